What follows belongs to an exercise in optimizing a design on an open flow for small area; a production flow would make more cautious choices.
In this exercise RTL edits were held to simulation tests only and were not proved equivalent to the original.
Runs are listed by start time; runs that overlapped did not see each other's results, and the first one shown may already differ from the original design.
Some runs may be left out. An edit can pass the tests and still lose a function that they never use.
No activity file was given, so power comes from the tool's default toggle rates.

$ cat flow/run.sh
#!/bin/bash
# synth_recipe.tcl (not shown) runs the flow's synth.tcl, then flattens the netlist and writes it again
# the make line also repeats each setting of config.mk as NAME=value (left out here)
make -C /OpenROAD-flow-scripts/flow DESIGN_CONFIG=/design/flow/config.mk WORK_HOME=/design/flow/orfs CLKGATE_MAP_FILE= SYNTH_SCRIPT=/design/flow/synth_recipe.tcl finish
$ cat flow/config.mk
export PLATFORM = sky130hd
export DESIGN_NAME = TimeTagger
export DESIGN_NICKNAME = TimeTagger
export VERILOG_FILES = /design/flow/design.v
export SDC_FILE = /design/flow/constraint.sdc
export NUM_CORES = 4
export LEC_CHECK = 0
export CAP_MARGIN = 20
export CORE_MARGIN = 2
export CORE_UTILIZATION = 40
export SLEW_MARGIN = 20
$ cat flow/constraint.sdc
create_clock -name core_clock -period 6.0 [get_ports {clk}]
set_input_delay 1.2000 -clock core_clock [delete_from_list [all_inputs] [get_ports {clk}]]
set_output_delay 1.2000 -clock core_clock [all_outputs]
set_load 0.01 [all_outputs]
$ cat flow/design.v
`timescale 1ns / 1ps
module ALU_TimeTagger(
    input clk,
    input clear,
    input count,
    input [5:0] dets,
    input [15:0] CoinWindow,
    input [23:0] tA, tB,
    output [31:0] C_0, C_1, C_2, C_3, C_4, C_5,
    output [31:0] CC_01, CC_02, CC_03, CC_04, CC_05,
    output [31:0] CC_12, CC_13, CC_14, CC_15,
    output [31:0] CC_23, CC_24, CC_25,
    output [31:0] CC_34, CC_35,
    output [31:0] CC_45
    );
    reg [29:0] c [0:5];
    reg [29:0] cc [0:14];
    wire [23:0] diff = (tA < tB) ? (tB - tA) : (tA - tB);
    wire coincidence = (diff[23:16] == 8'd0) & (diff[15:0] <= CoinWindow);
    wire [14:0] pair;
    genvar i, j;
    generate
        for (i = 0; i < 6; i = i + 1) begin : gi
            for (j = i + 1; j < 6; j = j + 1) begin : gj
                assign pair[i*(11-i)/2 + j - i - 1] =
                    dets == ((6'd1 << i) | (6'd1 << j));
            end
        end
    endgenerate
    integer k;
    always @(posedge clk) begin
        for (k = 0; k < 6; k = k + 1)
            if (clear)
                c[k] <= 30'd0;
            else if (count & dets[k])
                c[k] <= c[k] + 30'd1;
        for (k = 0; k < 15; k = k + 1)
            if (clear)
                cc[k] <= 30'd0;
            else if (count & coincidence & pair[k])
                cc[k] <= cc[k] + 30'd1;
    end
    assign C_0 = {2'b0, c[0]};
    assign C_1 = {2'b0, c[1]};
    assign C_2 = {2'b0, c[2]};
    assign C_3 = {2'b0, c[3]};
    assign C_4 = {2'b0, c[4]};
    assign C_5 = {2'b0, c[5]};
    assign CC_01 = {2'b0, cc[0]};
    assign CC_02 = {2'b0, cc[1]};
    assign CC_03 = {2'b0, cc[2]};
    assign CC_04 = {2'b0, cc[3]};
    assign CC_05 = {2'b0, cc[4]};
    assign CC_12 = {2'b0, cc[5]};
    assign CC_13 = {2'b0, cc[6]};
    assign CC_14 = {2'b0, cc[7]};
    assign CC_15 = {2'b0, cc[8]};
    assign CC_23 = {2'b0, cc[9]};
    assign CC_24 = {2'b0, cc[10]};
    assign CC_25 = {2'b0, cc[11]};
    assign CC_34 = {2'b0, cc[12]};
    assign CC_35 = {2'b0, cc[13]};
    assign CC_45 = {2'b0, cc[14]};
endmodule
`timescale 1ns / 1ps
module TimeTagger #(parameter [7:0] NTaps = 8'd192)(
    input wire clk,
    input wire [5:0] det,
    input wire [7:0] fine0,
    input wire [7:0] fine1,
    input wire [7:0] fine2,
    input wire [7:0] fine3,
    input wire [7:0] fine4,
    input wire [7:0] fine5,
    output reg enable,
    input wire start,
    input wire a_rst,
    output reg done,
    input wire [31:0] intTime,
    input wire [15:0] samplingWindow,
    input wire [15:0] CoinWindow,
    output wire [31:0] C_0,
    output wire [31:0] C_1,
    output wire [31:0] C_2,
    output wire [31:0] C_3,
    output wire [31:0] C_4,
    output wire [31:0] C_5,
    output wire [31:0] CC_01,
    output wire [31:0] CC_02,
    output wire [31:0] CC_03,
    output wire [31:0] CC_04,
    output wire [31:0] CC_05,
    output wire [31:0] CC_12,
    output wire [31:0] CC_13,
    output wire [31:0] CC_14,
    output wire [31:0] CC_15,
    output wire [31:0] CC_23,
    output wire [31:0] CC_24,
    output wire [31:0] CC_25,
    output wire [31:0] CC_34,
    output wire [31:0] CC_35,
    output wire [31:0] CC_45,
    input wire [15:0] delayTT0,
    input wire [15:0] delayTT1,
    input wire [15:0] delayTT2,
    input wire [15:0] delayTT3,
    input wire [15:0] delayTT4,
    input wire [15:0] delayTT5
    );
    reg [31:0] counter2;     
    reg [15:0] tick;         
    reg        notFirst;     
    reg        winStart;     
    reg [5:0]  dets;         
    reg [23:0] tsLo, tsHi;   
    reg        zLo, zHi;     
    wire integ   = enable & (counter2 != intTime);
    wire count   = enable & (winStart | ~integ);
    wire hasTick = ~winStart;
    wire winEnd  = hasTick & (tick == samplingWindow - 16'd1 - {15'd0, notFirst});
    wire [5:0] curF = winStart ? 6'd0 : dets;
    wire [5:0] g    = curF | det;
    wire [5:0] gLo  = g & ~(g - 6'd1);
    wire [5:0] gHi  = {g[5], g[4] & ~g[5], g[3] & ~|g[5:4], g[2] & ~|g[5:3],
                       g[1] & ~|g[5:2], g[0] & ~|g[5:1]};
    wire wLo = hasTick & |(gLo & det);
    wire wHi = hasTick & |(gHi & det);
    function [23:0] sel_ts;
        input [5:0] s;
        input [23:0] base;
        input [15:0] d0, d1, d2, d3, d4, d5;
        input [7:0]  f0, f1, f2, f3, f4, f5;
        reg [15:0] d;
        reg [7:0]  f;
        begin
            d = ({16{s[0]}} & d0) | ({16{s[1]}} & d1) | ({16{s[2]}} & d2) |
                ({16{s[3]}} & d3) | ({16{s[4]}} & d4) | ({16{s[5]}} & d5);
            f = ({8{s[0]}} & f0) | ({8{s[1]}} & f1) | ({8{s[2]}} & f2) |
                ({8{s[3]}} & f3) | ({8{s[4]}} & f4) | ({8{s[5]}} & f5);
            sel_ts = base + {8'd0, d} - {16'd0, f};
        end
    endfunction
    wire [23:0] base = {1'b0, tick, 7'd0} + {2'b0, tick, 6'd0};
    wire [23:0] newLo = sel_ts(gLo, base, delayTT0, delayTT1, delayTT2, delayTT3, delayTT4, delayTT5,
                               fine0, fine1, fine2, fine3, fine4, fine5);
    wire [23:0] newHi = sel_ts(gHi, base, delayTT0, delayTT1, delayTT2, delayTT3, delayTT4, delayTT5,
                               fine0, fine1, fine2, fine3, fine4, fine5);
    always @(posedge clk) begin
        if (a_rst) begin
            enable <= 1'b0;
            done   <= 1'b0;
        end else if (!enable) begin
            if (start) begin
                enable <= 1'b1;
                done   <= 1'b0;
            end
        end else if (!integ) begin
            enable <= 1'b0;
            done   <= 1'b1;
        end
        if (!enable) begin
            counter2 <= 32'd0;
            tick     <= 16'd0;
            notFirst <= 1'b0;
            winStart <= 1'b0;
            dets     <= 6'd0;
            zLo      <= 1'b1;
            zHi      <= 1'b1;
        end else if (integ) begin
            counter2 <= counter2 + 32'd1;
            winStart <= winEnd;
            if (winEnd) begin
                tick     <= 16'd0;
                notFirst <= 1'b1;
            end else if (hasTick) begin
                tick     <= tick + 16'd1;
            end
            dets <= g;
            if (winStart) begin
                zLo <= 1'b1;
                zHi <= 1'b1;
            end
            if (wLo) begin
                tsLo <= newLo;
                zLo  <= 1'b0;
            end
            if (wHi) begin
                tsHi <= newHi;
                zHi  <= 1'b0;
            end
        end
    end
    ALU_TimeTagger ALU_TimeTagger1(
        .clk(clk),
        .clear(~enable & start),
        .count(count),
        .dets(dets),
        .CoinWindow(CoinWindow),
        .tA(zLo ? 24'd0 : tsLo),
        .tB(zHi ? 24'd0 : tsHi),
        .C_0(C_0), .C_1(C_1), .C_2(C_2), .C_3(C_3), .C_4(C_4), .C_5(C_5),
        .CC_01(CC_01), .CC_02(CC_02), .CC_03(CC_03), .CC_04(CC_04), .CC_05(CC_05),
        .CC_12(CC_12), .CC_13(CC_13), .CC_14(CC_14), .CC_15(CC_15),
        .CC_23(CC_23), .CC_24(CC_24), .CC_25(CC_25),
        .CC_34(CC_34), .CC_35(CC_35),
        .CC_45(CC_45)
    );
endmodule
==> results of run 1 <==
power by group:
part / switching (mW) / internal (mW) / leakage [nW]
clock network: 2.28 / 3.18 / 1.44
registers: 0.0265 / 5.06 / 6.01
logic: 1.68 / 1.21 / 15.7
total: 3.99 / 9.45 / 23.2
state kept, by name, indices dropped and copies added, names as in the netlist:
signal / flops
tsHi: 24
ALU_TimeTagger1.c: 180
done: 1
counter2: 32
tick: 16
dets: 6
enable: 1
winStart: 1
zLo: 1
notFirst: 1
tsLo: 24
ALU_TimeTagger1.cc: 450
zHi: 1
path summary, 6_finish.rpt:
check                         from                                endpoint  slack, ns  depth (start not counted)
max               zHi$_SDFFE_PN1P_  ALU_TimeTagger1.cc[13][2]$_SDFFE_PP0P_       0.29                         30
min          notFirst$_SDFFE_PN0P_                   notFirst$_SDFFE_PN0P_       0.46                          2
max reg2reg       zHi$_SDFFE_PN1P_  ALU_TimeTagger1.cc[13][2]$_SDFFE_PP0P_       0.29                         30
min reg2reg  notFirst$_SDFFE_PN0P_                   notFirst$_SDFFE_PN0P_       0.46                          2
synthesized netlist by cell type (all sizes together) (148+ instances only):
| library cell | number | area share, % |
|---|---|---|
| nand4 | 148 | 2.1 |
| a21oi | 330 | 3.8 |
| clkbuf | 237 | 2.0 |
| and3 | 159 | 2.3 |
| o21ai | 216 | 2.5 |
| nand2b | 173 | 2.5 |
| xor2 | 181 | 3.6 |
| inv | 221 | 1.9 |
| nand2 | 563 | 4.9 |
| ha | 169 | 4.9 |
| nand3 | 193 | 2.2 |
| dfxtp | 690 | 32 |
| nor2 | 563 | 4.9 |
| xnor2 | 160 | 3.2 |
cell usage in the layout (no fill, tap or decap), types with 159 or more instances in the layout:
cell type	count
dfxtp_1	688
nand2b_1	167
nor2_1	560
o21ai_0	207
xor2_1	181
ha_1	161
xnor2_1	159
clkdlybuf4s50_1	848
inv_1	221
buf_4	258
nand3_1	190
nand2_1	562
a21oi_1	321
worst min-delay path: cells and delay by family, from the launching register on:
family / cells / cell delay, ns
flops: 1 / 0.33
compound gates: 1 / 0.06
simple gates: 1 / 0.05
area by class of cell:
type | count | area share [%]
antenna | 4 | 0.01723
clock buffer | 131 | 4.554
clock inverter | 26 | 0.4845
inverter | 221 | 1.428
multi-input combinational | 4124 | 45.25
sequential | 738 | 26.26
tap | 1403 | 3.021
timing repair buffer | 1139 | 18.99
logic make-up after synthesis:
kind of cell    after synthesis
other cells                   1
flops                       738
mux                         121
xor+xnor                    341
simple gates               2292
compound gates             1150
fa+ha+maj                   178
buf+inv                     581
repair_timing:
action | CTS | global route
pin swaps | 3 | 22
resized for setup | 14 | 58
endpoints found under the setup margin | 340 | 451
buffers inserted | 0 | 7
gates cloned | 0 | 0
hold endpoints to repair | 0 | 0
per-stage QoR:
stage | std cells | setup WS [ns] | power [mW]
floorplan | 5443 | 0.01672 | 6.856
global placement | 7618 | -0.3508 | 7.915
detailed placement | 7618 | -0.2921 | 7.923
CTS | 7775 | 0.009411 | 13.44
global route | 7784 | -0.03589 | 14.02
finish | 7786 | 0.2935 | 13.44
metal layers:
| metal | global-route usage [%] | share of wire, % |
|---|---|---|
| met1 | 34.49 | 41 |
| met5 | 0 | 0.034 |
| met4 | 11.08 | 4.2 |
| met3 | 7.512 | 7.8 |
| met2 | 47.60 | 47 |
==> results.txt, run 1 <==
- Status: no timing/DRC/antenna violations
- Crit path buf inv count: 8
- Netlist Area Pre-Place: 43,440 um^2
- Total congestion overflow: 0
- Largest net degree at the start of global routing: ~150
- Core area: 107,400 um^2
- Drt first-iter violations: roughly 3,100
- Post-synthesis xor/xnor area fraction: 6.892%
- Post-synthesis mux area share: 2.791%
- Final Hold Viols: 0
- Synth Instances: 5,402
- Compound-gate portion of the synthesized area: 17.76%
- # DRC: 0
- Fill count: between 10,000 and 15,000
- Static leakage: roughly 23 nW
- Die W: 333.6 um
- Vias: 43,620
- Post-DRT Antenna Nets: 0
- Layout cells sized above 1: 9.578%
- Clk slew on worst S/H paths: roughly 0.07 ns
- Slowest Stage Delay on Critical Path: about 0.37 ns
- # port buffers: 848
- Rows: 120
- EDFF count, synth: 48
- Fmax: 0.1752 GHz
- Total track usage: between 20% and 30%
- Critical Path RT: 6.55 ns
- Total I/O pin count: 891
- Min Hold Slack: 0.4621 ns
- Area grow syn2layout: 33.76%
- Max-slew violations: 0
- Wire length per cell: 21.04 um
- Adder-cell area share of the yosys netlist: under 10%
- Simple-gate share of the synthesized area: 26.51%
- Placed wire-length estimate: 126,200 um
- Yosys Warn Count: 4
- Initial core utilization: 40.47%
- Critical path launch point type: register
- HP Class: register to register
- CTS HTree Levels: 3
- Via-per-instance ratio: 5.602
- Clk buf depth: 3
- Post-layout util: a little over half
- Vias in the first global route: 41,110
- Critical path class: register to register
- Worst slew margin: a little under a third
- Clock Root Buffer: clkbuf_16
- Total placed instance area: 54,780 um^2
- Post-Route WL: 163,800 um
- # Max-Cap Violations: 0
- Top FF cell, synth: dfxtp_1
- Fin area: between 50,000 and 60,000 um^2
- Clock skew: slightly above 0.05 ns
- Unrepaired setup endpoints after global routing: yes
- Num Clock Sinks: 738
- Largest family of logic cells by synthesized area: simple AND/OR/NAND/NOR gates
- Die H: 333.6 um
- # nets final: roughly 6,700
- Most common cell on crit path: buf_4
- Setup TNS: 0 ns
- Initial antenna violation count: 12
- Avg Inst Size Synth: 8.042 um^2
- Critical Path AT: 6.26 ns
- Largest delay share family, worst path: simple AND/OR/NAND/NOR gates
- Hold-fix buffers at CTS: 0
- Inserted Clock Buffers: 88
- Post-synth ARST share: 0%
- Multi-input gate area in the final layout: 26,300 um^2
- Tcrit/Tclk final: ~95%
- CTS tree: built
- Die area: 111,300 um^2
- DRT Pass-1 Iters: 8
- Worst setup EP type: register
- First-pass GRT wire length: 249,700 um
- Critical-path top delay cell: dfxtp_4
- Crit path max fanout: 20
- Max rail drop VDD: about 0.22 mV
- Yosys reg bits: 738
- FF/Latch Area: 15,260 um^2
- Min cycle time layout: 5.707 ns
- Distinct cells, synth: 78
- Register area share after synthesis: 35.11%
- Placer Congestion: a little under 1
- PwrDens: 231.2 nW/um^2
- Worst-Margin Slew: between 1 and 1.5 ns
- Worst-Skew Late Latency: 0.69 ns
- Count of final setup violators: 0
==> run 2, diff against run 1 <==
--- a/flow/design.v
+++ b/flow/design.v
@@ -13,33 +13,35 @@
     output [31:0] CC_34, CC_35,
     output [31:0] CC_45
     );
-    reg [29:0] c [0:5];
-    reg [29:0] cc [0:14];
     wire [23:0] diff = (tA < tB) ? (tB - tA) : (tA - tB);
-    wire coincidence = (diff[23:16] == 8'd0) & (diff[15:0] <= CoinWindow);
+    reg       countR;
+    reg [5:0] detsR;
+    reg       coincidence;
+    always @(posedge clk) begin
+        countR      <= count & ~clear;
+        detsR       <= dets;
+        coincidence <= (diff[23:16] == 8'd0) & (diff[15:0] <= CoinWindow);
+    end
     wire [14:0] pair;
     genvar i, j;
     generate
         for (i = 0; i < 6; i = i + 1) begin : gi
             for (j = i + 1; j < 6; j = j + 1) begin : gj
                 assign pair[i*(11-i)/2 + j - i - 1] =
-                    dets == ((6'd1 << i) | (6'd1 << j));
+                    detsR == ((6'd1 << i) | (6'd1 << j));
             end
         end
     endgenerate
-    integer k;
-    always @(posedge clk) begin
-        for (k = 0; k < 6; k = k + 1)
-            if (clear)
-                c[k] <= 30'd0;
-            else if (count & dets[k])
-                c[k] <= c[k] + 30'd1;
-        for (k = 0; k < 15; k = k + 1)
-            if (clear)
-                cc[k] <= 30'd0;
-            else if (count & coincidence & pair[k])
-                cc[k] <= cc[k] + 30'd1;
-    end
+    wire [29:0] c [0:5];
+    wire [29:0] cc [0:14];
+    generate
+        for (i = 0; i < 6; i = i + 1) begin : gc
+            TT_counter u (.clk(clk), .clear(clear), .inc(countR & detsR[i]), .q(c[i]));
+        end
+        for (i = 0; i < 15; i = i + 1) begin : gcc
+            TT_counter u (.clk(clk), .clear(clear), .inc(countR & coincidence & pair[i]), .q(cc[i]));
+        end
+    endgenerate
     assign C_0 = {2'b0, c[0]};
     assign C_1 = {2'b0, c[1]};
     assign C_2 = {2'b0, c[2]};
@@ -61,6 +63,28 @@
     assign CC_34 = {2'b0, cc[12]};
     assign CC_35 = {2'b0, cc[13]};
     assign CC_45 = {2'b0, cc[14]};
+endmodule
+module TT_counter(
+    input clk,
+    input clear,
+    input inc,
+    output reg [29:0] q
+    );
+    reg pend;
+    wire [15:0] tl, th;
+    assign tl[0] = inc;
+    assign th[0] = pend;
+    genvar i;
+    generate
+        for (i = 0; i < 15; i = i + 1) begin : g
+            assign tl[i+1] = tl[i] & q[i];
+            assign th[i+1] = th[i] & q[15+i];
+        end
+    endgenerate
+    always @(posedge clk) begin
+        q    <= {30{~clear}} & (q ^ {th[14:0], tl[14:0]});
+        pend <= ~clear & tl[15];
+    end
 endmodule
 `timescale 1ns / 1ps
 module TimeTagger #(parameter [7:0] NTaps = 8'd192)(
@@ -145,18 +169,24 @@
                                fine0, fine1, fine2, fine3, fine4, fine5);
     wire [23:0] newHi = sel_ts(gHi, base, delayTT0, delayTT1, delayTT2, delayTT3, delayTT4, delayTT5,
                                fine0, fine1, fine2, fine3, fine4, fine5);
+    reg [1:0] fin;   
     always @(posedge clk) begin
         if (a_rst) begin
             enable <= 1'b0;
             done   <= 1'b0;
-        end else if (!enable) begin
-            if (start) begin
-                enable <= 1'b1;
-                done   <= 1'b0;
-            end
-        end else if (!integ) begin
-            enable <= 1'b0;
-            done   <= 1'b1;
+            fin    <= 2'd0;
+        end else begin
+            fin <= {fin[0], enable & ~integ};
+            if (!enable) begin
+                if (start) begin
+                    enable <= 1'b1;
+                    done   <= 1'b0;
+                end
+            end else if (!integ) begin
+                enable <= 1'b0;
+            end
+            if (fin[1])
+                done <= 1'b1;
         end
         if (!enable) begin
             counter2 <= 32'd0;
==> results.txt, run 2 <==
- Status: no timing/DRC/antenna violations
- Distinct cells, synth: 88
- P_sw: 3.638 mW
- Hold-fix buffers at CTS: 0
- Fill count: 8,743
- Rows: 114
- CTS tree: built
- Area grow syn2layout: 33.47%
- Hold path endpoint: fin[1]$_SDFF_PP0_
- Gates resized, CTS repair: 0
- EDFF count, synth: 48
- First-pass GRT wire length: roughly 180,000 um
- Top FF cell, synth: dfxtp_1
- Layout cells sized above 1: under 10%
- # nets final: 5,612
- Crit path max fanout: 23
- Worst-Margin Slew: 0.9963 ns
- Largest registers: ALU_TimeTagger1.gcc.u.q (450), ALU_TimeTagger1.gc.u.q (180), counter2 (32)
- Unrepaired setup endpoints after global routing: no
- Die area: 100,200 um^2
- Critical path class: input port to register
- Sequential Power Share: 40.1%
- Switching portion of total power: 27.47%
- Number of cells on the critical path: 18
- Critical Path AT: 5.86 ns
- CTS HTree Levels: 3
- Vias in the first global route: roughly 28,000
- Total congestion overflow: 0
- Slowest Stage Delay on Critical Path: 0.45 ns
- Combinational Power Share: 18.1%
- Worst setup EP type: register
- Initial core utilization: 40.41%
- Critical path launch point type: input port
- Min cycle time layout: 5.473 ns
- Placer Congestion: 0.9484
- # Max-Cap Violations: 0
- Pint: 9.605 mW
- HP Class: register to register
- PwrDens: 253.9 nW/um^2
- Yosys reg bits: 769
- Vias: 29,270
- Yosys Warn Count: 3
- # port buffers: ~850
- Worst-Skew Late Latency: between 0.6 and 0.7 ns
- Inserted Clock Buffers: 89
- Post-layout util: 53.93%
- Critical-path top delay cell: or3_1
- Num Clock Sinks: 769
- WHS Path Cells: 1
- Worst r2r src: zHi$_SDFFE_PN1P_
- Netlist Area Pre-Place: 39,080 um^2
- Clock power frac: 41.8%
- # DRC: 0
- Max rail drop VDD: 0.2013 mV
- Total placed instance area: 49,130 um^2
- Min Hold Slack: 0.4371 ns
- Setup TNS: 0 ns
- Post-synth ARST share: 0%
- Worst flop-to-flop path endpoint: ALU_TimeTagger1.coincidence$_DFF_P_
- Register area share after synthesis: 40.63%
- Reg-to-reg slack, setup: 0.56 ns
- Commonest cells in the netlist: ha_1 (757), dfxtp_1 (721), and2_1 (664)
- Synth Instances: ~3,800
- Fmax: 0.1827 GHz
- Most common cell after layout, fill and taps aside: clkdlybuf4s50_1
- Fin area: about 52,000 um^2
- Most frequent cells in the layout: clkdlybuf4s50_1 (848), ha_1 (757), dfxtp_1 (720), and2_1 (664), inv_1 (161)
- Max-slew violations: 0
- Cell taking the most area after synthesis: dfxtp_1
- Wire length per cell: 20.93 um
- Cell with the most instances after synthesis: ha_1
- Critical Path RT: ~6.4 ns
- Clock Root Buffer: clkbuf_16
- Crit path buf inv count: 2
- Via-per-instance ratio: 4.897
- Die H: 316.6 um
- Die W: 316.6 um
- Clk slew on worst S/H paths: about 0.060 ns
- Pwr Total: about 13 mW
- Largest delay share family, worst path: compound AO/OA/AOI/OAI gates
- Setup Fix Bufs, Post-CTS: 0
- CP Cell Sequence: clkdlybuf4s50_1 > a21o_1 > or3_1 > nor4b_4 > buf_12 > a221o_1 > a21oi_1 > ha_1 > ha_1 > a21o_1 > a21o_1 > a21oi_1 > o21ai_0 > a211oi_1 > nor3_1 > nor4_1 > o21ai_0 > xor2_1
- Min-delay src: fin[0]$_SDFF_PP0_
- Placed wire-length estimate: 104,000 um
- Initial antenna violation count: 17
- Post-Route WL: 125,100 um
- Drt first-iter violations: 1,380
- DRT Pass-1 Iters: 6
- R2R cell count: 19
- Top cells by area, synth: dfxtp_1 (37%), ha_1 (24%), and2_1 (11%), edfxtp_1 (3.7%), xnor2_1 (3.0%)
- Static leakage: between 20 and 30 nW
- Most common cell on crit path: a21o_1
- Clk buf depth: 3
- Max reg flops: 450
- Count of final setup violators: 0
- Biggest register: ALU_TimeTagger1.gcc.u.q
- Worst slew margin: between 30% and 40%
- Avg Inst Size Synth: approximately 10 um^2
- Total track usage: 24.20%
- Final Hold Viols: 0
- Post-DRT Antenna Nets: 0
- Core area: just under 100,000 um^2
- Share of the synthesized area in the top cell type: 36.94%
- Tcrit/Tclk final: 91.22%
- Total I/O pin count: 891
- Clock skew: 0.03258 ns
- Largest net degree at the start of global routing: 269
==> run 2: cell count changes after synthesis, moves of 120 or more <==
cell	before	now
a21oi_1	330	118
and2_1	64	664
and3_1	159	11
ha_1	169	757
nand2_1	562	110
nand3_1	193	39
nand4_1	148	28
nor2_1	563	145
o21ai_0	212	73
xor2_1	181	54
==> run 2: worst max-delay path by stage <==
stage / slack [ns] / endpoint / from
6_report: 0.53 / tsHi[22]$_DFFE_PP_ / det[5]
3_5_place_dp: -0.07 / tsHi[23]$_DFFE_PP_ / det[5]
2_1_floorplan: 0.70 / tsHi[23]$_DFFE_PP_ / det[5]
4_1_cts: 0.54 / ALU_TimeTagger1.coincidence$_DFF_P_ / zHi$_SDFFE_PN1P_
5_1_grt: 0.13 / ALU_TimeTagger1.coincidence$_DFF_P_ / zHi$_SDFFE_PN1P_
3_3_place_gp: 0.009 / tsHi[23]$_DFFE_PP_ / det[5]
==> run 2: per-stage QoR <==
step                      setup slack, ns  cells
final                              0.5266   5978
after global routing               0.1251   5974
after CTS                          0.5425   5974
after detailed placement         -0.06591   5814
after global placement           0.009256   5813
after floorplan                    0.6963   3801
==> run 2: logic make-up after synthesis <==
logic type / share of synthesized area, %
flip-flops: 40.63
AND/OR/NAND/NOR: 17.58
buffers and inverters: 3.900
adder cells (fa/ha/maj): 24.70
other: 0.009597
AO/OA/AOI/OAI: 8.569
XOR/XNOR: 4.191
multiplexers: 0.4227
==> run 2: power by group through the flow <==
stage	Clock [mW]	Sequential [mW]	Combinational, mW
final	5.53	5.31	2.40
after global routing	5.91	5.32	2.67
after CTS	5.69	5.31	2.41
after detailed placement	0	5.43	2.39
after global placement	0	5.43	2.40
after floorplan	0	5.40	1.59
==> run 2: per-layer routing <==
metal	GRT usage, %	vias to the layer above	routed length, um
met2	43.56	863	62190
met5	0	-	136
met4	7.258	22	3454
met1	28.07	13580	50750
met3	6.154	173	8571
li1	-	14640	-
==> run 2: final cells by class <==
type,instances,area [um^2],area share (%)
Inverter,162,608.1,1.166
Sequential cell,769,15880,30.44
Tap cell,1276,1597,3.061
Clock buffer,132,2675,5.129
Timing Repair Buffer,925,9174,17.59
Antenna cell,4,10.01,0.01919
Clock inverter,28,334.1,0.6405
Multi-Input combinational cell,2682,21880,41.95
==> run 3, diff against run 2 <==
--- a/flow/design.v
+++ b/flow/design.v
@@ -13,14 +13,29 @@
     output [31:0] CC_34, CC_35,
     output [31:0] CC_45
     );
-    wire [23:0] diff = (tA < tB) ? (tB - tA) : (tA - tB);
+    function geq;
+        input [23:0] x, y;
+        input [15:0] w;
+        reg [23:0] a, s, c;
+        reg [24:0] k;
+        integer n;
+        begin
+            a = {8'd0, w};
+            s = x ^ a ^ ~y;
+            c = (x & a) | (x & ~y) | (a & ~y);
+            k[1] = s[0];
+            for (n = 1; n < 24; n = n + 1)
+                k[n+1] = (s[n] & c[n-1]) | (s[n] & k[n]) | (c[n-1] & k[n]);
+            geq = k[24] | c[23];
+        end
+    endfunction
     reg       countR;
     reg [5:0] detsR;
     reg       coincidence;
     always @(posedge clk) begin
         countR      <= count & ~clear;
         detsR       <= dets;
-        coincidence <= (diff[23:16] == 8'd0) & (diff[15:0] <= CoinWindow);
+        coincidence <= geq(tB, tA, CoinWindow) & geq(tA, tB, CoinWindow);
     end
     wire [14:0] pair;
     genvar i, j;
@@ -131,17 +146,30 @@
     input wire [15:0] delayTT4,
     input wire [15:0] delayTT5
     );
-    reg [31:0] counter2;     
-    reg [15:0] tick;         
-    reg        notFirst;     
-    reg        winStart;     
-    reg [5:0]  dets;         
-    reg [23:0] tsLo, tsHi;   
-    reg        zLo, zHi;     
-    wire integ   = enable & (counter2 != intTime);
+    reg [15:0] remLo, remHi;   
+    reg        remBorrow;      
+    reg [15:0] winLeft;        
+    reg [17:0] base;           
+    reg        winStart;       
+    reg [5:0]  dets;           
+    reg [23:0] tsLo, tsHi;     
+    reg        zLo, zHi;       
+    wire integ   = enable & ~(remLo == 16'd0 & remHi == 16'd0 & ~remBorrow);
     wire count   = enable & (winStart | ~integ);
     wire hasTick = ~winStart;
-    wire winEnd  = hasTick & (tick == samplingWindow - 16'd1 - {15'd0, notFirst});
+    wire winEnd  = winLeft == 16'd1;
+    wire [16:0] bLo, bHi, bWin;
+    assign bLo[0] = 1'b1;
+    assign bHi[0] = remBorrow;
+    assign bWin[0] = 1'b1;
+    genvar i;
+    generate
+        for (i = 0; i < 16; i = i + 1) begin : gdec
+            assign bLo[i+1]  = bLo[i] & ~remLo[i];
+            assign bHi[i+1]  = bHi[i] & ~remHi[i];
+            assign bWin[i+1] = bWin[i] & ~winLeft[i];
+        end
+    endgenerate
     wire [5:0] curF = winStart ? 6'd0 : dets;
     wire [5:0] g    = curF | det;
     wire [5:0] gLo  = g & ~(g - 6'd1);
@@ -151,7 +179,7 @@
     wire wHi = hasTick & |(gHi & det);
     function [23:0] sel_ts;
         input [5:0] s;
-        input [23:0] base;
+        input [17:0] b;
         input [15:0] d0, d1, d2, d3, d4, d5;
         input [7:0]  f0, f1, f2, f3, f4, f5;
         reg [15:0] d;
@@ -161,10 +189,9 @@
                 ({16{s[3]}} & d3) | ({16{s[4]}} & d4) | ({16{s[5]}} & d5);
             f = ({8{s[0]}} & f0) | ({8{s[1]}} & f1) | ({8{s[2]}} & f2) |
                 ({8{s[3]}} & f3) | ({8{s[4]}} & f4) | ({8{s[5]}} & f5);
-            sel_ts = base + {8'd0, d} - {16'd0, f};
+            sel_ts = {b, 6'd0} + {8'd0, d} - {16'd0, f};
         end
     endfunction
-    wire [23:0] base = {1'b0, tick, 7'd0} + {2'b0, tick, 6'd0};
     wire [23:0] newLo = sel_ts(gLo, base, delayTT0, delayTT1, delayTT2, delayTT3, delayTT4, delayTT5,
                                fine0, fine1, fine2, fine3, fine4, fine5);
     wire [23:0] newHi = sel_ts(gHi, base, delayTT0, delayTT1, delayTT2, delayTT3, delayTT4, delayTT5,
@@ -189,34 +216,42 @@
                 done <= 1'b1;
         end
         if (!enable) begin
-            counter2 <= 32'd0;
-            tick     <= 16'd0;
-            notFirst <= 1'b0;
-            winStart <= 1'b0;
-            dets     <= 6'd0;
-            zLo      <= 1'b1;
-            zHi      <= 1'b1;
-        end else if (integ) begin
-            counter2 <= counter2 + 32'd1;
-            winStart <= winEnd;
-            if (winEnd) begin
-                tick     <= 16'd0;
-                notFirst <= 1'b1;
-            end else if (hasTick) begin
-                tick     <= tick + 16'd1;
-            end
-            dets <= g;
-            if (winStart) begin
-                zLo <= 1'b1;
-                zHi <= 1'b1;
-            end
-            if (wLo) begin
-                tsLo <= newLo;
-                zLo  <= 1'b0;
-            end
-            if (wHi) begin
-                tsHi <= newHi;
-                zHi  <= 1'b0;
+            remLo     <= intTime[15:0];
+            remHi     <= intTime[31:16];
+            remBorrow <= 1'b0;
+            winLeft   <= samplingWindow;
+            base      <= 18'd0;
+            winStart  <= 1'b0;
+            dets      <= 6'd0;
+            zLo       <= 1'b1;
+            zHi       <= 1'b1;
+        end else begin
+            remLo     <= remLo ^ bLo[15:0];
+            remHi     <= remHi ^ bHi[15:0];
+            remBorrow <= bLo[16];
+            if (integ) begin
+                winStart <= winEnd;
+                if (winEnd) begin
+                    winLeft <= samplingWindow;
+                    base    <= 18'd0;
+                end else begin
+                    winLeft <= winLeft ^ bWin[15:0];
+                    if (hasTick)
+                        base <= base + 18'd3;
+                end
+                dets <= g;
+                if (winStart) begin
+                    zLo <= 1'b1;
+                    zHi <= 1'b1;
+                end
+                if (wLo) begin
+                    tsLo <= newLo;
+                    zLo  <= 1'b0;
+                end
+                if (wHi) begin
+                    tsHi <= newHi;
+                    zHi  <= 1'b0;
+                end
             end
         end
     end
==> flow/flow/run.sh (new file) <==
#!/bin/bash
# The standard layout (standard.sh) with two changes:
# - the port buffers that buffer_ports adds use the smallest buffer cell;
# - the clock tree uses clkbuf_4 buffers on sink clusters of at most 10
#   flip-flops within 50 um, without dummy loads.
# Each tool's full output is in the ORFS logs under orfs/logs/; make's own
# output is in standard.log.
export BUFFER_PORTS_ARGS="-buffer_cell sky130_fd_sc_hd__buf_1"
export CTS_ARGS="-sink_clustering_enable -repair_clock_nets -dont_use_dummy_load -buf_list sky130_fd_sc_hd__clkbuf_4 -sink_clustering_size 10 -sink_clustering_max_diameter 50"
bash standard.sh > standard.log 2>&1
==> flow/standard.sh (new file) <==
#!/bin/bash
# synth_recipe.tcl (not shown) runs the flow's synth.tcl, then flattens the netlist and writes it again
# the make line also repeats each setting of config.mk as NAME=value (left out here)
make -C /OpenROAD-flow-scripts/flow DESIGN_CONFIG=/design/flow/config.mk WORK_HOME=/design/flow/orfs CLKGATE_MAP_FILE= SYNTH_SCRIPT=/design/flow/synth_recipe.tcl "${@:-finish}"
removed: flow/run.sh
==> results.txt, run 3 <==
- Status: no timing/DRC/antenna violations
- Worst-Margin Slew: between 0.8 and 0.9 ns
- Total congestion overflow: 0
- Vias: 26,930
- Post-synthesis mux area share: 0.5096%
- Max rail drop VDD: 0.1292 mV
- # nets final: 5,316
- Die H: 310.5 um
- Total placed instance area: 41,960 um^2
- Clock Root Buffer: clkbuf_4
- Pint: just under 7 mW
- Inserted Clock Buffers: 100
- Num Clock Sinks: about 790
- Static leakage: approximately 22 nW
- Post-synthesis xor/xnor area fraction: 1.702%
- # port buffers: 848
- Largest registers: ALU_TimeTagger1.gcc.u.q (450), ALU_TimeTagger1.gc.u.q (180)
- Clock power frac: 26.3%
- Share of the synthesized area in the top cell type: 38.53%
- Placer Congestion: 0.9803
- Switching portion of total power: 28.38%
- Simple-gate share of the synthesized area: 15.96%
- Pre-CTS WS: 0.2619 ns
- Adder-cell area share of the yosys netlist: between 20% and 30%
- Vias in the first global route: 26,310
- Worst setup margin: between 0.8 and 0.9 ns
- Largest net degree at the start of global routing: around 170
- Cell with the most instances after synthesis: ha_1
- Biggest register: ALU_TimeTagger1.gcc.u.q
- Min Hold Slack: 0.4322 ns
- # Max-Cap Violations: 0
- PwrDens: approximately 220 nW/um^2
- Fin area: between 40,000 and 50,000 um^2
- Drt first-iter violations: 1,429
- Die W: 310.5 um
- CTS HTree Levels: 3
- HP Class: input port to register
- Yosys Warn Count: 3
- Top FF cell, synth: dfxtp_1
- Avg Inst Size Synth: around 11 um^2
- Register area share after synthesis: 43.65%
- Compound-gate portion of the synthesized area: under 10%
- Area grow syn2layout: 13.76%
- Clk slew on worst S/H paths: 0.11 ns
- Core area: 93,190 um^2
- Yosys reg bits: a little under 800
- Min cycle time layout: 5.175 ns
- Critical Path AT: 5.84 ns
- Count of final setup violators: 0
- Top cells by area, synth: dfxtp_1 (39%), ha_1 (25%), and2_1 (11%), edfxtp_1 (5.1%), fa_1 (1.9%)
- Crit path max fanout: 11
- FF/Latch Area: 16,400 um^2
- Reg-to-reg slack, setup: a little over 0.8 ns
- Critical path class: register to register
- Pwr Total: 9.443 mW
- Cell taking the most area after synthesis: dfxtp_1
- Most common cell after layout, fill and taps aside: buf_1
- Fmax: roughly 0.19 GHz
- Max reg flops: 450
- Most frequent cells in the layout: buf_1 (848), ha_1 (745), dfxtp_1 (722), and2_1 (643), inv_1 (187)
- EDFF count, synth: 64
- Gates resized, CTS repair: 0
- Max-slew violations: 0
- Initial core utilization: 40.31%
- First-pass GRT wire length: approximately 160,000 um
- Post-DRT Antenna Nets: 0
- Die area: 96,380 um^2
- Placed wire-length estimate: 91,190 um
- Critical Path RT: 6.67 ns
- Netlist Area Pre-Place: 37,570 um^2
- Tcrit/Tclk final: 86.24%
- P_sw: 2.680 mW
- Multi-input gate area in the final layout: 19,820 um^2
- Sequential Power Share: between 50% and 60%
- Setup TNS: 0 ns
- Final Hold Viols: 0
- Layout cells sized above 1: 3.545%
- CTS tree: built
- Clock skew: 0.1241 ns
- Combinational Power Share: 15.5%
- Largest family of logic cells by synthesized area: adder cells
- Total I/O pin count: between 800 and 900
- Critical path launch point type: register
- Rows: between 100 and 150
- Post-Route WL: 112,000 um
- Via-per-instance ratio: 4.826
- Synth Instances: about 3,500
- Commonest cells in the netlist: ha_1 (745), dfxtp_1 (723), and2_1 (643)
- Worst setup EP type: register
- Post-synth ARST share: 0%
- Total track usage: 22.54%
- Setup Fix Bufs, Post-CTS: 0
- DRT Pass-1 Iters: 6
- Distinct cells, synth: 74
- Hold-fix buffers at CTS: 0
- # DRC: 0
- Fill count: 9,101
- Worst-Skew Late Latency: 0.95 ns
- Unrepaired setup endpoints after global routing: no
- Initial antenna violation count: 9
- Clk buf depth: 3
- Wire length per cell: 20.07 um
- Worst slew margin: between 40 and 50%
==> run 3: power by group through the flow <==
stage | sequential, mW | clock, mW | combinational, mW
finish | 5.50 | 2.48 | 1.46
global route | 5.52 | 2.82 | 1.64
CTS | 5.50 | 2.62 | 1.47
detailed placement | 5.62 | 0 | 1.46
global placement | 5.62 | 0 | 1.45
floorplan | 5.59 | 0 | 1.03
==> run 3: worst max-delay path: stages, from the launching register on <==
cell and delay (ns):
dfxtp_1 0.51, nor2b_1 0.14, or2_1 0.24, or3_4 0.42, and4bb_1 0.62, buf_4 0.30, a22oi_1 0.11, o21ai_1 0.09
a21oi_1 0.06, ha_1 0.32, ha_1 0.23, or4_1 0.47, a211oi_1 0.29, a221oi_1 0.18, o31ai_2 0.28, a21boi_1 0.15
o21ai_1 0.20, a21oi_1 0.11, xnor2_1 0.14
==> run 3: cells by family (layout without fill, tap and decap cells) <==
group,after synthesis,after routing
DFF,787,787
muxes,19,19
buffers and inverters,360,1167
adders and majority gates,789,789
xor gates and xnor gates,73,73
and+or+nand+nor,1050,1050
other,1,52
AOI/OAI and AO/OA,389,389
==> run 3: layout make-up <==
| type | count | area share (%) |
|---|---|---|
| timing repair buffer | 878 | 8.110 |
| inverter | 189 | 1.660 |
| clock buffer | 100 | 1.757 |
| tap | 1254 | 3.672 |
| multi-input combinational | 2362 | 46.37 |
| antenna | 10 | 0.05856 |
| sequential | 787 | 38.37 |
==> run 3: metrics by stage <==
stage	util (%)	std cells
detailed placement	45.02	5470
global placement	44.99	5469
global route	45.85	5577
CTS	45.83	5570
finish	45.86	5580
floorplan	-	3509
==> run 3: layer usage <==
layer,global-route usage [%],share of wire [%]
met3,5.966,7.2
met2,41.00,50
met4,8.718,3.7
met1,24.89,39
met5,0,0.027
==> run 3: worst paths after layout <==
path / from / end / depth (start not counted)
max: winStart$_SDFFE_PN0P_ / tsHi[20]$_DFFE_PP_ / 18
min: intTime[23] / remHi[7]$_DFF_P_ / 3
max reg2reg: winStart$_SDFFE_PN0P_ / tsHi[20]$_DFFE_PP_ / 18
min reg2reg: dets[3]$_SDFFE_PN0P_ / ALU_TimeTagger1.detsR[3]$_DFF_P_ / 0
==> run 4, diff against run 3 <==
--- a/flow/design.v
+++ b/flow/design.v
@@ -153,7 +153,6 @@
     reg        winStart;       
     reg [5:0]  dets;           
     reg [23:0] tsLo, tsHi;     
-    reg        zLo, zHi;       
     wire integ   = enable & ~(remLo == 16'd0 & remHi == 16'd0 & ~remBorrow);
     wire count   = enable & (winStart | ~integ);
     wire hasTick = ~winStart;
@@ -175,8 +174,10 @@
     wire [5:0] gLo  = g & ~(g - 6'd1);
     wire [5:0] gHi  = {g[5], g[4] & ~g[5], g[3] & ~|g[5:4], g[2] & ~|g[5:3],
                        g[1] & ~|g[5:2], g[0] & ~|g[5:1]};
-    wire wLo = hasTick & |(gLo & det);
-    wire wHi = hasTick & |(gHi & det);
+    wire wLo = winStart | |(gLo & det);
+    wire wHi = winStart | |(gHi & det);
+    wire [5:0] sLo = hasTick ? gLo : 6'd0;
+    wire [5:0] sHi = hasTick ? gHi : 6'd0;
     function [23:0] sel_ts;
         input [5:0] s;
         input [17:0] b;
@@ -192,9 +193,9 @@
             sel_ts = {b, 6'd0} + {8'd0, d} - {16'd0, f};
         end
     endfunction
-    wire [23:0] newLo = sel_ts(gLo, base, delayTT0, delayTT1, delayTT2, delayTT3, delayTT4, delayTT5,
+    wire [23:0] newLo = sel_ts(sLo, base, delayTT0, delayTT1, delayTT2, delayTT3, delayTT4, delayTT5,
                                fine0, fine1, fine2, fine3, fine4, fine5);
-    wire [23:0] newHi = sel_ts(gHi, base, delayTT0, delayTT1, delayTT2, delayTT3, delayTT4, delayTT5,
+    wire [23:0] newHi = sel_ts(sHi, base, delayTT0, delayTT1, delayTT2, delayTT3, delayTT4, delayTT5,
                                fine0, fine1, fine2, fine3, fine4, fine5);
     reg [1:0] fin;   
     always @(posedge clk) begin
@@ -223,8 +224,6 @@
             base      <= 18'd0;
             winStart  <= 1'b0;
             dets      <= 6'd0;
-            zLo       <= 1'b1;
-            zHi       <= 1'b1;
         end else begin
             remLo     <= remLo ^ bLo[15:0];
             remHi     <= remHi ^ bHi[15:0];
@@ -240,18 +239,10 @@
                         base <= base + 18'd3;
                 end
                 dets <= g;
-                if (winStart) begin
-                    zLo <= 1'b1;
-                    zHi <= 1'b1;
-                end
-                if (wLo) begin
+                if (wLo)
                     tsLo <= newLo;
-                    zLo  <= 1'b0;
-                end
-                if (wHi) begin
+                if (wHi)
                     tsHi <= newHi;
-                    zHi  <= 1'b0;
-                end
             end
         end
     end
@@ -261,8 +252,8 @@
         .count(count),
         .dets(dets),
         .CoinWindow(CoinWindow),
-        .tA(zLo ? 24'd0 : tsLo),
-        .tB(zHi ? 24'd0 : tsHi),
+        .tA(tsLo),
+        .tB(tsHi),
         .C_0(C_0), .C_1(C_1), .C_2(C_2), .C_3(C_3), .C_4(C_4), .C_5(C_5),
         .CC_01(CC_01), .CC_02(CC_02), .CC_03(CC_03), .CC_04(CC_04), .CC_05(CC_05),
         .CC_12(CC_12), .CC_13(CC_13), .CC_14(CC_14), .CC_15(CC_15),
==> results.txt, run 4 <==
- EDFF count, synth: 64
- Share of the synthesized area in the top cell type: between 30% and 40%
- Area grow syn2layout: 14.31%
- Yosys Warn Count: 3
- Yosys reg bits: just under 800
- Max rail drop VDD: 0.1409 mV
- Cell with the most instances after synthesis: ha_1
- DRT Pass-1 Iters: 7
- Critical Path AT: 5.87 ns
- Synth Instances: 3,355
- Clock Root Buffer: clkbuf_4
- Hold-fix buffers at CTS: 0
- M1 WL: approximately 40,000 um
- Final Non-Filler Cells: approximately 5,400
- Post-synth ARST share: 0%
- Total track usage: 21.45%
- Top cells by area, synth: dfxtp_1 (39%), ha_1 (25%), and2_1 (11%), edfxtp_1 (5.2%), inv_1 (2.1%)
- Cells after DPL: 5,314
- Vias: about 26,000
- Most common cell after layout, fill and taps aside: buf_1
- Clock skew: 0.1079 ns
- Unrepaired setup endpoints after global routing: no
- Tcrit/Tclk final: 87.27%
- Fmax: roughly 0.19 GHz
- Pwr Total: 9.492 mW
- Total I/O pin count: 891
- Critical-path top delay cell: fa_1
- Total placed instance area: ~41,000 um^2
- HP Class: register to register
- Die H: 307.4 um
- FF/Latch Area: 16,360 um^2
- Register area share after synthesis: 44.43%
- Count of final setup violators: 0
- Crit path max fanout: 18
- Gates resized, CTS repair: 0
- Min Hold Slack: 0.4442 ns
- # Max-Cap Violations: 0
- Die area: 94,480 um^2
- Pre-CTS WS: 0.02260 ns
- Fin area: 42,080 um^2
- Biggest register: ALU_TimeTagger1.gcc.u.q
- Top FF cell, synth: dfxtp_1
- Commonest cells in the netlist: ha_1 (743), dfxtp_1 (721), and2_1 (642)
- Die W: ~300 um
- Num Clock Sinks: 785
- Max reg flops: 450
- Slowest Stage Delay on Critical Path: 0.48 ns
- # port buffers: 848
- Wire length per cell: 19.24 um
- Routed wl met2: 52,560 um
- Worst setup EP type: register
- Worst-Margin Slew: 1.105 ns
- Drt first-iter violations: roughly 1,600
- Post-Route WL: 104,300 um
- Total congestion overflow: 0
- Placer Congestion: 0.9761
- Worst setup margin: roughly 0.76 ns
- Largest registers: ALU_TimeTagger1.gcc.u.q (450), ALU_TimeTagger1.gc.u.q (180)
- Crit path buf inv count: 2
- Static leakage: 21.26 nW
- Critical Path RT: 6.64 ns
- Post-layout util: between 40% and 50%
- CP Cell Sequence: buf_4 > nor2_1 > or4_4 > or4_4 > nor4_4 > buf_4 > a221o_1 > ha_1 > ha_1 > fa_1 > a21o_1 > a21oi_1 > o21bai_1 > a21oi_1 > o211ai_1 > a41oi_1 > a211o_1 > o21a_1 > o21ai_0 > xor2_1
- # DRC: 0
- Layout cells sized above 1: 3.926%
- Rows: 111
- Initial antenna violation count: 7
- CTS HTree Levels: 3
- Via-per-instance ratio: 4.842
- Inserted Clock Buffers: 100
- Setup TNS: 0 ns
- Critical path class: register to register
- Largest net degree at the start of global routing: around 290
- Setup Fix Bufs, Post-CTS: 0
- Worst-Skew Late Latency: around 0.97 ns
- Avg Inst Size Synth: 10.97 um^2
- Clk slew on worst S/H paths: 0.09 ns
- Met3 wire len: 7806 um
- Largest delay share family, worst path: compound AO/OA/AOI/OAI gates
- Clk buf depth: 3
- # nets final: ~5,200
- Critical path launch point type: register
- Most frequent cells in the layout: buf_1 (848), ha_1 (743), dfxtp_1 (720), and2_1 (642), inv_1 (203)
- Placed wire-length estimate: between 80,000 and 90,000 um
- Fill count: 8,870
- Post-DRT Antenna Nets: 0
- Vias in the first global route: 25,430
- Core area: a little over 90,000 um^2
- CTS tree: built
- Distinct cells, synth: 67
- First-pass GRT wire length: 153,500 um
- Max-slew violations: 0
- Cell taking the most area after synthesis: dfxtp_1
- Worst slew margin: 26.32%
- PwrDens: roughly 230 nW/um^2
- Netlist Area Pre-Place: 36,820 um^2
- DR top layer: met5
- Multi-input gate area in the final layout: 19,130 um^2
- Final Hold Viols: 0
- Min cycle time layout: 5.236 ns
- Initial core utilization: 40.29%
- Status: no timing/DRC/antenna violations
run 4: cell count changes after synthesis, sizes merged, moves of 10 or more:
cell,delta
a222oi,+39
a22o,-10
a22oi,-60
nand2b,-49
nand2,+54
o21ai,-58
inv,+16
nor2,-24
run 4: cell families after synthesis:
| group | Yosys count | synth area share [%] |
|---|---|---|
| other cells | 1 | 0.01019 |
| compound gates | 291 | 5.832 |
| flops | 785 | 44.43 |
| fa+ha+maj | 788 | 27.51 |
| simple gates | 1025 | 15.55 |
| buf+inv | 364 | 4.187 |
| xor+xnor | 78 | 1.856 |
| mux | 23 | 0.6287 |
run 4: cell type report:
type	instances	share of cell area, %
well taps	1186	3.526
flip-flops and latches	785	38.87
inverters	204	1.820
diodes	8	0.04757
repair buffers	892	8.506
multi-input cells	2247	45.45
clock buffers	100	1.784
run 4: worst min-delay path: stages, from the launching register on:
cell and delay, ns:
dfxtp_1 0.31, a21oi_1 0.03, nor2_1 0.07
run 4: where the power goes:
| part | total (mW) | internal (mW) | leakage [nW] | switching (mW) |
|---|---|---|---|---|
| registers | 5.52 | 5.43 | 6.43 | 0.0812 |
| logic | 1.51 | 0.618 | 14.4 | 0.890 |
| clock network | 2.47 | 0.760 | 0.460 | 1.71 |
run 4: path summary, 6_finish.rpt:
kind / cells past startpoint / end / startpoint / slack (ns)
worst max-delay path: 20 / tsHi[21]$_DFFE_PP_ / winStart$_SDFFE_PN0P_ / 0.76
worst min-delay path: 2 / done$_SDFFE_PP0P_ / fin[1]$_SDFF_PP0_ / 0.44
worst max register to register: 20 / tsHi[21]$_DFFE_PP_ / winStart$_SDFFE_PN0P_ / 0.76
worst min register to register: 2 / done$_SDFFE_PP0P_ / fin[1]$_SDFF_PP0_ / 0.44
run 4: routing by layer:
layer,track usage (%),vias to the layer above
met3,6.042,228
met2,39.31,905
li1,-,13080
met1,23.10,12030
met4,8.610,6
met5,0,-
==> run 5, diff against run 4 <==
--- a/flow/design.v
+++ b/flow/design.v
@@ -146,27 +146,27 @@
     input wire [15:0] delayTT4,
     input wire [15:0] delayTT5
     );
-    reg [15:0] remLo, remHi;   
-    reg        remBorrow;      
-    reg [15:0] winLeft;        
+    reg [15:0] nRemLo, nRemHi;  
+    reg        remCarry;        
+    reg [15:0] nWin;            
     reg [17:0] base;           
     reg        winStart;       
     reg [5:0]  dets;           
     reg [23:0] tsLo, tsHi;     
-    wire integ   = enable & ~(remLo == 16'd0 & remHi == 16'd0 & ~remBorrow);
+    wire integ   = enable & ~(&nRemLo & &nRemHi & ~remCarry);
     wire count   = enable & (winStart | ~integ);
     wire hasTick = ~winStart;
-    wire winEnd  = winLeft == 16'd1;
-    wire [16:0] bLo, bHi, bWin;
-    assign bLo[0] = 1'b1;
-    assign bHi[0] = remBorrow;
-    assign bWin[0] = 1'b1;
+    wire winEnd  = nWin == 16'hfffe;
+    wire [16:0] cLo, cHi, cWin;
+    assign cLo[0] = 1'b1;
+    assign cHi[0] = remCarry;
+    assign cWin[0] = 1'b1;
     genvar i;
     generate
-        for (i = 0; i < 16; i = i + 1) begin : gdec
-            assign bLo[i+1]  = bLo[i] & ~remLo[i];
-            assign bHi[i+1]  = bHi[i] & ~remHi[i];
-            assign bWin[i+1] = bWin[i] & ~winLeft[i];
+        for (i = 0; i < 16; i = i + 1) begin : ginc
+            assign cLo[i+1]  = cLo[i] & nRemLo[i];
+            assign cHi[i+1]  = cHi[i] & nRemHi[i];
+            assign cWin[i+1] = cWin[i] & nWin[i];
         end
     endgenerate
     wire [5:0] curF = winStart ? 6'd0 : dets;
@@ -197,6 +197,19 @@
                                fine0, fine1, fine2, fine3, fine4, fine5);
     wire [23:0] newHi = sel_ts(sHi, base, delayTT0, delayTT1, delayTT2, delayTT3, delayTT4, delayTT5,
                                fine0, fine1, fine2, fine3, fine4, fine5);
+    wire [17:0] base3;
+    wire [17:2] c3;
+    assign base3[0] = ~base[0];
+    assign base3[1] = ~(base[1] ^ base[0]);
+    assign c3[2] = base[1] | base[0];
+    generate
+        for (i = 2; i < 18; i = i + 1) begin : gb3
+            assign base3[i] = base[i] ^ c3[i];
+            if (i < 17) begin : gc
+                assign c3[i+1] = base[i] & c3[i];
+            end
+        end
+    endgenerate
     reg [1:0] fin;   
     always @(posedge clk) begin
         if (a_rst) begin
@@ -217,34 +230,28 @@
                 done <= 1'b1;
         end
         if (!enable) begin
-            remLo     <= intTime[15:0];
-            remHi     <= intTime[31:16];
-            remBorrow <= 1'b0;
-            winLeft   <= samplingWindow;
-            base      <= 18'd0;
-            winStart  <= 1'b0;
-            dets      <= 6'd0;
+            nRemLo   <= ~intTime[15:0];
+            nRemHi   <= ~intTime[31:16];
+            remCarry <= 1'b0;
         end else begin
-            remLo     <= remLo ^ bLo[15:0];
-            remHi     <= remHi ^ bHi[15:0];
-            remBorrow <= bLo[16];
-            if (integ) begin
-                winStart <= winEnd;
-                if (winEnd) begin
-                    winLeft <= samplingWindow;
-                    base    <= 18'd0;
-                end else begin
-                    winLeft <= winLeft ^ bWin[15:0];
-                    if (hasTick)
-                        base <= base + 18'd3;
-                end
-                dets <= g;
-                if (wLo)
-                    tsLo <= newLo;
-                if (wHi)
-                    tsHi <= newHi;
-            end
-        end
+            nRemLo   <= nRemLo ^ cLo[15:0];
+            nRemHi   <= nRemHi ^ cHi[15:0];
+            remCarry <= cLo[16];
+        end
+        if (!enable | winEnd)
+            nWin <= ~samplingWindow;
+        else
+            nWin <= nWin ^ cWin[15:0];
+        if (!enable | winEnd | winStart)
+            base <= 18'd0;
+        else
+            base <= base3;
+        winStart <= enable & winEnd;
+        dets     <= enable ? g : 6'd0;
+        if (wLo)
+            tsLo <= newLo;
+        if (wHi)
+            tsHi <= newHi;
     end
     ALU_TimeTagger ALU_TimeTagger1(
         .clk(clk),
==> results.txt, run 5 <==
- Status: no timing/DRC/antenna violations
- Critical Path RT: between 6 and 7 ns
- Total congestion overflow: 0
- PwrDens: 245.4 nW/um^2
- Worst-Skew Late Latency: 0.97 ns
- Die H: 305.7 um
- Clock Root Buffer: clkbuf_4
- Initial core utilization: 40.37%
- Max reg flops: 450
- Total track usage: 22.40%
- Hold-fix buffers at CTS: 0
- Core area: approximately 90,000 um^2
- DRT Pass-1 Iters: 9
- Met2 Usage GRT: 40.26%
- Final Hold Viols: 0
- Worst-Margin Slew: approximately 0.95 ns
- Via-per-instance ratio: 4.849
- Vias: 25,860
- Cell taking the most area after synthesis: dfxtp_1
- First-pass GRT wire length: 157,300 um
- Clk buf depth: 3
- Largest registers: ALU_TimeTagger1.gcc.u.q (450), ALU_TimeTagger1.gc.u.q (180)
- Top cells by area, synth: dfxtp_1 (41%), ha_1 (26%), and2_1 (11%), edfxtp_1 (4.0%), fa_1 (2.1%)
- Die W: between 300 and 400 um
- Critical-path top delay cell: fa_1
- Worst setup margin: around 0.99 ns
- Tcrit/Tclk final: 83.48%
- CTS tree: built
- Clock skew: 0.1312 ns
- Layout cells sized above 1: approximately 3.8%
- Commonest cells in the netlist: ha_1 (752), dfxtp_1 (737), and2_1 (653)
- Critical path launch point type: register
- Count of final setup violators: 0
- R2R cell count: 17
- Worst slew margin: 36.91%
- Unrepaired setup endpoints after global routing: no
- Vias in the first global route: approximately 25,000
- Yosys reg bits: 785
- Num Clock Sinks: 785
- Crit path buf inv count: 2
- Global Route met1 Usage: 24.53%
- Most common cell after layout, fill and taps aside: buf_1
- Rows: between 100 and 150
- Worst r2r src: winStart$_DFF_P_
- Gates resized, CTS repair: 0
- Register area share after synthesis: 44.50%
- Clk slew on worst S/H paths: 0.11 ns
- Synth Instances: 3,292
- Distinct cells, synth: 69
- HP Class: input port to register
- Critical Path AT: 5.68 ns
- Number of cells on the critical path: 17
- Max-slew violations: 0
- Max rail drop VDD: 0.1535 mV
- Largest net degree at the start of global routing: 162
- Slowest Stage Delay on Critical Path: 0.50 ns
- Total I/O pin count: 891
- Post-DRT Antenna Nets: 0
- Inserted Clock Buffers: 105
- CTS HTree Levels: 3
- Top FF cell, synth: dfxtp_1
- Die area: 93,420 um^2
- Avg Inst Size Synth: 11.06 um^2
- Share of the synthesized area in the top cell type: 40.54%
- Crit path from: winStart$_DFF_P_
- Setup TNS: 0 ns
- Cell with the most instances after synthesis: ha_1
- EDFF count, synth: 48
- Initial antenna violation count: 5
- Area grow syn2layout: 14.26%
- # port buffers: 848
- Setup Fix Bufs, Post-CTS: 0
- Static leakage: 21.02 nW
- Min cycle time layout: 5.009 ns
- Placed wire-length estimate: 88,600 um
- # Max-Cap Violations: 0
- Wire length per cell: 20.24 um
- Post-Route WL: 108,000 um
- Placer Congestion: 0.9765
- Worst flop-to-flop path endpoint: tsLo[19]$_DFFE_PP_
- CP Cell Sequence: inv_2 > a21oi_2 > o2111ai_2 > nor4_4 > buf_12 > nand2_1 > nand3_1 > ha_1 > ha_1 > fa_1 > a211oi_1 > o21ai_0 > a31oi_1 > o31ai_1 > o22ai_1 > o21ai_0 > xor2_1
- Post-synth ARST share: 0%
- Worst setup EP type: register
- Yosys Warn Count: 3
- Netlist Area Pre-Place: 36,400 um^2
- Most frequent cells in the layout: buf_1 (848), ha_1 (752), dfxtp_1 (736), and2_1 (653), nand2_1 (145)
- Pre-CTS WS: around 0.22 ns
- # nets final: 5,160
- Met3 Use GR: 6.191%
- Most used routing layer: met2
- Biggest register: ALU_TimeTagger1.gcc.u.q
- Fill count: between 8,000 and 9,000
- Reg-to-reg slack, setup: about 0.99 ns
- Min Hold Slack: 0.4350 ns
- Crit path max fanout: 19
- # DRC: 0
- Critical path class: register to register
- Largest delay share family, worst path: compound AO/OA/AOI/OAI gates
- Fmax: 0.1996 GHz
- Worst Setup EP: tsLo[19]$_DFFE_PP_
- Drt first-iter violations: about 1,600
[run 5: cell count changes in the layout (fill, tap and decap cells not counted), moves of 11 or more]
cell / previous run / this run
dfxtp_1: 720 / 736
buf_4: 38 / 23
o21ai_0: 25 / 60
nor2_1: 125 / 107
xnor2_1: 70 / 42
a22oi_1: 4 / 22
edfxtp_1: 64 / 48
inv_1: 203 / 129
nand3_1: 11 / 25
and2_1: 642 / 653
a21oi_1: 79 / 62
mux2i_1: 22 / 3
[run 5: power breakdown]
group / total, mW / switching (mW) / internal [mW]
Clock: 2.53 / 1.73 / 0.797
Combinational: 2.04 / 1.23 / 0.809
Sequential: 5.64 / 0.150 / 5.49
Total: 10.2 / 3.11 / 7.10
[run 5: kinds of logic after synthesis]
family	share of synthesized area, %
multiplexers	0.08251
other	0.01030
buffers and inverters	3.489
AND/OR/NAND/NOR	15.79
XOR/XNOR	1.323
AO/OA/AOI/OAI	6.762
flip-flops	44.50
adder cells (fa/ha/maj)	28.05
[run 5: worst register-to-register path, cell delays in order (launching register included)]
cell       delay (ns)
dfxtp_1          0.38
inv_2            0.09
a21oi_2          0.41
o2111ai_2        0.35
nor4_4           0.44
buf_12           0.23
nand2_1          0.07
nand3_1          0.08
ha_1             0.23
ha_1             0.26
fa_1             0.50
a211oi_1         0.31
o21ai_0          0.24
a31oi_1          0.32
o31ai_1          0.15
o22ai_1          0.37
o21ai_0          0.16
xor2_1           0.16
[run 5: worst min-delay path by stage]
| stage | startpoint | endpoint | slack [ns] | cells past startpoint |
|---|---|---|---|---|
| finish | intTime[8] | nRemLo[8]$_DFF_P_ | 0.44 | 2 |
| floorplan | dets[3]$_SDFF_PN0_ | ALU_TimeTagger1.detsR[3]$_DFF_P_ | 0.38 | 0 |
| CTS | intTime[13] | nRemLo[13]$_DFF_P_ | 0.30 | 2 |
| detailed placement | nRemLo[0]$_DFF_P_ | nRemLo[0]$_DFF_P_ | 0.44 | 1 |
| global placement | fin[1]$_SDFF_PP0_ | done$_SDFFE_PP0P_ | 0.43 | 2 |
| global route | intTime[7] | nRemLo[7]$_DFF_P_ | 0.31 | 2 |
[run 5: area by class of cell]
class                           count  area (um^2)  area share, %
Multi-Input combinational cell   2254        19150          46.05
Inverter                          130        488.0          1.173
Tap cell                         1176         1471          3.538
Antenna cell                        6        15.01        0.03610
Sequential cell                   785        16200          38.95
Clock buffer                      105        788.3          1.895
Timing Repair Buffer              877         3476          8.358
[run 5: per-stage QoR]
step                      power (mW)  utilization, %  std cells  instance area [um^2]
after floorplan                7.165               -       3333                 36550
after global placement         7.777           45.24       5222                 40790
after detailed placement       7.788           45.24       5222                 40790
after global routing           10.83           46.13       5333                 41590
after CTS                      10.35           46.12       5327                 41570
final                          10.21           46.13       5333                 41590
[run 5: layer usage]
layer  wire length [um]  vias up
met5                 34        -
met2              53320      897
met1              42070    11820
met3               7564      176
li1                   -    12960
met4               4980        6
==> run 6, diff against run 5 <==
--- a/flow/design.v
+++ b/flow/design.v
@@ -33,7 +33,7 @@
     reg [5:0] detsR;
     reg       coincidence;
     always @(posedge clk) begin
-        countR      <= count & ~clear;
+        countR      <= count;
         detsR       <= dets;
         coincidence <= geq(tB, tA, CoinWindow) & geq(tA, tB, CoinWindow);
     end
@@ -98,7 +98,7 @@
     endgenerate
     always @(posedge clk) begin
         q    <= {30{~clear}} & (q ^ {th[14:0], tl[14:0]});
-        pend <= ~clear & tl[15];
+        pend <= tl[15];
     end
 endmodule
 `timescale 1ns / 1ps
==> results.txt, run 6 <==
- Fmax: ~0.21 GHz
- Clock skew: ~0.15 ns
- Worst setup EP type: register
- Worst slew margin: 31.28%
- Crit path max fanout: 12
- Final Hold Viols: 0
- Area grow syn2layout: 14.16%
- Min cycle time layout: 4.709 ns
- First-pass GRT wire length: 157,600 um
- Critical Path AT: 5.32 ns
- Hold path endpoint: done$_SDFFE_PP0P_
- Inserted Clock Buffers: 104
- Netlist Area Pre-Place: 36,380 um^2
- CTS tree: built
- Fill count: 8,696
- # DRC: 0
- Share of the synthesized area in the top cell type: 40.56%
- Reg-to-reg slack, setup: 1.29 ns
- FF/Latch Area: 16,200 um^2
- Worst-Skew Late Latency: ~0.96 ns
- # port buffers: 848
- R2R cell count: 16
- Initial core utilization: 40.42%
- Static leakage: 20.97 nW
- Core area: 90,010 um^2
- Unrepaired setup endpoints after global routing: no
- Vias: 25,990
- Yosys reg bits: 785
- Drt first-iter violations: approximately 1,600
- Hold-fix buffers at CTS: 0
- Biggest register: ALU_TimeTagger1.gcc.u.q
- CP Cell Sequence: inv_4 > a21oi_2 > nand4_1 > inv_1 > and3_1 > buf_4 > a221oi_1 > ha_1 > ha_1 > a211oi_1 > o21ai_0 > a31oi_1 > a311oi_1 > nor2_1 > a21oi_1 > xor2_1
- Num Clock Sinks: around 790
- Top cells by area, synth: dfxtp_1 (41%), ha_1 (26%), and2_1 (11%), edfxtp_1 (4.0%), fa_1 (2.1%)
- Vias in the first global route: 25,450
- Placed wire-length estimate: 86,670 um
- Critical-path top delay cell: and3_1
- WHS Path Cells: 2
- EDFF count, synth: 48
- Multi-input gate area in the final layout: about 19,000 um^2
- PwrDens: 246.3 nW/um^2
- Post-DRT Antenna Nets: 0
- Clk slew on worst S/H paths: 0.08 ns
- Top FF cell, synth: dfxtp_1
- Min Hold Slack: 0.4248 ns
- Total I/O pin count: 891
- Clk buf depth: 3
- Status: no timing/DRC/antenna violations
- Die H: approximately 310 um
- Total congestion overflow: 0
- Cell with the most instances after synthesis: ha_1
- Avg Inst Size Synth: 11.09 um^2
- Layout cells sized above 1: ~3.7%
- Die area: 93,380 um^2
- Rows: 110
- Largest net degree at the start of global routing: 187
- HP Class: register to register
- Worst flop-to-flop path endpoint: tsLo[22]$_DFFE_PP_
- Most frequent cells in the layout: buf_1 (848), ha_1 (752), dfxtp_1 (736), and2_1 (634), nand2_1 (158)
- Max reg flops: 450
- Worst r2r src: winStart$_DFF_P_
- Commonest cells in the netlist: ha_1 (752), dfxtp_1 (737), and2_1 (634)
- Gates resized, CTS repair: 0
- Yosys Warn Count: 3
- Cells after DPL: 5,213
- Cell taking the most area after synthesis: dfxtp_1
- Distinct cells, synth: 79
- Placer Congestion: 0.9821
- Max rail drop VDD: 0.1546 mV
- Wire length per cell: 20.00 um
- Clock Root Buffer: clkbuf_4
- Total track usage: 22.30%
- Max-slew violations: 0
- Critical path launch point type: register
- Worst setup margin: 1.291 ns
- Most common cell on crit path: ha_1
- Synth Instances: 3,281
- Critical path class: register to register
- Min-delay src: fin[1]$_SDFF_PP0_
- Pre-CTS WS: 0.5084 ns
- Post-Route WL: 106,500 um
- # Max-Cap Violations: 0
- Final Non-Filler Cells: between 5,000 and 6,000
- Largest registers: ALU_TimeTagger1.gcc.u.q (450), ALU_TimeTagger1.gc.u.q (180)
- Slowest Stage Delay on Critical Path: 0.58 ns
- Setup Fix Bufs, Post-CTS: 0
- Critical Path RT: 6.61 ns
- DRT Pass-1 Iters: 9
- Largest delay share family, worst path: compound AO/OA/AOI/OAI gates
- # nets final: 5,150
- CTS HTree Levels: 3
- Worst-Margin Slew: 1.031 ns
- Post-synth ARST share: 0%
- Setup TNS: 0 ns
- Count of final setup violators: 0
- Tcrit/Tclk final: 78.49%
- Crit path buf inv count: 3
- Die W: 305.6 um
- Most common cell after layout, fill and taps aside: buf_1
- Register area share after synthesis: 44.52%
- Via-per-instance ratio: 4.879
- Initial antenna violation count: 8
-- run 6: changes by cell type after synthesis, sizes merged, moves of 8 or more --
cell,change
nand3,-11
nand2b,+9
nand2,+13
a22oi,-20
a221o,+17
nor2,-20
and2,-18
xnor2,+8
nor3,+11
-- run 6: where the power goes --
group	switching, mW	total [mW]	leakage (nW)	internal (mW)
Combinational	1.23	2.07	14.0	0.843
Clock	1.72	2.51	0.479	0.788
Sequential	0.148	5.64	6.45	5.49
-- run 6: per-layer routing --
| metal | GRT usage (%) | part of all wire [%] |
|---|---|---|
| met5 | 0 | 0.012 |
| met4 | 7.744 | 3.2 |
| met3 | 6.309 | 7.4 |
| met2 | 40.97 | 51 |
| met1 | 24.37 | 39 |
-- run 6: area by class of cell --
cell class,instances,share of cell area [%]
Clock buffer,104,1.880
Multi-Input combinational cell,2237,45.98
Inverter,137,1.244
Timing Repair Buffer,878,8.297
Sequential cell,785,39.00
Antenna cell,9,0.05423
Tap cell,1176,3.543
-- run 6: logic make-up after synthesis --
| kind of cell | share of synthesized area (%) |
|---|---|
| AND/OR/NAND/NOR | 15.72 |
| adder cells (fa/ha/maj) | 27.98 |
| flip-flops | 44.52 |
| AO/OA/AOI/OAI | 6.590 |
| buffers and inverters | 3.594 |
| XOR/XNOR | 1.469 |
| multiplexers | 0.1101 |
| other | 0.01031 |
-- run 6: metrics by stage --
| step | cell area [um^2] | util [%] | total power [mW] |
|---|---|---|---|
| 6_report | 41530 | 46.14 | 10.23 |
| 5_1_grt | 41530 | 46.13 | 10.86 |
| 4_1_cts | 41510 | 46.11 | 10.39 |
| 3_5_place_dp | 40730 | 45.24 | 7.824 |
| 3_3_place_gp | 40730 | 45.24 | 7.815 |
| 2_1_floorplan | 36530 | - | 7.208 |
-- run 6: worst min-delay path, cell delays in order, from the launching register on --
cell	delay [ns]
dfxtp_1	0.31
a21oi_1	0.03
nor2_1	0.07
-- run 6: how the worst max path moves through the flow --
stage | slack (ns) | depth (start not counted) | endpoint | startpoint
floorplan | 1.17 | 16 | tsHi[21]$_DFFE_PP_ | det[3]
global placement | 0.56 | 17 | tsHi[21]$_DFFE_PP_ | det[3]
detailed placement | 0.51 | 17 | tsHi[21]$_DFFE_PP_ | det[3]
finish | 1.29 | 16 | tsLo[22]$_DFFE_PP_ | winStart$_DFF_P_
CTS | 1.35 | 18 | tsHi[21]$_DFFE_PP_ | winStart$_DFF_P_
global route | 0.98 | 18 | tsHi[21]$_DFFE_PP_ | winStart$_DFF_P_
==> run 7, diff against run 6 <==
==> flow/flow/run.sh (replaced) <==
#!/bin/bash
# The standard layout (standard.sh) with two changes:
# - the port buffers that buffer_ports adds use the smallest buffer cell;
# - the clock tree uses clkbuf_4 buffers on sink clusters of at most 10
#   flip-flops within 70 um, without dummy loads.
# Each tool's full output is in the ORFS logs under orfs/logs/; make's own
# output is in standard.log.
export BUFFER_PORTS_ARGS="-buffer_cell sky130_fd_sc_hd__buf_1"
export CTS_ARGS="-sink_clustering_enable -repair_clock_nets -dont_use_dummy_load -buf_list sky130_fd_sc_hd__clkbuf_4 -sink_clustering_size 10 -sink_clustering_max_diameter 70"
bash standard.sh > standard.log 2>&1
==> results.txt, run 7 <==
- Status: no timing/DRC/antenna violations
- Synth Instances: roughly 3,300
- Crit path max fanout: 24
- Tcrit/Tclk final: 79.53%
- Count of final setup violators: 0
- Num Clock Sinks: 785
- Register area share after synthesis: 44.52%
- Worst setup EP type: register
- Met3 Use GR: 6.156%
- Cell with the most instances after synthesis: ha_1
- Inserted Clock Buffers: 94
- Min cycle time layout: 4.772 ns
- Initial core utilization: 40.42%
- Crit path buf inv count: 1
- Hold-fix buffers at CTS: 0
- Critical Path RT: 6.57 ns
- Clock skew: 0.1069 ns
- Clock Root Buffer: clkbuf_4
- Reg-to-reg slack, setup: between 1 and 1.5 ns
- Worst Setup EP: tsHi[21]$_DFFE_PP_
- First-pass GRT wire length: 157,600 um
- Most common cell on crit path: ha_1
- Total placed instance area: 40,730 um^2
- CTS tree: built
- Most frequent cells in the layout: buf_1 (848), ha_1 (752), dfxtp_1 (736), and2_1 (634), nand2_1 (158)
- Worst flop-to-flop path endpoint: tsHi[21]$_DFFE_PP_
- Initial antenna violation count: 7
- FF/Latch Area: 16,200 um^2
- Critical path launch point type: register
- Wire length per cell: 20.09 um
- Biggest register: ALU_TimeTagger1.gcc.u.q
- Number of cells on the critical path: 16
- # nets final: approximately 5,100
- DRT Pass-1 Iters: 10
- Total congestion overflow: 0
- Critical path class: register to register
- Yosys Warn Count: 3
- Largest registers: ALU_TimeTagger1.gcc.u.q (450), ALU_TimeTagger1.gc.u.q (180)
- # Max-Cap Violations: 0
- Placer Congestion: ~0.98
- Post-Route WL: around 110,000 um
- Rows: 110
- Total track usage: 22.29%
- # DRC: 0
- Setup TNS: 0 ns
- Core area: 90,010 um^2
- Drt first-iter violations: 1,686
- Via-per-instance ratio: 4.873
- Critical-path top delay cell: fa_1
- Area grow syn2layout: 13.94%
- R2R cell count: 16
- Netlist Area Pre-Place: 36,380 um^2
- Avg Inst Size Synth: 11.09 um^2
- Fmax: 0.2096 GHz
- Top cells by area, synth: dfxtp_1 (41%), ha_1 (26%), and2_1 (11%), edfxtp_1 (4.0%), fa_1 (2.1%)
- Post-DRT Antenna Nets: 0
- Largest net degree at the start of global routing: 187
- Vias: 25,900
- Crit path from: dets[3]$_SDFF_PN0_
- Fin area: between 40,000 and 50,000 um^2
- Most used routing layer: met2
- Cell taking the most area after synthesis: dfxtp_1
- Worst-Margin Slew: 1.045 ns
- Fill count: 8,693
- Slowest Stage Delay on Critical Path: roughly 0.47 ns
- Met2 Usage GRT: between 40% and 50%
- Worst r2r src: dets[3]$_SDFF_PN0_
- Worst slew margin: between 30% and 40%
- Placed wire-length estimate: 86,670 um
- Max-slew violations: 0
- Post-synth ARST share: 0%
- # port buffers: 848
- Worst-Skew Late Latency: 0.95 ns
- Largest delay share family, worst path: compound AO/OA/AOI/OAI gates
- Die H: 305.6 um
- Clk buf depth: 3
- Distinct cells, synth: 79
- EDFF count, synth: 48
- CP Cell Sequence: a21oi_4 > nand4_1 > or3_1 > nor4_4 > buf_4 > a221oi_1 > ha_1 > ha_1 > fa_1 > a21oi_1 > o211ai_1 > nand3b_1 > a31oi_1 > o41a_1 > mux2i_1 > nand3_1
- Unrepaired setup endpoints after global routing: no
- HP Class: input port to register
- Layout cells sized above 1: approximately 3.5%
- Max rail drop VDD: 0.1502 mV
- Die area: roughly 93,000 um^2
- Final Hold Viols: 0
- Total I/O pin count: 891
- Vias in the first global route: between 20,000 and 30,000
- Most common cell after layout, fill and taps aside: buf_1
- Setup Fix Bufs, Post-CTS: 0
- Top FF cell, synth: dfxtp_1
- Clk slew on worst S/H paths: roughly 0.11 ns
- PwrDens: 245.0 nW/um^2
- Yosys reg bits: 785
- CTS HTree Levels: 3
- Global Route met1 Usage: approximately 24%
- Share of the synthesized area in the top cell type: 40.56%
- Gates resized, CTS repair: 0
- Commonest cells in the netlist: ha_1 (752), dfxtp_1 (737), and2_1 (634)
- Multi-input gate area in the final layout: 19,090 um^2
- Max reg flops: 450
- Critical Path AT: 5.34 ns
- Static leakage: 20.92 nW
- Die W: around 300 um
run 7: cell types whose count changed in the layout (fill, tap and decap cells not counted):
cell / before / now
diode_2: 9 / 8
clkbuf_4: 104 / 94
run 7: final cells by class:
| class | instances | share of cell area, % |
|---|---|---|
| multi-input combinational | 2237 | 46.07 |
| sequential | 785 | 39.07 |
| timing repair buffer | 878 | 8.313 |
| tap | 1176 | 3.550 |
| clock buffer | 94 | 1.702 |
| inverter | 137 | 1.247 |
| antenna | 8 | 0.04830 |
run 7: power breakdown:
| part | switching (mW) | internal, mW | total, mW |
|---|---|---|---|
| clock | 1.72 | 0.716 | 2.43 |
| combinational | 1.24 | 0.843 | 2.08 |
| sequential | 0.148 | 5.49 | 5.64 |
| total | 3.10 | 7.05 | 10.2 |
run 7: per-stage QoR:
stage	instances	power, mW	hold slack, ns	worst slack [ns]	util, %
floorplan	3322	7.208	0.3752	1.170	-
global placement	5213	7.815	0.4236	0.5591	45.24
detailed placement	5213	7.824	0.4239	0.5084	45.24
CTS	5307	10.31	0.2948	1.296	46.03
global route	5313	10.76	0.3320	0.9425	46.05
finish	5315	10.16	0.4381	1.228	46.05
run 7: logic make-up after synthesis:
kind of cell,synth area share [%]
simple gates,15.72
fa+ha+maj,27.98
flops,44.52
compound gates,6.590
buf+inv,3.594
xor+xnor,1.469
mux,0.1101
other cells,0.01031
run 7: worst min path at each step:
stage	start	cells after the start	to	slack (ns)
after floorplan	dets[3]$_SDFF_PN0_	0	ALU_TimeTagger1.detsR[3]$_DFF_P_	0.38
after global placement	fin[0]$_SDFF_PP0_	1	fin[1]$_SDFF_PP0_	0.42
after detailed placement	fin[0]$_SDFF_PP0_	1	fin[1]$_SDFF_PP0_	0.42
after CTS	samplingWindow[14]	2	nWin[14]$_DFF_P_	0.29
after global routing	samplingWindow[3]	2	nWin[3]$_DFF_P_	0.33
final	samplingWindow[15]	2	nWin[15]$_DFF_P_	0.44
run 7: layer usage:
layer | wire (um) | part of all wire, %
met2 | 53900 | 50
met5 | 12 | 0.011
met3 | 7629 | 7.1
met1 | 41580 | 39
met4 | 3678 | 3.4
==> run 8, diff against run 7 <==
==> flow/flow/run.sh (replaced) <==
#!/bin/bash
# The standard layout (standard.sh) with two changes:
# - the port buffers that buffer_ports adds use the smallest buffer cell;
# - the clock tree uses clkbuf_4 buffers on sink clusters of at most 10
#   flip-flops within 50 um, without dummy loads;
# - the constant-0 outputs share synthesis's single tie cell instead of
#   getting one tie cell each (SKIP_REPAIR_TIE_FANOUT).
# Each tool's full output is in the ORFS logs under orfs/logs/; make's own
# output is in standard.log.
export BUFFER_PORTS_ARGS="-buffer_cell sky130_fd_sc_hd__buf_1"
export CTS_ARGS="-sink_clustering_enable -repair_clock_nets -dont_use_dummy_load -buf_list sky130_fd_sc_hd__clkbuf_4 -sink_clustering_size 10 -sink_clustering_max_diameter 50"
export SKIP_REPAIR_TIE_FANOUT=1
bash standard.sh > standard.log 2>&1
==> results.txt, run 8 <==
- Critical path launch point type: register
- Avg Inst Size Synth: 11.09 um^2
- Max reg flops: 450
- Count of final setup violators: 0
- Post-Route WL: 106,700 um
- Worst-Margin Slew: 1.038 ns
- Multi-input gate area in the final layout: approximately 19,000 um^2
- Reg-to-reg slack, setup: around 1.1 ns
- Max rail drop VDD: 0.1404 mV
- Die W: 305.6 um
- # nets final: a little over 5,000
- Top cells by area, synth: dfxtp_1 (41%), ha_1 (26%), and2_1 (11%), edfxtp_1 (4.0%), fa_1 (2.1%)
- Tcrit/Tclk final: 81.59%
- Crit path max fanout: 24
- Inserted Clock Buffers: 104
- Cell taking the most area after synthesis: dfxtp_1
- Area grow syn2layout: 13.69%
- First-pass GRT wire length: 157,800 um
- Num Clock Sinks: 785
- Min Hold Slack: 0.3913 ns
- HP Class: input port to register
- Layout cells sized above 1: 3.756%
- EDFF count, synth: 48
- Fill count: 8,709
- Netlist Area Pre-Place: 36,380 um^2
- Vias in the first global route: 25,350
- Initial antenna violation count: 6
- Most frequent cells in the layout: buf_1 (848), ha_1 (752), dfxtp_1 (736), and2_1 (634), nand2_1 (158)
- Biggest register: ALU_TimeTagger1.gcc.u.q
- Crit path buf inv count: 1
- Initial core utilization: between 40% and 50%
- Rows: 110
- Die area: approximately 93,000 um^2
- Yosys reg bits: 785
- Final Hold Viols: 0
- Crit path from: dets[5]$_SDFF_PN0_
- Static leakage: about 21 nW
- Register area share after synthesis: 44.52%
- Gates resized, CTS repair: 0
- Commonest cells in the netlist: ha_1 (752), dfxtp_1 (737), and2_1 (634)
- CTS HTree Levels: 3
- Core area: 90,010 um^2
- # port buffers: ~850
- Yosys Warn Count: 3
- Worst setup EP type: register
- Critical-path top delay cell: nor2_1
- Setup TNS: 0 ns
- Post-DRT Antenna Nets: 0
- Max-slew violations: 0
- CP Cell Sequence: nor2_1 > nor2_1 > and3_1 > buf_4 > a221o_1 > ha_1 > ha_1 > fa_1 > a211oi_1 > o21ai_0 > nand2_1 > o311a_1 > a21oi_1 > a211oi_1 > xnor2_1
- Unrepaired setup endpoints after global routing: no
- Distinct cells, synth: 79
- Clock Root Buffer: clkbuf_4
- Min-delay src: intTime[30]
- Critical path class: register to register
- DRT Pass-1 Iters: 9
- FF/Latch Area: 16,200 um^2
- # DRC: 0
- Placed wire-length estimate: 86,540 um
- Top FF cell, synth: dfxtp_1
- R2R cell count: 15
- PwrDens: 248.0 nW/um^2
- Die H: between 300 and 400 um
- Fmax: between 0.2 and 0.25 GHz
- Via-per-instance ratio: between 4 and 5
- Worst r2r src: dets[5]$_SDFF_PN0_
- Synth Instances: roughly 3,300
- Hold path endpoint: nRemHi[14]$_DFF_P_
- Critical Path AT: roughly 5.5 ns
- Critical Path RT: about 6.6 ns
- Cell with the most instances after synthesis: ha_1
- Total congestion overflow: 0
- Vias: around 26,000
- Clk slew on worst S/H paths: about 0.11 ns
- Share of the synthesized area in the top cell type: 40.56%
- Largest registers: ALU_TimeTagger1.gcc.u.q (450), ALU_TimeTagger1.gc.u.q (180)
- Post-synth ARST share: 0%
- Min cycle time layout: 4.895 ns
- Met3 Use GR: 5.678%
- Post-layout util: 45.95%
- Wire length per cell: 20.21 um
- CTS tree: built
- # Max-Cap Violations: 0
- Largest delay share family, worst path: compound AO/OA/AOI/OAI gates
- Largest net degree at the start of global routing: 219
- Clk buf depth: 3
- Drt first-iter violations: about 1,600
- Hold-fix buffers at CTS: 0
- Worst flop-to-flop path endpoint: tsLo[21]$_DFFE_PP_
- Slowest Stage Delay on Critical Path: 0.73 ns
- Setup Fix Bufs, Post-CTS: 0
- Worst slew margin: 30.80%
- Most used routing layer: met2
- Clock skew: 0.1138 ns
- Total I/O pin count: 891
- Worst-Skew Late Latency: 0.94 ns
- Met2 Usage GRT: between 40% and 50%
- Most common cell after layout, fill and taps aside: buf_1
- Global Route met1 Usage: 24.45%
- WHS Path Cells: 2
- Placer Congestion: approximately 0.94
- Total track usage: 22.35%
- Status: no timing/DRC/antenna violations
-- run 8: cell types whose count changed in the layout (fill, tap and decap cells not counted) --
cell / previous run / this run
conb_1: 42 / 1
diode_2: 8 / 3
clkbuf_4: 94 / 104
-- run 8: per-stage QoR --
stage	worst slack, ns	instance area, um^2	total power, mW	std cells
2_1_floorplan	1.170	36380	7.208	3281
3_3_place_gp	0.3436	40570	7.846	5172
3_5_place_dp	0.2766	40570	7.853	5172
4_1_cts	1.077	41350	10.41	5276
5_1_grt	0.7698	41360	10.86	5278
6_report	1.105	41360	10.26	5279
-- run 8: cell type report --
cell class	instances	area share, %
inverter	137	1.249
multi-input combinational	2196	45.80
sequential	785	39.16
antenna	3	0.01815
timing repair buffer	878	8.331
clock buffer	104	1.888
tap	1176	3.558
-- run 8: metal layers --
| layer | wire [um] | vias up |
|---|---|---|
| met5 | 48 | - |
| met3 | 7484 | 189 |
| met2 | 53510 | 860 |
| li1 | - | 12890 |
| met4 | 4195 | 8 |
| met1 | 41460 | 11860 |
-- run 8: logic make-up (layout without fill, tap and decap cells) --
kind of cell	after synthesis	after routing	share of synthesized area, %
AND/OR/NAND/NOR	1012	1012	15.72
adder cells (fa/ha/maj)	791	791	27.98
flip-flops	785	785	44.52
AO/OA/AOI/OAI	327	327	6.590
buffers and inverters	300	1119	3.594
XOR/XNOR	61	61	1.469
multiplexers	4	4	0.1101
other	1	4	0.01031
-- run 8: worst max-delay path by stage --
stage / cells past startpoint / slack, ns / to
final: 15 / 1.10 / tsLo[21]$_DFFE_PP_
after global routing: 15 / 0.77 / tsLo[21]$_DFFE_PP_
after CTS: 15 / 1.08 / tsLo[21]$_DFFE_PP_
after detailed placement: 16 / 0.28 / tsLo[21]$_DFFE_PP_
after global placement: 16 / 0.34 / tsLo[21]$_DFFE_PP_
after floorplan: 16 / 1.17 / tsHi[21]$_DFFE_PP_
-- run 8: worst register-to-register path, delay by kind of cell (launching register included) --
kind                       cells  cell delay, ns
AOI/OAI and AO/OA              6            1.43
and+or+nand+nor                4            1.22
adders and majority gates      3            0.95
DFF                            1            0.55
buffers and inverters          1            0.32
xor gates and xnor gates       1            0.10
-- run 8: power breakdown --
group	switching [mW]	internal (mW)	total [mW]	leakage [nW]
logic	1.25	0.845	2.09	13.9
clock network	1.72	0.788	2.51	0.478
registers	0.156	5.49	5.65	6.45
total	3.13	7.13	10.3	20.8
==> run 9, diff against run 8 <==
==> flow/flow/run.sh (replaced) <==
#!/bin/bash
# The standard layout (standard.sh) with these changes:
# - the port buffers that buffer_ports adds use the smallest buffer cell;
# - the clock tree uses clkbuf_4 buffers on sink clusters of at most 9
#   flip-flops within 40 um, without dummy loads;
export BUFFER_PORTS_ARGS="-buffer_cell sky130_fd_sc_hd__buf_1"
export CTS_ARGS="-sink_clustering_enable -repair_clock_nets -dont_use_dummy_load -buf_list sky130_fd_sc_hd__clkbuf_4 -sink_clustering_size 9 -sink_clustering_max_diameter 40"
export SKIP_REPAIR_TIE_FANOUT=1
bash standard.sh > standard.log 2>&1
--- a/flow/config.mk
+++ b/flow/config.mk
@@ -6,6 +6,7 @@
 export NUM_CORES = 4
 export LEC_CHECK = 0
 export CAP_MARGIN = 20
+export CORE_ASPECT_RATIO = 2.5
 export CORE_MARGIN = 2
-export CORE_UTILIZATION = 40
+export CORE_UTILIZATION = 55
 export SLEW_MARGIN = 20
==> results.txt, run 9 <==
- Initial core utilization: 55.44%
- Compound-gate portion of the synthesized area: 6.590%
- Distinct cells, synth: 79
- Fin area: 40,830 um^2
- # nets final: 5,097
- Combinational Power Share: between 20% and 30%
- Min cycle time layout: 5.056 ns
- # port buffers: 848
- Crit path max fanout: 18
- Most common cell after layout, fill and taps aside: buf_1
- Setup Fix Bufs, Post-CTS: 0
- Max reg flops: 450
- Via-per-instance ratio: roughly 5.3
- Rows: 149
- Top FF cell, synth: dfxtp_1
- Critical Path AT: 5.71 ns
- Clk slew on worst S/H paths: 0.11 ns
- Fill count: 5,699
- Worst r2r src: winStart$_DFF_P_
- Post-Route WL: 103,700 um
- Hold-fix buffers at CTS: 0
- Total I/O pin count: 891
- Final Hold Viols: 0
- Wire length per cell: 21.05 um
- First-pass GRT wire length: 154,800 um
- DRT Pass-1 Iters: 9
- Cell taking the most area after synthesis: dfxtp_1
- Sequential Power Share: between 50% and 60%
- Post-synthesis xor/xnor area fraction: 1.469%
- Total placed instance area: 40,080 um^2
- Worst flop-to-flop path endpoint: tsLo[21]$_DFFE_PP_
- Total congestion overflow: 0
- P_sw: 3.036 mW
- Static leakage: between 20 and 25 nW
- Post-synth ARST share: 0%
- # DRC: 0
- Gates resized, CTS repair: 0
- Tcrit/Tclk final: 84.26%
- Pint: 7.073 mW
- FF/Latch Area: 16,200 um^2
- Biggest register: ALU_TimeTagger1.gcc.u.q
- Area grow syn2layout: 12.23%
- EDFF count, synth: 48
- Met2 Usage GRT: between 50% and 60%
- Switching portion of total power: 30.03%
- Max-slew violations: 0
- Global Route met1 Usage: 30.75%
- Most frequent cells in the layout: buf_1 (848), ha_1 (752), dfxtp_1 (736), and2_1 (634), nand2_1 (158)
- Post-DRT Antenna Nets: 0
- Largest family of logic cells by synthesized area: adder cells
- Most used routing layer: met2
- Placed wire-length estimate: 85,390 um
- Multi-input gate area in the final layout: 18,930 um^2
- Share of the synthesized area in the top cell type: 40.56%
- Largest net degree at the start of global routing: between 200 and 250
- # Max-Cap Violations: 0
- Setup TNS: 0 ns
- Largest registers: ALU_TimeTagger1.gcc.u.q (450), ALU_TimeTagger1.gc.u.q (180)
- PwrDens: 247.6 nW/um^2
- Clk buf depth: 3
- Drt first-iter violations: 1,495
- Initial antenna violation count: 17
- R2R cell count: 18
- Clock Root Buffer: clkbuf_4
- Post-synthesis mux area share: 0.1101%
- Yosys Warn Count: 3
- Status: no timing/DRC/antenna violations
- Avg Inst Size Synth: 11.09 um^2
- Worst setup EP type: register
- Die H: approximately 410 um
- Commonest cells in the netlist: ha_1 (752), dfxtp_1 (737), and2_1 (634)
- Worst Setup EP: tsLo[21]$_DFFE_PP_
- Cell with the most instances after synthesis: ha_1
- Max rail drop VDD: between 0.15 and 0.2 mV
- Clock skew: ~0.085 ns
- CTS tree: built
- Critical path launch point type: register
- Unrepaired setup endpoints after global routing: no
- Worst-Skew Late Latency: 0.90 ns
- Yosys reg bits: 785
- Simple-gate share of the synthesized area: 15.72%
- Num Clock Sinks: 785
- Register area share after synthesis: 44.52%
- CTS HTree Levels: 3
- Inserted Clock Buffers: 97
- Crit path from: winStart$_DFF_P_
- Worst slew margin: 35.27%
- Count of final setup violators: 0
- Layout cells sized above 1: 3.425%
- Post-layout util: around 62%
- Critical path class: register to register
- Met3 Use GR: a little under a tenth
- Placer Congestion: 1.017
- HP Class: register to register
- Clock power frac: a little under a quarter
- Adder-cell area share of the yosys netlist: 27.98%
- Fmax: between 0.15 and 0.2 GHz
- Top cells by area, synth: dfxtp_1 (41%), ha_1 (26%), and2_1 (11%), edfxtp_1 (4.0%), fa_1 (2.1%)
- Total track usage: 29.54%
- Synth Instances: 3,281
- Vias: 26,260
- Die W: 166.7 um
- Die area: 68,440 um^2
- Critical Path RT: 6.65 ns
- Netlist Area Pre-Place: 36,380 um^2
- Worst-Margin Slew: 0.9710 ns
- Reg-to-reg slack, setup: around 0.94 ns
- Vias in the first global route: 26,220
- Core area: 65,620 um^2
-- run 9: cell counts after synthesis --
No cell type changed its count.
-- run 9: stage by stage --
stage          hold WS, ns  power (mW)  worst slack (ns)  std cells
4_1_cts             0.3118       10.23             1.040       4918
2_1_floorplan       0.3752       7.208             1.170       3281
3_3_place_gp        0.4238       7.762            0.4251       4821
6_report            0.4331       10.11            0.9445       4926
3_5_place_dp        0.4184       7.805            0.3531       4821
5_1_grt             0.3689       10.67            0.6351       4926
-- run 9: power by group through the flow --
stage | Clock, mW | Combinational (mW) | Sequential, mW
floorplan | 0 | 1.50 | 5.71
global placement | 0 | 2.00 | 5.76
detailed placement | 0 | 2.04 | 5.77
CTS | 2.54 | 2.05 | 5.64
global route | 2.70 | 2.30 | 5.67
finish | 2.41 | 2.06 | 5.64
-- run 9: cell families after synthesis --
group                    Yosys count
AO/OA/AOI/OAI                    327
XOR/XNOR                          61
adder cells (fa/ha/maj)          791
buffers and inverters            300
flip-flops                       785
multiplexers                       4
other                              1
AND/OR/NAND/NOR                 1012
-- run 9: per-layer routing --
layer / wire [um] / part of all wire [%] / vias to the layer above
met4: 5528 / 5.3 / 10
met2: 52190 / 50 / 1084
met1: 36770 / 35 / 12110
met5: 69 / 0.067 / -
met3: 9125 / 8.8 / 195
li1: - / - / 12860
-- run 9: final cells by class --
class	count	area share, %
multi-input cells	2196	46.37
flip-flops and latches	785	39.67
repair buffers	873	8.317
well taps	830	2.544
clock buffers	97	1.784
inverters	137	1.266
diodes	8	0.04903
-- run 9: worst min-delay path by stage --
stage,from,endpoint,cells past startpoint
detailed placement,dets[3]$_SDFF_PN0_,ALU_TimeTagger1.detsR[3]$_DFF_P_,0
global route,intTime[20],nRemHi[4]$_DFF_P_,2
floorplan,dets[3]$_SDFF_PN0_,ALU_TimeTagger1.detsR[3]$_DFF_P_,0
finish,dets[3]$_SDFF_PN0_,ALU_TimeTagger1.detsR[3]$_DFF_P_,0
global placement,dets[3]$_SDFF_PN0_,ALU_TimeTagger1.detsR[3]$_DFF_P_,0
CTS,intTime[21],nRemHi[5]$_DFF_P_,2
-- run 9: worst max-delay path, stage by stage (launching register included) --
cell,delay [ns]
dfxtp_1,0.32
buf_4,0.26
inv_4,0.10
a21oi_2,0.34
nor4bb_4,0.60
buf_4,0.36
a222oi_1,0.12
nand2_1,0.11
a221o_1,0.17
ha_1,0.27
ha_1,0.24
fa_1,0.50
a211oi_1,0.30
o21ai_0,0.18
nand2_1,0.13
o311a_1,0.21
a21oi_1,0.18
a211oi_1,0.32
xnor2_1,0.11

-- port drivers added, routing unchanged --
In the flow no input, the clock included, has a driving cell. The finished layouts below were timed again as built, in two steps.
Step 1, drivers: a clkbuf_16 drives clk and a buf_2 each remaining input, both assumed.
Step 2 also shifts input and output timing later by t, the mid clock arrival at the registers, as if the neighbouring blocks saw the same clock.
Three values: ideal ports, drivers, drivers and shift; two values: the first two.
| run | shift t [ns] | setup WS [ns] | hold slack, ns |
|---|---|---|---|
| run 1 | 0.740 | 0.293 / 0.293 / -0.385 | 0.462 / 0.462 / 0.462 |
| run 2 | 0.709 | 0.527 / 0.565 / -0.132 | 0.437 / 0.437 / 0.437 |
| run 3 | 0.962 | 0.825 / 0.825 / 0.167 | 0.432 / 0.402 / 0.441 |
| run 4 | 0.972 | 0.764 / 0.764 / -0.070 | 0.444 / 0.435 / 0.444 |
| run 5 | 0.964 | 0.991 / 0.991 / 0.145 | 0.435 / 0.400 / 0.443 |
| run 6 | 0.952 | 1.291 / 1.291 / 0.387 | 0.425 / 0.412 / 0.425 |
| run 7 | 0.962 | 1.228 / 1.228 / 0.350 | 0.438 / 0.398 / 0.452 |
| run 8 | 0.956 | 1.105 / 1.105 / 0.169 | 0.391 / 0.371 / 0.392 |
| run 9 | 0.911 | 0.944 / 0.944 / 0.281 | 0.433 / 0.433 / 0.433 |
Met with ideal ports but missed after step 2: setup timing in run 1, run 2 and run 4. The setup slack of run 8, which loses most, moves by 0.000 ns with the drivers and by -0.936 ns with both steps.
